Source: an optimization exercise on an open RTL-to-GDS flow (aim: small area). Production flows keep margins and buffers that such runs may drop. In this exercise RTL edits were held to simulation tests only and were not proved equivalent to the original. The runs stand in the order in which they began. Some may have run side by side, so a run need not build on the results above it, and the first need not be the original design. The series may have gaps, and a smaller design here may also do less where the tests do not look. The clock cells of runs 7 to 15 come from the design's own scripts or RTL, not from TritonCTS. The clock input has no modelled driver; a real chip could not lean on it and would need a root buffer or a full tree. Power is estimated from default activity; no workload was simulated.

**design/flow/config.mk**
```make
export PLATFORM = sky130hd
export DESIGN_NAME = pass_through
export DESIGN_NICKNAME = pass_through
export VERILOG_FILES = /design/flow/design.v
export SDC_FILE = /design/flow/constraint.sdc
export NUM_CORES = 4
export LEC_CHECK = 0
export CAP_MARGIN = 20
export CORE_MARGIN = 2
export CORE_UTILIZATION = 40
export SLEW_MARGIN = 20
```
**design/flow/constraint.sdc**
```tcl
create_clock -name core_clock -period 10.0 [get_ports {mclk}]
set_input_delay 2.0000 -clock core_clock [delete_from_list [all_inputs] [get_ports {mclk}]]
set_output_delay 2.0000 -clock core_clock [all_outputs]
set_load 0.01 [all_outputs]
```
**design/flow/design.v**
```verilog
module Barrel_Shift_Gen#(
    parameter ADDRESS_BITS = 3,
              LEFT         = 0,
              RIGHT        = 0
    )(
    input  wire[ADDRESS_BITS-1:0] amt,
    input  wire[2**ADDRESS_BITS-1:0] num,
    output wire[2**ADDRESS_BITS-1:0] shifted
    );
    parameter WIDTH = 2**ADDRESS_BITS;
    wire[WIDTH-1:0] intermediate[ADDRESS_BITS:0];
    assign intermediate[0] = num;
    assign shifted         = intermediate[ADDRESS_BITS];
    genvar i;
    generate
       if (LEFT == 1)
         for(i=0;i<ADDRESS_BITS;i=i+1) begin: barrel_l_gen
            assign intermediate[i+1] = amt[i] ? {intermediate[i][WIDTH-2**i-1:0],intermediate[i][WIDTH-1:WIDTH-2**i]} : intermediate[i];
         end
       else if (RIGHT == 1)
         for(i=0;i<ADDRESS_BITS;i=i+1) begin: barrel_r_gen
            assign intermediate[i+1] = amt[i] ? {intermediate[i][2**i-1:0],intermediate[i][WIDTH-1:2**i]} : intermediate[i];
         end
    endgenerate
endmodule
`timescale 1ns / 1ps
module counter #(parameter BITS=20)
   (input                 clk,
    input                 reset,
    output reg [BITS-1:0] count
    );
   always @(posedge(clk), posedge(reset))
     if(reset)
       count <= 0;
     else
       count <= count+1;
endmodule
module debounce
   (
    input wire clk, reset,
    input wire sw,
    output reg db_level, db_tick
   );
   localparam  [1:0]
               zero  = 2'b00,
               wait0 = 2'b01,
               one   = 2'b10,
               wait1 = 2'b11;
   localparam N=14;
   reg [N-1:0] q_reg, q_next;
   reg [1:0] state_reg, state_next;
    always @(posedge clk, posedge reset)
       if (reset)
          begin
             state_reg <= zero;
             q_reg <= 0;
          end
       else
          begin
             state_reg <= state_next;
             q_reg <= q_next;
          end
   always @*
   begin
      state_next = state_reg;    
      q_next = q_reg;            
      db_tick = 1'b0;            
      db_level = 1'b0;           
      case (state_reg)
         zero:
            begin
               db_level = 1'b0;
               if (sw)
                  begin
                     state_next = wait1;
                     q_next = {N{1'b1}};  
                  end
            end
         wait1:
            begin
               db_level = 1'b0;
               if (sw)
                  begin
                     q_next = q_reg - 1;
                     if (q_next==0)
                        begin
                           state_next = one;
                           db_tick = 1'b1;
                        end
                  end
               else  
                  state_next = zero;
            end
         one:
            begin
               db_level = 1'b1;
               if (~sw)
                  begin
                     state_next = wait0;
                     q_next = {N{1'b1}};  
                  end
            end
         wait0:
            begin
               db_level = 1'b1;
               if (~sw)
                  begin
                     q_next = q_reg - 1;
                     if (q_next==0)
                        state_next = zero;
                  end
               else  
                  state_next = one;
            end
         default: state_next = zero;
      endcase
   end
endmodule
`timescale 1ns / 1ps
module sseg_driver(
    input [3:0] num,
    output reg [0:6] sseg,
    output dp
    );
    assign dp = 1;
    always@* begin
        case(num)
        0:       sseg <= 7'b0000001;
        1:       sseg <= 7'b1001111;
        2:       sseg <= 7'b0010010;
        3:       sseg <= 7'b0000110;
        4:       sseg <= 7'b1001100;
        5:       sseg <= 7'b0100100;
        6:       sseg <= 7'b0000010;
        7:       sseg <= 7'b0001111;
        8:       sseg <= 7'b0000000;
        9:       sseg <= 7'b0001100;
        10:      sseg <= 7'b0001000;
        11:      sseg <= 7'b1100000;
        12:      sseg <= 7'b0110001;
        13:      sseg <= 7'b1000010;
        14:      sseg <= 7'b0110000;
        default: sseg <= 7'b0111000;
        endcase
    end
endmodule
`timescale 1ns / 1ps
module pass_through
  (input [7:0]      sw,
   input            mclk,
   input            reset,
   input [2:0]      btn,
   output [7:0]     led,
   output [0:6]     seg,
   output           dp,
   output reg [3:0] an
   );
   reg [3:0]        value;
   reg [7:0]        shift_reg, shift_next,
                    result_reg, result_next;
   reg              start, start_next;
   wire [7:0]       right_shifted, left_shifted;
   wire [25:0]      count;
   wire             btn_0,
                    btn_1,
                    btn_2;
   assign led = shift_reg;
   debounce btn_0_db (.clk(mclk), .reset(reset), .sw(btn[0]), .db_level(), .db_tick(btn_0));
   debounce btn_1_db (.clk(mclk), .reset(reset), .sw(btn[1]), .db_level(), .db_tick(btn_1));
   debounce btn_2_db (.clk(mclk), .reset(reset), .sw(btn[2]), .db_level(), .db_tick(btn_2));
   sseg_driver my_sseg_conv(.num(value),
                            .sseg(seg),
                            .dp(dp)
                            );
   counter #(26) my_timer(.clk(mclk),
                          .reset(reset),
                          .count(count)
                          );
   Barrel_Shift_Gen #(.ADDRESS_BITS(3), .RIGHT(1))
   right_shifter (.num(result_reg),
                  .amt(sw[2:0]),
                  .shifted(right_shifted)
                  );
   Barrel_Shift_Gen #(.ADDRESS_BITS(3), .LEFT(1))
   left_shifter (.num(result_reg),
                 .amt(sw[2:0]),
                 .shifted(left_shifted)
                 );
   always @(posedge mclk, posedge reset)
     begin
        if (reset)
          begin
             start      <= 1'b0;
             result_reg <= 8'h00;
             shift_reg  <= 8'h00;
          end
        else
          begin
             start      <= start_next;
             result_reg <= result_next;
             shift_reg  <= shift_next;
          end
     end
   always @*
     begin
        value       <= 4'h0;
        an          <= 4'b1111;
        start_next  <= start;
        result_next <= result_reg;
        shift_next  <= shift_reg;
        case(count[19:18])
          2'b00: begin
             value <= sw[3:0];
             an    <= 4'b1110;
          end
          2'b01: begin
             value <= sw[7:4];
             an    <= 4'b1101;
          end
          2'b10: begin
             value <= result_reg[3:0];
             an    <= 4'b1011;
          end
          2'b11: begin
             value <= result_reg[7:4];
             an    <= 4'b0111;
          end
        endcase  
        case({btn_2, btn_1, btn_0})
          3'b000: begin
             if (start)
               result_next <= shift_reg;
          end
          3'b100: begin
             result_next <= sw;
             start_next  <= 1'b0;
          end
          3'b010: begin
             shift_next <= left_shifted;
             start_next <= 1'b1;
          end
          3'b001: begin
             shift_next <= right_shifted;
             start_next <= 1'b1;
          end
        endcase  
     end
endmodule
```
**design/flow/run.sh**
```bash
#!/bin/bash
# synth_recipe.tcl (not shown) runs the flow's synth.tcl, then flattens the netlist and writes it again
# the make line also repeats each setting of config.mk as NAME=value (left out here)
make -C /OpenROAD-flow-scripts/flow DESIGN_CONFIG=/design/flow/config.mk WORK_HOME=/design/flow/orfs CLKGATE_MAP_FILE= SYNTH_SCRIPT=/design/flow/synth_recipe.tcl finish
```
==> results of run 1 <==
## worst paths after layout
| path | start | end | cells past startpoint |
|---|---|---|---|
| max | sw[0] | seg[3] | 9 |
| min | my_timer.count[17] | my_timer.count[17] | 1 |
| max reg2reg | btn_2_db.q_reg[3] | result_reg[7] | 7 |
| min reg2reg | my_timer.count[17] | my_timer.count[17] | 1 |
| max in group asynchronous | reset | result_reg[3] | 3 |
| min in group asynchronous | reset | btn_1_db.q_reg[0] | 3 |
## metrics by stage
stage          power (mW)  setup slack (ns)
2_1_floorplan      0.5732             4.468
4_1_cts            0.9607             3.101
5_1_grt             1.012             2.916
6_report           0.9524             3.093
3_5_place_dp       0.6288             3.094
3_3_place_gp       0.6180             3.170
## kinds of logic after synthesis
family / count (synthesis) / share of synthesized area (%)
AO/OA/AOI/OAI: 186 / 20.23
XOR/XNOR: 32 / 4.943
adder cells (fa/ha/maj): 12 / 2.648
buffers and inverters: 60 / 4.523
flip-flops: 85 / 37.51
multiplexers: 47 / 9.576
other: 1 / 0.06613
AND/OR/NAND/NOR: 221 / 20.50
## critical path, cell delays in order
cell             delay (ns)
clkdlybuf4s50_1        1.09
mux4_2                 0.45
inv_1                  0.10
ha_1                   0.31
a21oi_1                0.07
a21oi_1                0.12
a21oi_1                0.05
a31oi_1                0.14
clkdlybuf4s50_1        0.55
## cells in the final DEF, fill, tap and decap left out, drive strengths merged, types with 4 or more instances in the layout
| master | instances |
|---|---|
| nor2 | 46 |
| and3 | 8 |
| nand3 | 19 |
| dfrtp | 85 |
| or4b | 4 |
| clkdlybuf4s50 | 31 |
| a2bb2oi | 8 |
| a41oi | 5 |
| a31oi | 18 |
| or2 | 6 |
| or4 | 6 |
| nor3 | 27 |
| clkbuf | 10 |
| o21a | 6 |
| mux4 | 4 |
| xnor2 | 25 |
| nand3b | 5 |
| nor4 | 8 |
| inv | 19 |
| o41ai | 6 |
| o21ai | 51 |
| o31ai | 4 |
| a21oi | 57 |
| mux2i | 25 |
| and2 | 4 |
| nand2b | 19 |
| nand2 | 49 |
| mux2 | 18 |
| ha | 12 |
| o22ai | 10 |
| xor2 | 7 |
## power by group through the flow
stage	clock, mW	combinational [mW]	sequential (mW)
floorplan	0	0.170	0.403
global placement	0	0.194	0.424
detailed placement	0	0.202	0.427
CTS	0.338	0.203	0.421
global route	0.354	0.229	0.429
finish	0.329	0.202	0.422
## layout make-up
class | instances | area [µm²] | area share [%]
Multi-Input combinational cell | 499 | 3294 | 51.95
Inverter | 17 | 65.06 | 1.026
Clock inverter | 6 | 53.80 | 0.8485
Clock buffer | 10 | 239.0 | 3.769
Tap cell | 180 | 225.2 | 3.552
Timing Repair Buffer | 34 | 336.6 | 5.308
Sequential cell | 85 | 2127 | 33.54
## routing by layer
| layer | vias up | GRT usage, % | part of all wire [%] |
|---|---|---|---|
| met3 | 13 | 3.183 | 3.9 |
| li1 | 2366 | - | - |
| met5 | - | 0 | 0 |
| met1 | 2371 | 25.64 | 49 |
| met2 | 91 | 27.97 | 46 |
| met4 | 0 | 5.043 | 1.1 |
==> results.txt, run 1 <==
outcome=finished clean; # setup viols final=0; clk buf depth=2; Initial Util=40.85%; CP required=8.00 ns; Root Driver=clkbuf_16; RSZ-0062 raised after global routing=no; FF+latch count, synth=85; post-layout util=45.68%; Rows=43; Unique masters post-synth=64; ys flop type=dfrtp_1; antenna cells=0; Routed Antenna Nets=0; clk sinks=85; fin. max-slew vios=0; CTS Hold Bufs=0; final WL=13,190 µm; die area=15,150 µm²; Post-synth top cells=85 x dfrtp_1, 56 x a21oi_1, 51 x o21ai_0, 49 x nand2_1, 46 x nor2_1; share of Yosys cell area claimed by the top area cell type=37.51%; Final nets=671; Syn Area/Cell=8.805 µm²; Crit path arrival time=4.91 ns; switch share=33.95%; Post-synth EDFFs=0; Total GRT Usage=17.95%; Setup Fix Bufs, Post-CTS=0; max-cap violations=0; P_sw=323.4 µW; First DRT Iteration DRCs=298; Fin Setup TNS=0 ns; Ports=33; count leader, synth=dfrtp_1; Port Buffers=31; hpwl dp=9445 µm; H-tree lvl count=3; Largest Register=my_timer.count; HP Class=reg -> reg; critical path peak fanout=18; Flop pwr share=44.3%; CTS tree=done; Worst Setup Start Kind=primary input; vias in the first global route=4,435; clk_skew=0.006624 ns; yosys warns=6; Fin Hold WS=0.4742 ns; maximum vdd drop=0.08678 mV; Synth Instances=644; cell taking the most area after synthesis=dfrtp_1; fin crit share=69.07%; Fmax=144.8 MHz; placed insts=815; drt drc=0; Placed Area=6045 µm²; initial antenna violation count=0; sequential area share after synthesis=37.51%; clock latency (worst-skew pair)=0.35 ns; Tmin final=6.907 ns; Synth Cell Area=5670 µm²; GPL Wtd Cong=0.8273; Worst Max-Slew Pin Slew=0.9662 ns; endpoints failing hold=0; Area Overhead vs Synth=11.83%; fillers=1,325; share of layout cells above drive strength 1=8.909%; post_cts resized=0; clock transition at the registers of the reported paths=0.07 ns; Lkg Pwr=2.441 nW; Avg WL per Cell=15.88 µm; Clock power frac=34.5%; R2R setup slack=6.22 ns; total core area=13,880 µm²; Non-Filler Instances=831; GR Overflow Total=0; power density over the cells=150.2 nW/µm²; post-synthesis net count=669; drt via density=5.826; Pre-antenna DRT Iters=5; largest net degree at the start of global routing=86; WS Path Type=in -> out; top cells by area, synth=dfrtp_1 38%, a21oi_1 4.9%, o21ai_0 4.5%, mux2i_1 4.4%, xnor2_1 3.9%; fin area=6341 µm²; chip height=123.1 µm; first-pass GRT wire length=21,760 µm; Rel. slew slack=35.40%; Comb power frac=21.2%; fraction of registers with async set/reset=100.0%; Die W=123.1 µm; Vias=4,841; Int Power=629.0 µW; Inserted Clock Buffers=9; Largest register FFs=20; endpoint class of the critical path=output port
==> run 2, diff against run 1 <==
==> design/flow/design.v (replaced) <==
module Barrel_Shift_Gen
   (input  wire [2:0] amt,
    input  wire [7:0] num,
    output wire [7:0] shifted
    );
   wire [7:0] s1 = amt[0] ? {num[0],   num[7:1]} : num;
   wire [7:0] s2 = amt[1] ? {s1[1:0],  s1[7:2]}  : s1;
   assign shifted = amt[2] ? {s2[3:0], s2[7:4]}  : s2;
endmodule
module counter
   (input            clk,
    input            reset,
    output reg [1:0] sel
    );
   reg [17:0] lo;
   wire       z  = ~|lo[16:0];
   wire       fb = lo[17] ^ lo[10] ^ z;
   wire       wrap = lo[17] & z;    
   always @(posedge clk, posedge reset)
     if (reset) begin
        lo  <= 18'b0;
        sel <= 2'b0;
     end else begin
        lo     <= {lo[16:0], fb};
        sel[0] <= sel[0] ^ wrap;
        sel[1] <= sel[1] ^ (sel[0] & wrap);
     end
endmodule
module debounce
   (
    input  wire clk, reset,
    input  wire sw,
    output wire db_tick
   );
   reg        L, W;
   reg [13:0] p;
   wire d    = sw ^ L;           
   wire term = &p;
   wire fire = W & d & term;
   always @(posedge clk, posedge reset)
     if (reset) begin
        L <= 1'b0;
        W <= 1'b0;
     end else begin
        L <= L ^ fire;
        W <= d & ~(W & term);
     end
   wire fb = p[0] ^ p[1] ^ p[11] ^ p[13];
   always @(posedge clk)
     p <= W ? {~p[12:0], fb} : 14'b0;
   assign db_tick = fire & ~L;
endmodule
module sseg_driver(
    input [3:0] num,
    output reg [0:6] sseg,
    output dp
    );
    assign dp = 1;
    always@* begin
        case(num)
        0:       sseg = 7'b0000001;
        1:       sseg = 7'b1001111;
        2:       sseg = 7'b0010010;
        3:       sseg = 7'b0000110;
        4:       sseg = 7'b1001100;
        5:       sseg = 7'b0100100;
        6:       sseg = 7'b0000010;
        7:       sseg = 7'b0001111;
        8:       sseg = 7'b0000000;
        9:       sseg = 7'b0001100;
        10:      sseg = 7'b0001000;
        11:      sseg = 7'b1100000;
        12:      sseg = 7'b0110001;
        13:      sseg = 7'b1000010;
        14:      sseg = 7'b0110000;
        default: sseg = 7'b0111000;
        endcase
    end
endmodule
module pass_through
  (input [7:0]      sw,
   input            mclk,
   input            reset,
   input [2:0]      btn,
   output [7:0]     led,
   output [0:6]     seg,
   output           dp,
   output [3:0]     an
   );
   reg  [7:0] shift_reg, result_reg;
   reg        start;
   wire       t0, t1, t2;
   wire [1:0] sel;
   wire [7:0] rotated;
   assign led = shift_reg;
   debounce btn_0_db (.clk(mclk), .reset(reset), .sw(btn[0]), .db_tick(t0));
   debounce btn_1_db (.clk(mclk), .reset(reset), .sw(btn[1]), .db_tick(t1));
   debounce btn_2_db (.clk(mclk), .reset(reset), .sw(btn[2]), .db_tick(t2));
   counter my_timer (.clk(mclk), .reset(reset), .sel(sel));
   wire [2:0] amt = t1 ? (3'd0 - sw[2:0]) : sw[2:0];
   Barrel_Shift_Gen rotator (.amt(amt), .num(result_reg), .shifted(rotated));
   wire none  = ~(t0 | t1 | t2);
   wire load  = t2 & ~t1 & ~t0;
   wire rot   = (t1 ^ t0) & ~t2;
   always @(posedge mclk, posedge reset)
     if (reset) begin
        start      <= 1'b0;
        result_reg <= 8'h00;
        shift_reg  <= 8'h00;
     end else begin
        if (load)
          result_reg <= sw;
        else if (none & start)
          result_reg <= shift_reg;
        if (rot)
          shift_reg <= rotated;
        if (load | rot)
          start <= rot;
     end
   wire [7:0] digits = sel[1] ? result_reg : sw;
   wire [3:0] value  = sel[0] ? digits[7:4] : digits[3:0];
   assign an = ~(4'b0001 << sel);
   sseg_driver my_sseg_conv (.num(value), .sseg(seg), .dp(dp));
endmodule
==> run 2 against run 1 <==
  * Worst hold slack worse by 0.091 ns
  * Maximum frequency up 5.2%
  * Critical path depth down 2
  * Setup slack better by 0.34 ns
  * Flip-flop and latch count unchanged
  * Via count down 52%
  * First-iteration DRC count down 67%
  * Sequential power down 11%
  * Global-route usage down 3.7 points
  * Still clean
  * Total power down 29%
  * Final cell count down 45%
==> results.txt, run 2 <==
drt drc=0; hpwl dp=4455 µm; total core area=8721 µm²; Placed Area=3971 µm²; max-cap violations=0; fraction of registers with async set/reset=50.59%; area of the multi-input gates=1545 µm²; antenna cells=0; commonest cells after routing, fill and taps aside=46 x nor2b_1, 43 x dfrtp_1, 42 x dfxtp_1; slowest cell delay on critical path=0.65 ns; post-synthesis net count=345; CTS tree=done; placed insts=443; GR Overflow Total=0; Lkg Pwr=1.765 nW; register area=1917 µm²; Top Layer Used=met4; clk_skew=0.008314 ns; Largest register FFs=18; CTS Hold Bufs=0; Tmin final=6.565 ns; power density over the cells=162.4 nW/µm²; fin area=4161 µm²; worst r2r src=btn_1_db.W; Total GRT Usage=14.29%; Ports=33; Pre-antenna DRT Iters=4; Worst Setup Start Kind=primary input; H-tree lvl count=3; Fmax=152.3 MHz; critical path peak fanout=10; fillers=816; share of Yosys cell area claimed by the top area cell type=29.91%; Rows=34; Worst Setup SP=sw[0]; vias in the first global route=2,320; met2 WL=2936 µm; final WL=6411 µm; Worst Max-Slew Pin Slew=0.9588 ns; clock transition at the registers of the reported paths=0.09 ns; # setup viols final=0; yosys warns=4; top cells by area, synth=dfrtp_1 30%, dfxtp_1 23%, nor2b_1 8.0%, ha_1 4.9%, mux4_1 4.4%; Place WS=3.431 ns; RSZ-0062 raised after global routing=no; Rel. slew slack=35.95%; Die W=98.83 µm; Area Overhead vs Synth=15.69%; Fin Setup TNS=0 ns; initial antenna violation count=0; Vias=2,315; drt via density=5.044; Port Buffers=31; clock latency (worst-skew pair)=0.35 ns; maximum vdd drop=0.09708 mV; Initial Util=41.25%; clk buf depth=2; Routed Antenna Nets=0; Avg WL per Cell=13.97 µm; FF+latch count, synth=85; count leader, synth=nor2b_1; endpoints failing hold=0; slowest cell on the critical path=clkdlybuf4s50_1; sequential area share after synthesis=53.29%; Synth Cell Area=3597 µm²; cell taking the most area after synthesis=dfrtp_1; worst path cell trace=clkdlybuf4s50_1 > mux4_2 > inv_1 > ha_1 > a32o_1 > a21oi_1 > clkdlybuf4s50_1; Inserted Clock Buffers=9; Crit path arrival time=4.57 ns; clk sinks=85; post-layout util=47.72%; Post-synth EDFFs=0; Unique masters post-synth=35; Largest Register=my_timer.lo; Setup WS post-layout=3.435 ns; Syn Area/Cell=11.31 µm²; R2R setup slack=6.89 ns; First DRT Iteration DRCs=98; Most common cell on crit path=clkdlybuf4s50_1; share of layout cells above drive strength 1=7.407%; Setup Fix Bufs, Post-CTS=0; endpoint class of the critical path=output port; post_cts resized=0; GPL Wtd Cong=0.7728; fin crit share=65.65%; chip height=98.83 µm; CP required=8.00 ns; largest net degree at the start of global routing=44; ys flop type=dfrtp_1; HP Class=reg -> reg; HP Start=my_timer.lo[5]; Root Driver=clkbuf_8; met3 routed wirelength=286 µm; Met1 Routed Length=3105 µm; outcome=finished clean; WP buf/inv=3; Non-Filler Instances=459; commonest non-fill, non-tap cell in the layout=nor2b_1; die area=9767 µm²; first-pass GRT wire length=11,130 µm; Synth Instances=318; WS Path Type=in -> out; Top delay family on crit path=buffers and inverters; fin. max-slew vios=0; Final nets=373; Post-synth top cells=46 x nor2b_1, 43 x dfrtp_1, 42 x dfxtp_1, 25 x nand2_1, 25 x nand3_1
==> run 2: worst paths after layout <==
| path | end | cells past startpoint |
|---|---|---|
| setup / recovery | seg[3] | 7 |
| hold / removal | my_timer.lo[6] | 0 |
| setup reg to reg | shift_reg[1] | 8 |
| hold reg to reg | my_timer.lo[6] | 0 |
| max in group asynchronous | btn_2_db.L | 3 |
| min in group asynchronous | my_timer.lo[5] | 3 |
==> run 2: area by class of cell <==
cell class,instances,area share (%)
sequential,85,46.06
multi-input combinational,203,37.13
tap,108,3.247
inverter,15,1.353
timing repair buffer,32,7.637
clock buffer,10,3.307
clock inverter,6,1.263
==> run 2: per-stage QoR <==
| stage | hold WS [ns] | power (mW) |
|---|---|---|
| after CTS | 0.3823 | 0.6885 |
| after global routing | 0.3986 | 0.7124 |
| after floorplan | 0.3540 | 0.4304 |
| final | 0.3836 | 0.6758 |
| after detailed placement | 0.3613 | 0.4503 |
| after global placement | 0.3591 | 0.4491 |
==> run 2: worst register-to-register path: cells and delay by family, from the launching register on <==
family / cells / cell delay [ns]
muxes: 2 / 1.34
and+or+nand+nor: 5 / 0.88
DFF: 1 / 0.55
adders and majority gates: 1 / 0.25
==> run 2: kinds of logic after synthesis <==
kind of cell / share of synthesized area (%)
multiplexers: 11.55
other: 0.1042
AND/OR/NAND/NOR: 19.76
AO/OA/AOI/OAI: 3.270
XOR/XNOR: 3.408
buffers and inverters: 3.757
adder cells (fa/ha/maj): 4.870
flip-flops: 53.29
==> run 2: per-layer routing <==
layer | vias up | global-route usage [%]
li1 | 1146 | -
met1 | 1110 | 19.23
met2 | 48 | 22.19
met3 | 11 | 4.184
met4 | 0 | 4.953
met5 | - | 0
==> run 2: power breakdown <==
| part | switching (mW) | internal, mW | leakage (nW) |
|---|---|---|---|
| sequential | 0.0134 | 0.363 | 0.905 |
| clock | 0.132 | 0.102 | 0.0971 |
| combinational | 0.0283 | 0.0377 | 0.763 |
| total | 0.173 | 0.502 | 1.76 |
==> run 3, diff against run 2 <==
--- a/design/flow/config.mk
+++ b/design/flow/config.mk
@@ -6,4 +6,5 @@
 export NUM_CORES = 4
 export LEC_CHECK = 0
+export ABC_AREA = 1
 export CAP_MARGIN = 20
 export CORE_MARGIN = 2
==> run 3 against run 2 <==
  * Count of clock-buffer cells in the layout shrank 1
  * Synthesized area rose by 4.2%
  * Flip-flop and latch count unchanged
  * Synthesized cell count rose by 48%
  * Setup slack improved by 0.46 ns
  * Largest cell class unchanged
  * Non-clock buffer count did not move
  * Still clean
  * Design area up 3.6%
  * Clock power decreased by 8%
  * Maximum frequency up 7.6%
==> results.txt, run 3 <==
Lkg Pwr=2.155 nW; Rel. slew slack=56.86%; WHS Path Cells=0; drt drc=0; Fin Setup TNS=0 ns; CTS Hold Bufs=0; Largest register FFs=18; count leader, synth=nand2_1; post_cts resized=0; clk_skew=0.008640 ns; Routed Antenna Nets=0; Largest Register=my_timer.lo; Place WS=3.899 ns; switch share=26.96%; clk sinks=85; HP Start=my_timer.lo[6]; placed insts=606; Total GRT Usage=15.50%; Synth Cell Area=3749 µm²; antenna cells=0; clock transition at the registers of the reported paths=0.09 ns; Crit path arrival time=4.10 ns; HP Class=reg -> reg; top cells by area, synth=dfrtp_1 29%, dfxtp_1 22%, nand2_1 17%, nor2_1 6.6%, ha_1 4.7%; die area=10,160 µm²; Reg2Reg Depth=11; yosys warns=4; Initial Util=40.96%; fraction of registers with async set/reset=50.59%; Synth Instances=472; Int Power=498.3 µW; Root Driver=clkbuf_8; H-tree lvl count=3; P_sw=183.9 µW; clock latency (worst-skew pair)=0.35 ns; Fmax=163.8 MHz; share of layout cells above drive strength 1=6.262%; Worst Hold End=my_timer.lo[7]; critical path peak fanout=11; RSZ-0062 raised after global routing=no; initial antenna violation count=0; Post-synth top cells=170 x nand2_1, 66 x nor2_1, 43 x dfrtp_1, 42 x dfxtp_1, 36 x inv_1; endpoint class of the critical path=output port; Die W=100.8 µm; Most common cell on crit path=nand2_1; drt via density=4.632; First DRT Iteration DRCs=146; commonest non-fill, non-tap cell in the layout=nand2_1; final WL=6983 µm; Final nets=533; endpoints failing hold=0; share of Yosys cell area claimed by the top area cell type=28.70%; Unique masters post-synth=34; worst path cell trace=clkdlybuf4s50_1 > nand2_1 > nand2_1 > nor2_1 > ha_1 > inv_1 > nand2_1 > nand2_1 > nand2_1 > nand2_1 > clkdlybuf4s50_1; Rows=35; R2R setup slack=7.68 ns; Worst Setup SP=sw[0]; Avg WL per Cell=11.23 µm; Vias=2,881; worst r2r src=btn_1_db.p[5]; Clock power frac=31.6%; cell taking the most area after synthesis=dfrtp_1; sequential area share after synthesis=51.13%; power density over the cells=158.2 nW/µm²; CTS tree=done; Post-synth EDFFs=0; Pre-antenna DRT Iters=4; slowest cell delay on critical path=0.59 ns; clk buf depth=2; hpwl dp=5160 µm; commonest cells after routing, fill and taps aside=170 x nand2_1, 66 x nor2_1, 43 x dfrtp_1; Setup Fix Bufs, Post-CTS=0; Comb power frac=10.7%; ys flop type=dfrtp_1; GPL Wtd Cong=0.8844; fin. max-slew vios=0; outcome=finished clean; post-layout util=47.11%; maximum vdd drop=0.09948 mV; Inserted Clock Buffers=9; GR Overflow Total=0; Area Overhead vs Synth=15.02%; total core area=9153 µm²; fin crit share=61.04%; Setup WS post-layout=3.896 ns; chip height=100.8 µm; CP required=8.00 ns; max-cap violations=0; Syn Area/Cell=7.942 µm²; Worst Setup Start Kind=primary input; post-synthesis net count=499; Ports=33; Flop pwr share=57.6%; first-pass GRT wire length=12,540 µm; vias in the first global route=2,712; slowest cell on the critical path=clkdlybuf4s50_1; WS Path Type=in -> out; # setup viols final=0; Tmin final=6.104 ns; Worst Max-Slew Pin Slew=0.6470 ns; largest net degree at the start of global routing=44; Non-Filler Instances=622; Port Buffers=31; FF+latch count, synth=85; RR Endpoint=shift_reg[5]
run 3: changes by cell type in the layout (fill, tap and decap cells not counted), sizes merged, moves of 10 or more:
cell / before / now
nand2: 25 / 176
mux2i: 10 / 0
nor2: 4 / 68
nor2b: 46 / 1
mux4: 12 / 0
inv: 18 / 42
run 3: routing by layer:
metal	global-route usage, %	share of wire [%]	up-vias
li1	-	-	1544
met1	21.13	50	1291
met2	23.74	45	38
met3	4.646	3.7	8
met4	4.847	1.2	0
met5	0	0	-
run 3: final cells by class:
type                    instances  area, µm²
inverters                      41      158.9
fillers                       900       4841
clock inverters                 7      47.55
repair buffers                 32      317.8
flip-flops and latches         85       1917
well taps                     111      138.9
multi-input cells             337       1608
clock buffers                   9      123.9
run 3: power by group through the flow:
| stage | Combinational [mW] | Clock [mW] | Sequential [mW] |
|---|---|---|---|
| detailed placement | 0.0746 | 0 | 0.400 |
| floorplan | 0.0546 | 0 | 0.396 |
| CTS | 0.0750 | 0.223 | 0.393 |
| global route | 0.0873 | 0.240 | 0.397 |
| finish | 0.0733 | 0.216 | 0.393 |
| global placement | 0.0727 | 0 | 0.399 |
run 3: cells by family (layout without fill, tap and decap cells):
family / count (synthesis) / count (layout) / synth area share (%)
adder cells (fa/ha/maj): 14 / 14 / 4.673
AO/OA/AOI/OAI: 23 / 23 / 3.772
buffers and inverters: 50 / 89 / 5.974
XOR/XNOR: 8 / 8 / 1.869
other: 1 / 1 / 0.1000
flip-flops: 85 / 85 / 51.13
AND/OR/NAND/NOR: 291 / 291 / 32.48
run 3: through the flow:
step / hold slack (ns) / area, µm² / power (mW)
floorplan: 0.3543 / 3749 / 0.4501
global placement: 0.3590 / 4140 / 0.4720
detailed placement: 0.3635 / 4140 / 0.4748
CTS: 0.3821 / 4312 / 0.6919
global route: 0.3877 / 4312 / 0.7244
finish: 0.3821 / 4312 / 0.6822
run 3: how the worst max path moves through the flow:
stage	to	slack [ns]
floorplan	seg[3]	5.00
global placement	seg[3]	3.94
detailed placement	seg[3]	3.90
CTS	seg[3]	3.90
global route	seg[3]	3.75
finish	seg[3]	3.90
run 3: worst max-delay path, delay by kind of cell:
| family | cells | cell delay (ns) |
|---|---|---|
| buffers and inverters | 3 | 1.18 |
| and+or+nand+nor | 7 | 0.63 |
| adders and majority gates | 1 | 0.29 |
==> run 4, diff against run 3 <==
==> design/flow/flow/run.sh (new file) <==
#!/bin/bash
# Standard layout, with two changes: synthesis maps with an area-oriented
# ABC script, and the port buffers are the smallest buffer (buf_1).
set -euo pipefail
W=$(pwd)
export FLOW_ABC_SCRIPT=$W/flow/area.abc
bash standard.sh \
  SYNTH_SCRIPT=$W/flow/synth_area.tcl \
  "BUFFER_PORTS_ARGS=-buffer_cell sky130_fd_sc_hd__buf_1" \
  finish > $W/flow.log 2>&1
==> design/flow/flow/area.abc (new file) <==
strash
balance
rewrite
refactor
balance
rewrite
rewrite -z
balance
refactor -z
rewrite -z
balance
dch -f
amap -m
topo
==> design/flow/flow/synth_area.tcl (new file) <==
# synth_recipe.tcl with one change: ABC maps for area with flow/area.abc.
proc synth {args} { yosys synth -nofsm -noshare {*}$args }
proc abc {args} {
  set i [lsearch -exact $args -script]
  if { $i >= 0 } { lset args [expr {$i + 1}] $::env(FLOW_ABC_SCRIPT) }
  yosys abc {*}$args
}
source $::env(SCRIPTS_DIR)/synth.tcl
# left out here: clear keep_hierarchy, flatten, clean up, hide names made inside functions, write 1_2_yosys.v
==> design/flow/standard.sh (new file) <==
#!/bin/bash
# synth_recipe.tcl (not shown) runs the flow's synth.tcl, then flattens the netlist and writes it again
# the make line also repeats each setting of config.mk as NAME=value (left out here)
make -C /OpenROAD-flow-scripts/flow DESIGN_CONFIG=/design/flow/config.mk WORK_HOME=/design/flow/orfs CLKGATE_MAP_FILE= SYNTH_SCRIPT=/design/flow/synth_recipe.tcl "${@:-finish}"
--- a/design/flow/config.mk
+++ b/design/flow/config.mk
@@ -6,5 +6,4 @@
 export NUM_CORES = 4
 export LEC_CHECK = 0
-export ABC_AREA = 1
 export CAP_MARGIN = 20
 export CORE_MARGIN = 2
removed: design/flow/run.sh
==> run 4 against run 3 <==
  * Setup slack better by 0.38 ns
  * Sequential share of layout area up 7.2 points
  * Clock power up 14%
  * Critical path depth down 3
  * First-iteration DRC count down 24%
  * Worst hold slack worse by 0.0019 ns
  * Non-clock buffer count unchanged
  * Synthesized cell count down 30%
  * Critical path type unchanged
  * Critical endpoint is now seg[0]
  * Largest cell class unchanged
  * Largest power group unchanged
==> results.txt, run 4 <==
critical path peak fanout=10; cell taking the most area after synthesis=dfrtp_1; Synth Instances=332; antenna cells=0; post-synthesis net count=359; First DRT Iteration DRCs=111; Setup Fix Bufs, Post-CTS=0; # setup viols final=0; CTS Hold Bufs=0; Setup WS post-layout=4.273 ns; Non-Filler Instances=481; R2R setup slack=6.66 ns; Syn Area/Cell=9.810 µm²; yosys warns=4; RSZ-0062 raised after global routing=no; Place WS=4.287 ns; Total GRT Usage=15.08%; maximum vdd drop=0.1005 mV; Largest register FFs=18; post_cts resized=0; Crit path arrival time=3.73 ns; commonest cells after routing, fill and taps aside=69 x nor2_1, 43 x dfrtp_1, 42 x dfxtp_1; fin. max-slew vios=0; Pre-antenna DRT Iters=4; FF+latch count, synth=85; clock latency (worst-skew pair)=0.34 ns; fin crit share=57.27%; Reg2Reg Depth=10; Worst Setup Start Kind=primary input; Final nets=401; sequential area share after synthesis=58.86%; largest net degree at the start of global routing=44; clk_skew=0.009562 ns; Rows=32; Avg WL per Cell=12.88 µm; CP required=8.00 ns; GR Overflow Total=0; Tmin final=5.727 ns; clock transition at the registers of the reported paths=0.09 ns; post-layout util=47.48%; Synth Cell Area=3257 µm²; Worst Max-Slew Pin Slew=0.9811 ns; endpoint class of the critical path=output port; Post-synth EDFFs=0; Largest Register=my_timer.lo; Port Buffers=31; H-tree lvl count=3; Area Overhead vs Synth=13.83%; outcome=finished clean; Unique masters post-synth=30; drt drc=0; die area=8880 µm²; Rel. slew slack=34.09%; share of layout cells above drive strength 1=4.749%; worst r2r src=btn_1_db.p[0]; WS Path Type=in -> out; chip height=94.24 µm; clk sinks=85; vias in the first global route=2,314; Fmax=174.6 MHz; Lkg Pwr=1.532 nW; initial antenna violation count=0; Root Driver=clkbuf_8; clk buf depth=2; total core area=7807 µm²; top cells by area, synth=dfrtp_1 33%, dfxtp_1 26%, nor2_1 8.0%, ha_1 5.4%, o22ai_1 4.6%; CTS tree=done; count leader, synth=nor2_1; power density over the cells=180.2 nW/µm²; endpoints failing hold=0; RR Endpoint=shift_reg[6]; Fin Setup TNS=0 ns; hpwl dp=4481 µm; Fin Hold WS=0.3802 ns; GPL Wtd Cong=0.9079; Ports=33; placed insts=465; Post-synth top cells=69 x nor2_1, 43 x dfrtp_1, 42 x dfxtp_1, 32 x clkinv_1, 24 x o22ai_1; first-pass GRT wire length=10,360 µm; Routed Antenna Nets=0; commonest non-fill, non-tap cell in the layout=nor2_1; Inserted Clock Buffers=9; Initial Util=41.71%; HP Start=my_timer.lo[14]; ys flop type=dfrtp_1; fraction of registers with async set/reset=50.59%; share of Yosys cell area claimed by the top area cell type=33.04%; final WL=6193 µm; Worst Hold End=my_timer.lo[15]; max-cap violations=0; WHS Path Cells=0; drt via density=5.146; HP Class=reg -> reg; Die W=94.24 µm; Vias=2,475
## run 4: cell count changes after synthesis, sizes merged, moves of 4 or more
cell | previous run | this run
nand4 | 5 | 9
inv | 40 | 0
buf | 6 | 1
nand2 | 176 | 23
clkinv | 1 | 32
o22a | 0 | 8
nand3 | 34 | 1
or2 | 0 | 4
xnor2 | 6 | 0
nor4 | 0 | 5
o22ai | 5 | 24
a21oi | 4 | 16
## run 4: cells by family (layout without fill, tap and decap cells)
| kind of cell | Yosys count | in the layout | synth area share [%] |
|---|---|---|---|
| AO/OA/AOI/OAI | 79 | 79 | 15.83 |
| adder cells (fa/ha/maj) | 14 | 14 | 5.378 |
| other | 1 | 1 | 0.1151 |
| AND/OR/NAND/NOR | 120 | 120 | 15.90 |
| flip-flops | 85 | 85 | 58.86 |
| buffers and inverters | 33 | 80 | 3.919 |
## run 4: worst max-delay path by stage
stage	startpoint	endpoint	slack, ns
after floorplan	sw[4]	seg[0]	4.73
after global placement	sw[0]	seg[0]	4.33
after detailed placement	sw[0]	seg[0]	4.29
after CTS	sw[0]	seg[0]	4.28
after global routing	sw[0]	seg[0]	4.16
final	sw[0]	seg[0]	4.27
## run 4: layer usage
metal  track usage [%]  share of wire (%)  up-vias
li1                  -                  -     1254
met1             19.21                 47     1149
met2             23.69                 45       62
met3             4.976                5.4       10
met4             5.918                2.0        0
met5                 0                  0        -
## run 4: stage by stage
stage               area (µm²)  power, mW
detailed placement        3501     0.4293
global route              3707     0.7017
CTS                       3705     0.6776
finish                    3707     0.6682
floorplan                 3257     0.4140
global placement          3501     0.4273
## run 4: worst max-delay path, stage by stage
cell      delay (ns)
buf_1           0.19
o22a_1          0.26
o221ai_1        0.16
clkinv_1        0.22
ha_1            0.27
or2_0           0.25
a32o_1          0.25
buf_1           0.12
## run 4: layout make-up
cell class | instances | area [µm²]
Clock buffer | 9 | 123.9
Multi-Input combinational cell | 214 | 1215
Inverter | 32 | 120.1
Timing Repair Buffer | 32 | 123.9
Tap cell | 102 | 127.6
Clock inverter | 7 | 80.08
Fill cell | 750 | 4100
Sequential cell | 85 | 1917
## run 4: report_power, final
| part | switching, mW | internal [mW] | leakage [nW] | total (mW) |
|---|---|---|---|---|
| sequential | 0.0108 | 0.360 | 0.897 | 0.371 |
| combinational | 0.0322 | 0.0197 | 0.532 | 0.0519 |
| clock | 0.126 | 0.119 | 0.103 | 0.246 |
| total | 0.169 | 0.499 | 1.53 | 0.668 |
==> run 5, diff against run 4 <==
==> design/flow/flow/run.sh (replaced) <==
#!/bin/bash
set -euo pipefail
W=$(pwd)
export FLOW_ABC_SCRIPT=$W/flow/area.abc
bash standard.sh \
  SYNTH_SCRIPT=$W/flow/synth_area.tcl ADDER_MAP_FILE= \
  "BUFFER_PORTS_ARGS=-buffer_cell sky130_fd_sc_hd__buf_1" \
  "CTS_ARGS=-sink_clustering_enable -repair_clock_nets -dont_use_dummy_load -sink_clustering_size 90 -sink_clustering_max_diameter 200 -buf_list sky130_fd_sc_hd__clkbuf_16" \
  finish > $W/flow.log 2>&1
==> design/flow/flow/area.abc (replaced) <==
strash
balance
rewrite
refactor
balance
rewrite
rewrite -z
balance
refactor -z
rewrite -z
balance
dch
amap
topo
==> run 5 against run 4 <==
  * First-iteration DRC count down 2.7%
  * Clock power rose by 8.9%
  * Setup slack better by 0.042 ns
  * Still clean on timing, DRC and antenna
  * Via count down 1.3%
  * Die area fell by 4.0%
  * Routed wire length fell by 0.61%
  * Count of clock-buffer cells in the layout unchanged
  * Worst hold slack worse by 0.011 ns
==> results.txt, run 5 <==
top cells by area, synth=dfrtp_1 34%, dfxtp_1 27%, nor2_1 10%, o22ai_1 3.6%, nand2_1 3.1%; Synth Instances=326; clk buf depth=2; post-synthesis net count=339; H-tree lvl count=3; largest net degree at the start of global routing=44; antenna cells=0; sequential area share after synthesis=61.40%; first-pass GRT wire length=10,350 µm; slowest cell on the critical path=buf_1; Rows=32; clock transition at the registers of the reported paths=0.05 ns; commonest non-fill, non-tap cell in the layout=nor2_1; total core area=7647 µm²; Synth Cell Area=3122 µm²; Inserted Clock Buffers=9; hpwl dp=4367 µm; commonest cells after routing, fill and taps aside=87 x nor2_1, 43 x dfrtp_1, 42 x dfxtp_1; WS Path Type=in -> out; ys flop type=dfrtp_1; CP Depth=8; Lkg Pwr=1.451 nW; clk sinks=85; placed insts=459; RSZ-0062 raised after global routing=no; maximum vdd drop=0.1159 mV; Worst Max-Slew Pin Slew=1.093 ns; post_cts resized=0; drt via density=5.220; Reg2Reg Depth=9; HP Class=reg -> reg; final WL=6155 µm; share of layout cells above drive strength 1=2.732%; fraction of registers with async set/reset=50.59%; Pre-antenna DRT Iters=4; Unique masters post-synth=28; Root Driver=clkbuf_16; drt drc=0; Routed Antenna Nets=0; Setup Fix Bufs, Post-CTS=0; Port Buffers=31; Vias=2,443; Largest register FFs=18; clock latency (worst-skew pair)=0.32 ns; Fin Setup TNS=0 ns; Tmin final=5.684 ns; GPL Wtd Cong=0.9236; Syn Area/Cell=9.576 µm²; fin area=3591 µm²; count leader, synth=nor2_1; Final nets=381; Initial Util=40.82%; initial antenna violation count=0; outcome=finished clean; chip height=92.34 µm; overall power=716.3 µW; First DRT Iteration DRCs=108; Non-Filler Instances=468; Rel. slew slack=26.56%; vias in the first global route=2,201; Crit path arrival time=3.68 ns; Worst Setup Start Kind=primary input; WP buf/inv=3; Placed Area=3366 µm²; Top delay family on crit path=buffers and inverters; fin crit share=56.84%; Post-synth top cells=87 x nor2_1, 43 x dfrtp_1, 42 x dfxtp_1, 26 x nand2_1, 25 x clkinv_1; CTS tree=done; endpoints failing hold=0; # setup viols final=0; Area Overhead vs Synth=15.03%; critical path peak fanout=13; Largest Register=my_timer.lo; Total GRT Usage=15.45%; post-layout util=46.96%; fin. max-slew vios=0; GR Overflow Total=0; share of Yosys cell area claimed by the top area cell type=34.47%; CP required=8.00 ns; slowest cell delay on critical path=0.39 ns; Die W=92.34 µm; Avg WL per Cell=13.15 µm; Fmax=175.9 MHz; yosys warns=4; cell taking the most area after synthesis=dfrtp_1; endpoint class of the critical path=output port; max-cap violations=0; clk_skew=0.01715 ns; WHS Path Cells=0; power density over the cells=199.5 nW/µm²; FF+latch count, synth=85; Ports=33; CTS Hold Bufs=0; worst path cell trace=buf_1 > o22ai_1 > nor2_1 > clkinv_1 > nor2_1 > a21oi_1 > o21ai_0 > buf_1; die area=8527 µm²; Post-synth EDFFs=0
[run 5: worst paths after layout]
| kind | start | end | slack, ns |
|---|---|---|---|
| worst max-delay path | sw[0] | seg[3] | 4.32 |
| worst min-delay path | my_timer.lo[15] | my_timer.lo[16] | 0.37 |
| worst max register to register | btn_0_db.p[11] | result_reg[0] | 6.37 |
| worst min register to register | my_timer.lo[15] | my_timer.lo[16] | 0.37 |
| max in group asynchronous | reset | shift_reg[3] | 7.85 |
| min in group asynchronous | reset | my_timer.lo[13] | 1.77 |
[run 5: cell type report]
class	instances	area [µm²]
fillers	746	4056
flip-flops and latches	85	1917
repair buffers	32	123.9
clock buffers	9	225.2
multi-input cells	215	1104
inverters	25	93.84
well taps	102	127.6
[run 5: worst register-to-register path, cell delays in order, from the launching register on]
cell and delay (ns):
dfxtp_1 0.38, nand4_1 0.11, nor4_1 0.53, clkinv_1 0.19, nor3_1 0.35, nor3_1 0.27
a31oi_1 0.65, clkinv_1 0.46, and3_1 0.31, a221o_1 0.25
[run 5: cells by family after synthesis]
group | count (synthesis) | share of synthesized area [%]
flip-flops | 85 | 61.40
other | 1 | 0.1201
AND/OR/NAND/NOR | 137 | 18.20
AO/OA/AOI/OAI | 77 | 17.03
buffers and inverters | 26 | 3.247
[run 5: where the power goes]
group | internal (mW) | switching, mW | total [mW]
registers | 0.368 | 0.0186 | 0.386
logic | 0.0238 | 0.0383 | 0.0621
clock network | 0.158 | 0.110 | 0.268
total | 0.549 | 0.167 | 0.716
[run 5: routing by layer]
metal,vias up,GRT usage (%),routed length [µm]
li1,1234,-,-
met1,1145,22.07,3124
met5,-,0,0
met2,58,22.57,2678
met4,0,5.970,72
met3,6,3.987,279
[run 5: through the flow]
step,setup WS [ns],hold WS [ns]
6_report,4.316,0.3696
3_3_place_gp,4.489,0.3562
2_1_floorplan,4.994,0.3461
4_1_cts,4.348,0.3718
3_5_place_dp,4.358,0.3579
5_1_grt,4.082,0.3802
==> run 6, diff against run 5 <==
==> design/flow/flow/run.sh (replaced) <==
#!/bin/bash
set -euo pipefail
W=$(pwd)
export FLOW_ABC_SCRIPT=$W/flow/area.abc
bash standard.sh \
  SYNTH_SCRIPT=$W/flow/synth_area.tcl ADDER_MAP_FILE= \
  "BUFFER_PORTS_ARGS=-buffer_cell sky130_fd_sc_hd__buf_1" \
  "CTS_ARGS=-sink_clustering_enable -repair_clock_nets -dont_use_dummy_load -sink_clustering_size 50 -sink_clustering_max_diameter 200 -buf_list sky130_fd_sc_hd__clkbuf_8" \
  finish > $W/flow.log 2>&1
==> run 6 against run 5 <==
  * Still clean on timing, DRC and antenna
  * Non-clock buffer count unchanged
  * Final cell count unchanged
  * Flip-flop and latch count unchanged
  * Register-to-register slack improved by 0.05 ns
  * Setup slack got worse by 0.0085 ns
  * Total power decreased by 12%
  * Via count decreased by 0.57%
  * Critical path depth unchanged
  * Critical endpoint unchanged
==> results.txt, run 6 <==
maximum vdd drop=0.09314 mV; count leader, synth=nor2_1; Worst Max-Slew Pin Slew=1.076 ns; final WL=6130 µm; Final nets=381; post-synthesis net count=339; Met1 Routed Length=3122 µm; vias in the first global route=2,200; Worst Setup Start Kind=primary input; GR Overflow Total=0; power density over the cells=180.2 nW/µm²; Die W=92.34 µm; R2R setup slack=6.42 ns; die area=8527 µm²; Port Buffers=31; met2 WL=2663 µm; largest net degree at the start of global routing=44; Unique masters post-synth=28; Top Layer Used=met4; Worst Setup EP=seg[3]; post_cts resized=0; switch share=25.03%; Avg WL per Cell=13.10 µm; endpoints failing hold=0; sequential area share after synthesis=61.40%; cell taking the most area after synthesis=dfrtp_1; Lkg Pwr=1.405 nW; top cells by area, synth=dfrtp_1 34%, dfxtp_1 27%, nor2_1 10%, o22ai_1 3.6%, nand2_1 3.1%; Tmin final=5.693 ns; Non-Filler Instances=468; Ports=33; Int Power=471.4 µW; first-pass GRT wire length=10,220 µm; Clock power frac=28.8%; GPL Wtd Cong=0.9236; Initial Util=40.82%; outcome=finished clean; Post-synth EDFFs=0; Fmax=175.7 MHz; antenna cells=0; clk buf depth=2; register area=1917 µm²; Crit path arrival time=3.69 ns; yosys warns=4; Syn Area/Cell=9.576 µm²; clock latency (worst-skew pair)=0.34 ns; Worst Setup SP=sw[0]; Rel. slew slack=27.69%; initial antenna violation count=0; Synth Instances=326; Area Overhead vs Synth=11.78%; FF+latch count, synth=85; Total GRT Usage=15.28%; worst r2r src=btn_0_db.p[11]; fin crit share=56.93%; Root Driver=clkbuf_8; # setup viols final=0; endpoint class of the critical path=output port; drt via density=5.190; commonest cells after routing, fill and taps aside=87 x nor2_1, 43 x dfrtp_1, 42 x dfxtp_1; ys flop type=dfrtp_1; Inserted Clock Buffers=9; Vias=2,429; clock transition at the registers of the reported paths=0.07 ns; Synth Cell Area=3122 µm²; max-cap violations=0; Flop pwr share=61.3%; WS Path Type=in -> out; HP Class=reg -> reg; Rows=32; RR Endpoint=result_reg[0]; Pre-antenna DRT Iters=4; Fin Setup TNS=0 ns; P_sw=157.3 µW; critical path peak fanout=13; placed insts=459; Comb power frac=9.9%; Setup WS post-layout=4.307 ns; RSZ-0062 raised after global routing=no; fillers=755; commonest non-fill, non-tap cell in the layout=nor2_1; hpwl dp=4367 µm; Largest register FFs=18; Place WS=4.358 ns; total core area=7647 µm²; clk_skew=0.02460 ns; Largest Register=my_timer.lo; Fin Hold WS=0.3681 ns; drt drc=0; clk sinks=85; share of layout cells above drive strength 1=2.732%; area of the multi-input gates=1104 µm²; fin. max-slew vios=0; CTS tree=done; Reg2Reg Depth=9; First DRT Iteration DRCs=86; chip height=92.34 µm; share of Yosys cell area claimed by the top area cell type=34.47%; CP required=8.00 ns; CTS Hold Bufs=0; fraction of registers with async set/reset=50.59%; Routed Antenna Nets=0; met3 routed wirelength=263 µm; Post-synth top cells=87 x nor2_1, 43 x dfrtp_1, 42 x dfxtp_1, 26 x nand2_1, 25 x clkinv_1; H-tree lvl count=3; Setup Fix Bufs, Post-CTS=0
[run 6: cell counts after synthesis]
Identical to the previous run, type by type.
[run 6: critical path: stages]
cell and delay (ns):
buf_1 0.40, o22ai_1 0.16, nor2_1 0.36, clkinv_1 0.18, nor2_1 0.17, a21oi_1 0.05, o21ai_0 0.19, buf_1 0.17
[run 6: logic make-up (layout without fill, tap and decap cells)]
kind of cell	Yosys count	after routing	synth area share [%]
other	1	1	0.1201
AO/OA/AOI/OAI	77	77	17.03
buffers and inverters	26	66	3.247
flip-flops	85	85	61.40
AND/OR/NAND/NOR	137	137	18.20
[run 6: area by class of cell]
class / count / share of cell area [%]
sequential: 85 / 54.93
multi-input combinational: 215 / 31.62
tap: 102 / 3.657
clock buffer: 9 / 3.550
timing repair buffer: 32 / 3.550
inverter: 25 / 2.689
[run 6: how the worst min path moves through the flow]
| stage | start | endpoint | slack [ns] | cells after the start |
|---|---|---|---|---|
| after floorplan | my_timer.lo[14] | my_timer.lo[15] | 0.35 | 0 |
| after global placement | my_timer.lo[7] | my_timer.lo[8] | 0.36 | 0 |
| after detailed placement | my_timer.lo[15] | my_timer.lo[16] | 0.36 | 0 |
| after CTS | my_timer.lo[3] | my_timer.lo[4] | 0.37 | 0 |
| after global routing | my_timer.lo[7] | my_timer.lo[8] | 0.38 | 0 |
| final | my_timer.lo[7] | my_timer.lo[8] | 0.37 | 0 |
[run 6: metrics by stage]
stage                     util, %  power, mW  instance area [µm²]
after floorplan                 -     0.4337                 3122
after global placement      44.01     0.4527                 3366
after detailed placement    44.01     0.4545                 3366
after CTS                   45.63     0.6377                 3490
after global routing        45.63     0.6653                 3490
final                       45.63     0.6287                 3490
[run 6: power groups by stage]
stage | sequential (mW) | clock (mW) | combinational, mW
2_1_floorplan | 0.389 | 0 | 0.0452
3_3_place_gp | 0.392 | 0 | 0.0604
3_5_place_dp | 0.393 | 0 | 0.0620
4_1_cts | 0.385 | 0.190 | 0.0622
5_1_grt | 0.389 | 0.205 | 0.0711
6_report | 0.386 | 0.181 | 0.0621
[run 6: per-layer routing]
metal,up-vias,track usage (%)
met5,-,0
met4,0,5.970
met3,8,3.987
met2,58,22.63
met1,1131,21.52
li1,1232,-
==> run 7, diff against run 6 <==
==> design/flow/flow/run.sh (replaced) <==
#!/bin/bash
# Standard layout with three changes: synthesis maps with an area-oriented
# ABC script (without the half-adder extraction), the port buffers are
# buf_1, and the clock tree is one buffer driving all registers.
set -euo pipefail
W=$(pwd)
export FLOW_ABC_SCRIPT=$W/flow/area.abc
export FLOW_CLKBUF=${FLOW_CLKBUF:-sky130_fd_sc_hd__clkbuf_16}
export FLOW_CLK_K=${FLOW_CLK_K:-4}
bash standard.sh \
  SYNTH_SCRIPT=$W/flow/synth_area.tcl ADDER_MAP_FILE= \
  "BUFFER_PORTS_ARGS=-buffer_cell sky130_fd_sc_hd__buf_1" \
  PRE_CTS_TCL=$W/flow/cts_single.tcl \
  finish > $W/flow.log 2>&1
==> design/flow/flow/cts_single.tcl (new file) <==
rename clock_tree_synthesis orig_clock_tree_synthesis
proc clock_tree_synthesis {args} {
  set db [ord::get_db]
  set block [ord::get_db_block]
  set clk_net [$block findNet mclk]
  set master [$db findMaster $::env(FLOW_CLKBUF)]
  set k $::env(FLOW_CLK_K)
  set sinks {}
  foreach it [$clk_net getITerms] {
    set bb [[$it getInst] getBBox]
    lappend sinks [list $it [expr {([$bb xMin] + [$bb xMax]) / 2.0}] \
                       [expr {([$bb yMin] + [$bb yMax]) / 2.0}]]
  }
  set n [llength $sinks]
  # initial centres: sinks spread along x
  set sorted [lsort -real -index 1 $sinks]
  set cx {}; set cy {}
  for {set j 0} {$j < $k} {incr j} {
    set s [lindex $sorted [expr {int(($j + 0.5) * $n / $k)}]]
    lappend cx [lindex $s 1]; lappend cy [lindex $s 2]
  }
  for {set iter 0} {$iter < 50} {incr iter} {
    set assign {}
    foreach s $sinks {
      set best 0; set bd 1e30
      for {set j 0} {$j < $k} {incr j} {
        set d [expr {abs([lindex $s 1] - [lindex $cx $j]) + abs([lindex $s 2] - [lindex $cy $j])}]
        if {$d < $bd} { set bd $d; set best $j }
      }
      lappend assign $best
    }
    set nx {}; set ny {}
    for {set j 0} {$j < $k} {incr j} {
      set sx 0; set sy 0; set c 0
      foreach s $sinks a $assign {
        if {$a == $j} { set sx [expr {$sx + [lindex $s 1]}]; set sy [expr {$sy + [lindex $s 2]}]; incr c }
      }
      if {$c > 0} { lappend nx [expr {$sx / $c}]; lappend ny [expr {$sy / $c}] } else { lappend nx [lindex $cx $j]; lappend ny [lindex $cy $j] }
    }
    set cx $nx; set cy $ny
  }
  for {set j 0} {$j < $k} {incr j} {
    set inst [odb::dbInst_create $block $master clkbuf_leaf_$j]
    set leaf [odb::dbNet_create $block clknet_leaf_$j]
    $leaf setSigType CLOCK
    set c 0
    foreach s $sinks a $assign {
      if {$a == $j} {
        set it [lindex $s 0]
        $it disconnect
        $it connect $leaf
        incr c
      }
    }
    [$inst findITerm A] connect $clk_net
    [$inst findITerm X] connect $leaf
    $inst setLocation [expr {int([lindex $cx $j])}] [expr {int([lindex $cy $j])}]
    $inst setPlacementStatus PLACED
    puts "cts: clkbuf_leaf_$j ($::env(FLOW_CLKBUF)) drives $c registers"
  }
}
==> run 7 against run 6 <==
  * Sequential power is essentially flat
  * Clock skew barely moved
  * Design area down 0.68%
  * First-iteration DRC count shrank 15%
  * Highest routed layer unchanged
  * Routed wire length decreased by 1.8%
  * Maximum frequency grew 0.12%
  * Core utilization shrank 0.31 points
  * Still clean
  * Flip-flop and latch count did not move
  * Worst hold slack improved by 0.012 ns
==> results.txt, run 7 <==
outcome=finished clean; register area=1917 µm²; endpoints failing hold=0; Routed Antenna Nets=0; share of Yosys cell area claimed by the top area cell type=34.47%; clock transition at the registers of the reported paths=0.09 ns; Setup Fix Bufs, Post-CTS=0; Syn Area/Cell=9.576 µm²; GPL Wtd Cong=0.9236; # setup viols final=0; Fmax=175.9 MHz; WP buf/inv=3; critical path peak fanout=13; CTS Hold Bufs=0; total core area=7647 µm²; Worst Setup SP=sw[0]; Worst Setup EP=seg[3]; initial antenna violation count=0; Area Overhead vs Synth=11.02%; power density over the cells=173.7 nW/µm²; RSZ-0062 raised after global routing=no; area of the multi-input gates=1104 µm²; drt via density=5.259; Final nets=376; clock latency (worst-skew pair)=0.15 ns; final WL=6020 µm; Vias=2,435; sequential area share after synthesis=61.40%; yosys warns=4; Unique masters post-synth=28; antenna cells=0; commonest non-fill, non-tap cell in the layout=nor2_1; drt drc=0; largest net degree at the start of global routing=44; CP required=8.00 ns; top cells by area, synth=dfrtp_1 34%, dfxtp_1 27%, nor2_1 10%, o22ai_1 3.6%, nand2_1 3.1%; Worst Max-Slew Pin Slew=1.070 ns; R2R setup slack=6.36 ns; Lkg Pwr=1.389 nW; hpwl dp=4367 µm; Reg2Reg Depth=9; Worst Setup Start Kind=primary input; slowest cell delay on critical path=0.38 ns; Avg WL per Cell=13.00 µm; vias in the first global route=2,165; ys flop type=dfrtp_1; Initial Util=40.82%; cell taking the most area after synthesis=dfrtp_1; First DRT Iteration DRCs=73; Largest Register=my_timer.lo; worst r2r src=btn_0_db.p[11]; Post-synth top cells=87 x nor2_1, 43 x dfrtp_1, 42 x dfxtp_1, 26 x nand2_1, 25 x clkinv_1; Synth Instances=326; post-synthesis net count=339; maximum vdd drop=0.1194 mV; share of layout cells above drive strength 1=1.385%; chip height=92.34 µm; Synth Cell Area=3122 µm²; endpoint class of the critical path=output port; WS Path Type=in -> out; HP Class=reg -> reg; Port Buffers=31; Place WS=4.358 ns; commonest cells after routing, fill and taps aside=87 x nor2_1, 43 x dfrtp_1, 42 x dfxtp_1; Crit path arrival time=3.69 ns; Setup WS post-layout=4.314 ns; max-cap violations=0; Tmin final=5.686 ns; fin. max-slew vios=0; RR Endpoint=result_reg[0]; count leader, synth=nor2_1; fin crit share=56.86%; worst path cell trace=buf_1 > o22ai_1 > nor2_1 > clkinv_1 > nor2_1 > a21oi_1 > o21ai_0 > buf_1; GR Overflow Total=0; FF+latch count, synth=85; Pre-antenna DRT Iters=4; Ports=33; Die W=92.34 µm; Rows=32; die area=8527 µm²; fraction of registers with async set/reset=50.59%; Top delay family on crit path=buffers and inverters; CP Depth=8; Rel. slew slack=28.13%; Total GRT Usage=13.91%; Post-synth EDFFs=0; Largest register FFs=18; clk_skew=0.02434 ns; Fin Setup TNS=0 ns; fillers=751; post_cts resized=0; first-pass GRT wire length=10,050 µm; slowest cell on the critical path=buf_1
[run 7: cell type report]
cell class | count | share of cell area, %
flip-flops and latches | 85 | 55.31
inverters | 25 | 2.708
multi-input cells | 215 | 31.84
repair buffers | 32 | 3.574
plain buffers | 4 | 2.888
well taps | 102 | 3.682
[run 7: layer usage]
layer / up-vias / global-route usage [%] / share of wire (%)
li1: 1227 / - / -
met1: 1141 / 20.70 / 50
met2: 57 / 22.69 / 43
met3: 10 / 1.139 / 4.6
met4: 0 / 2.363 / 1.6
met5: - / 0 / 0
[run 7: report_power, final]
| part | internal [mW] | switching [mW] | total, mW |
|---|---|---|---|
| sequential | 0.367 | 0.0185 | 0.385 |
| combinational | 0.0238 | 0.0381 | 0.0619 |
| clock | 0.0728 | 0.0818 | 0.155 |
[run 7: logic make-up (layout without fill, tap and decap cells)]
kind of cell           Yosys count  in the layout  share of synthesized area [%]
and+or+nand+nor                137            137                          18.20
DFF                             85             85                          61.40
AOI/OAI and AO/OA               77             77                          17.03
buffers and inverters           26             61                          3.247
other                            1              1                         0.1201
[run 7: worst register-to-register path: cells and delay by family (launching register included)]
family                 cells  cell delay, ns
AO/OA/AOI/OAI              2            0.89
buffers and inverters      2            0.65
flip-flops                 1            0.38
AND/OR/NAND/NOR            5            1.58
[run 7: through the flow]
step | util (%) | power, mW | std cells | cell area (µm²) | hold WS [ns]
after CTS | 45.32 | 0.5780 | 463 | 3466 | 0.3617
after floorplan | - | 0.4337 | 326 | 3122 | 0.3461
after global placement | 44.01 | 0.4527 | 459 | 3366 | 0.3562
after detailed placement | 44.01 | 0.4545 | 459 | 3366 | 0.3579
final | 45.32 | 0.6019 | 463 | 3466 | 0.3798
after global routing | 45.32 | 0.6320 | 463 | 3466 | 0.3958
[run 7: how the worst min path moves through the flow]
| stage | from | endpoint | slack (ns) | cells past startpoint |
|---|---|---|---|---|
| 6_report | my_timer.lo[14] | my_timer.lo[15] | 0.38 | 0 |
| 5_1_grt | my_timer.lo[16] | my_timer.lo[17] | 0.40 | 0 |
| 4_1_cts | my_timer.lo[15] | my_timer.lo[16] | 0.36 | 0 |
| 3_5_place_dp | my_timer.lo[15] | my_timer.lo[16] | 0.36 | 0 |
| 3_3_place_gp | my_timer.lo[7] | my_timer.lo[8] | 0.36 | 0 |
| 2_1_floorplan | my_timer.lo[14] | my_timer.lo[15] | 0.35 | 0 |
==> run 8, diff against run 7 <==
--- a/design/flow/flow/run.sh
+++ b/design/flow/flow/run.sh
@@ -7,5 +7,5 @@
 export FLOW_ABC_SCRIPT=$W/flow/area.abc
 export FLOW_CLKBUF=${FLOW_CLKBUF:-sky130_fd_sc_hd__clkbuf_16}
-export FLOW_CLK_K=${FLOW_CLK_K:-4}
+export FLOW_CLK_K=${FLOW_CLK_K:-3}
 bash standard.sh \
   SYNTH_SCRIPT=$W/flow/synth_area.tcl ADDER_MAP_FILE= \
==> run 8 against run 7 <==
  * Clock skew down 0.012 ns
  * Largest cell class unchanged
  * Synthesized cell count stayed put
  * Still clean
  * Setup slack better by 0.0016 ns
  * Die area unchanged
  * Total power shrank 2.9%
  * Via count shrank 0.74%
  * Combinational power hardly changed
  * Critical path depth is the same
==> results.txt, run 8 <==
yosys warns=4; Avg WL per Cell=12.91 µm; share of Yosys cell area claimed by the top area cell type=34.47%; Initial Util=40.82%; Post-synth EDFFs=0; Area Overhead vs Synth=10.22%; largest net degree at the start of global routing=44; Syn Area/Cell=9.576 µm²; maximum vdd drop=0.1474 mV; top cells by area, synth=dfrtp_1 34%, dfxtp_1 27%, nor2_1 10%, o22ai_1 3.6%, nand2_1 3.1%; Largest register FFs=18; share of layout cells above drive strength 1=1.111%; Synth Instances=326; first-pass GRT wire length=10,030 µm; drt via density=5.232; outcome=finished clean; Vias=2,417; Final nets=375; fin. max-slew vios=0; initial antenna violation count=0; ys flop type=dfrtp_1; die area=8527 µm²; Routed Antenna Nets=0; post_cts resized=0; Setup Fix Bufs, Post-CTS=0; slowest cell delay on critical path=0.39 ns; HP Class=reg -> reg; GR Overflow Total=0; antenna cells=0; Fin Hold WS=0.3787 ns; Fmax=175.9 MHz; Synth Cell Area=3122 µm²; CTS Hold Bufs=0; Ports=33; final WL=5966 µm; CP required=8.00 ns; RSZ-0062 raised after global routing=no; Post-synth top cells=87 x nor2_1, 43 x dfrtp_1, 42 x dfxtp_1, 26 x nand2_1, 25 x clkinv_1; GPL Wtd Cong=0.9236; WS Path Type=in -> out; Worst Max-Slew Pin Slew=1.075 ns; fin crit share=56.85%; commonest cells after routing, fill and taps aside=87 x nor2_1, 43 x dfrtp_1, 42 x dfxtp_1; drt drc=0; sequential area share after synthesis=61.40%; Port Buffers=31; Die W=92.34 µm; Worst Setup Start Kind=primary input; WHS Path Cells=0; max-cap violations=0; Crit path arrival time=3.68 ns; commonest non-fill, non-tap cell in the layout=nor2_1; chip height=92.34 µm; Lkg Pwr=1.377 nW; hpwl dp=4367 µm; placed insts=459; # setup viols final=0; endpoint class of the critical path=output port; clk_skew=0.01221 ns; Fin Setup TNS=0 ns; Total GRT Usage=13.85%; Largest Register=my_timer.lo; slowest cell on the critical path=buf_1; First DRT Iteration DRCs=92; Unique masters post-synth=28; Pre-antenna DRT Iters=4; Non-Filler Instances=462; count leader, synth=nor2_1; vias in the first global route=2,149; Reg2Reg Depth=9; FF+latch count, synth=85; power density over the cells=169.8 nW/µm²; cell taking the most area after synthesis=dfrtp_1; critical path peak fanout=13; Rel. slew slack=27.80%; post-synthesis net count=339; worst path cell trace=buf_1 > o22ai_1 > nor2_1 > clkinv_1 > nor2_1 > a21oi_1 > o21ai_0 > buf_1; Tmin final=5.685 ns; fraction of registers with async set/reset=50.59%; clock transition at the registers of the reported paths=0.11 ns; clock latency (worst-skew pair)=0.17 ns; Rows=32; total core area=7647 µm²; endpoints failing hold=0
## run 8: changes by cell type in the layout (fill, tap and decap cells not counted), sizes merged
cell and delta:
clkbuf -1
## run 8: path summary, 6_finish.rpt
path	start	to	slack [ns]
max in group asynchronous	reset	shift_reg[1]	7.71
min	my_timer.lo[16]	my_timer.lo[17]	0.38
max reg2reg	btn_0_db.p[11]	result_reg[0]	6.40
min in group asynchronous	reset	my_timer.lo[12]	1.91
max	sw[0]	seg[3]	4.32
min reg2reg	my_timer.lo[16]	my_timer.lo[17]	0.38
## run 8: cells by family (layout without fill, tap and decap cells)
| group | Yosys count | count (layout) | synth area share [%] |
|---|---|---|---|
| buf+inv | 26 | 60 | 3.247 |
| other cells | 1 | 1 | 0.1201 |
| compound gates | 77 | 77 | 17.03 |
| flops | 85 | 85 | 61.40 |
| simple gates | 137 | 137 | 18.20 |
## run 8: layout make-up
type	count	area, µm²
buffer	3	75.07
fill	755	4207
inverter	25	93.84
multi-input combinational	215	1104
sequential	85	1917
tap	102	127.6
timing repair buffer	32	123.9
## run 8: routing by layer
metal | global-route usage [%] | vias to the layer above | routed length (µm)
met4 | 1.244 | 0 | 53
met5 | 0 | - | 0
met2 | 22.63 | 52 | 2634
met3 | 1.139 | 6 | 250
li1 | - | 1226 | -
met1 | 21.05 | 1133 | 3027
## run 8: stage by stage
| stage | setup WS [ns] | utilization (%) | cell area [µm²] | power (mW) |
|---|---|---|---|---|
| CTS | 4.348 | 44.99 | 3441 | 0.5608 |
| detailed placement | 4.358 | 44.01 | 3366 | 0.4545 |
| floorplan | 4.994 | - | 3122 | 0.4337 |
| finish | 4.315 | 44.99 | 3441 | 0.5844 |
| global route | 4.082 | 44.99 | 3441 | 0.6145 |
| global placement | 4.489 | 44.01 | 3366 | 0.4527 |
## run 8: report_power, final
| group | switching, mW | internal [mW] | leakage, nW |
|---|---|---|---|
| logic | 0.0382 | 0.0238 | 0.450 |
| registers | 0.0185 | 0.367 | 0.890 |
| clock network | 0.0815 | 0.0555 | 0.0370 |
## run 8: worst max-delay path, delay by kind of cell
family | cells | cell delay [ns]
compound gates | 3 | 0.40
buf+inv | 3 | 0.74
simple gates | 2 | 0.53
==> run 9, diff against run 8 <==
--- a/design/flow/config.mk
+++ b/design/flow/config.mk
@@ -8,4 +8,5 @@
 export CAP_MARGIN = 20
 export CORE_MARGIN = 2
-export CORE_UTILIZATION = 40
+export CORE_UTILIZATION = 70
+export PLACE_DENSITY = 0.8
 export SLEW_MARGIN = 20
==> run 9 against run 8 <==
  * Critical endpoint is now seg[0]
  * Synthesized area stayed put
  * Sequential power hardly changed
  * Maximum frequency is 0.49% higher
  * Still clean on timing, DRC and antenna
  * Sequential share of layout area is 0.95 points higher
  * Combinational power is 2% higher
  * Setup slack better by 0.028 ns
  * Via count is 2.2% higher
  * Design area is 1.7% lower
  * Final cell count is 11% lower
==> results.txt, run 9 <==
Largest register FFs=18; Pre-antenna DRT Iters=5; GR Overflow Total=0; Top delay family on crit path=simple AND/OR/NAND/NOR gates; first-pass GRT wire length=10,630 µm; Tmin final=5.657 ns; # setup viols final=0; RSZ-0062 raised after global routing=no; Synth Cell Area=3122 µm²; total core area=4324 µm²; fraction of registers with async set/reset=50.59%; worst path cell trace=buf_1 > o22ai_1 > nor2_1 > o21ai_0 > nor2_1 > nand2_1 > o41ai_1 > buf_1; drt drc=0; top cells by area, synth=dfrtp_1 34%, dfxtp_1 27%, nor2_1 10%, o22ai_1 3.6%, nand2_1 3.1%; vias in the first global route=2,330; final WL=6311 µm; commonest non-fill, non-tap cell in the layout=nor2_1; largest net degree at the start of global routing=44; WS Path Type=in -> out; sequential area share after synthesis=61.40%; First DRT Iteration DRCs=177; maximum vdd drop=0.1536 mV; Rel. slew slack=38.21%; hpwl dp=4737 µm; Total GRT Usage=25.75%; slowest cell delay on critical path=0.38 ns; max-cap violations=0; Fmax=176.8 MHz; Lkg Pwr=1.382 nW; Vias=2,471; clock transition at the registers of the reported paths=0.11 ns; Crit path arrival time=3.66 ns; initial antenna violation count=0; post-layout util=78.24%; Routed Antenna Nets=0; clock latency (worst-skew pair)=0.17 ns; Non-Filler Instances=412; count leader, synth=nor2_1; share of layout cells above drive strength 1=1.389%; drt via density=5.998; Avg WL per Cell=15.32 µm; Final nets=375; slowest cell on the critical path=nor2_1; Post-synth EDFFs=0; FF+latch count, synth=85; CTS Hold Bufs=0; Synth Instances=326; Initial Util=72.19%; Largest Register=my_timer.lo; outcome=finished clean; WP buf/inv=2; power density over the cells=172.6 nW/µm²; endpoints failing hold=0; post_cts resized=0; commonest cells after routing, fill and taps aside=87 x nor2_1, 43 x dfrtp_1, 42 x dfxtp_1; Area Overhead vs Synth=8.377%; yosys warns=4; CP required=8.00 ns; fin. max-slew vios=0; Post-synth top cells=87 x nor2_1, 43 x dfrtp_1, 42 x dfxtp_1, 26 x nand2_1, 25 x clkinv_1; Fin Hold WS=0.3909 ns; antenna cells=0; Rows=24; HP Class=reg -> reg; endpoint class of the critical path=output port; post-synthesis net count=339; Ports=33; clk_skew=0.02874 ns; Worst Max-Slew Pin Slew=0.9171 ns; Die W=70.78 µm; fin crit share=56.57%; chip height=70.78 µm; share of Yosys cell area claimed by the top area cell type=34.47%; critical path peak fanout=13; Unique masters post-synth=28; Port Buffers=31; die area=5010 µm²; placed insts=409; ys flop type=dfrtp_1; Worst Setup Start Kind=primary input; Setup Fix Bufs, Post-CTS=0; Fin Setup TNS=0 ns; Syn Area/Cell=9.576 µm²; GPL Wtd Cong=0.9271; cell taking the most area after synthesis=dfrtp_1
run 9: cell families after synthesis:
| kind of cell | share of synthesized area, % |
|---|---|
| simple gates | 18.20 |
| flops | 61.40 |
| compound gates | 17.03 |
| buf+inv | 3.247 |
| other cells | 0.1201 |
run 9: layout make-up:
type | count | area [µm²]
fill | 301 | 940.9
timing repair buffer | 32 | 123.9
sequential | 85 | 1917
tap | 52 | 65.06
inverter | 25 | 93.84
multi-input combinational | 215 | 1109
buffer | 3 | 75.07
run 9: worst paths after layout:
check	from	end	slack (ns)	cells after the start
hold / removal	my_timer.lo[15]	my_timer.lo[16]	0.39	0
setup reg to reg	btn_0_db.p[11]	result_reg[0]	6.48	9
hold reg to reg	my_timer.lo[15]	my_timer.lo[16]	0.39	0
max in group asynchronous	reset	my_timer.sel[0]	7.67	3
min in group asynchronous	reset	btn_2_db.L	1.93	3
setup / recovery	sw[0]	seg[0]	4.34	8
run 9: stage by stage:
stage          worst slack [ns]  power, mW  area [µm²]
3_5_place_dp              4.405     0.4559        3303
3_3_place_gp              4.484     0.4509        3303
5_1_grt                   4.098     0.6093        3383
4_1_cts                   4.392     0.5626        3378
2_1_floorplan             4.994     0.4337        3122
6_report                  4.343     0.5840        3383
run 9: power breakdown:
group / switching [mW] / internal (mW)
Clock: 0.0791 / 0.0554
Combinational: 0.0392 / 0.0238
Sequential: 0.0197 / 0.367
Total: 0.138 / 0.446
run 9: metal layers:
metal  routed length [µm]  global-route usage [%]  part of all wire (%)
met3                  310                   2.137                   4.9
met1                 2811                   36.49                    45
met2                 3105                   44.96                    49
met5                    0                       0                     0
met4                   82                   3.983                   1.3
==> run 10, diff against run 9 <==
--- a/design/flow/flow/run.sh
+++ b/design/flow/flow/run.sh
@@ -6,6 +6,7 @@
 W=$(pwd)
 export FLOW_ABC_SCRIPT=$W/flow/area.abc
-export FLOW_CLKBUF=${FLOW_CLKBUF:-sky130_fd_sc_hd__clkbuf_16}
-export FLOW_CLK_K=${FLOW_CLK_K:-3}
+export FLOW_CLKBUF=${FLOW_CLKBUF:-sky130_fd_sc_hd__inv_16}
+export FLOW_CLK_K=3
+export FLOW_CLK_ROOT=sky130_fd_sc_hd__inv_4
 bash standard.sh \
   SYNTH_SCRIPT=$W/flow/synth_area.tcl ADDER_MAP_FILE= \
--- a/design/flow/flow/cts_single.tcl
+++ b/design/flow/flow/cts_single.tcl
@@ -40,4 +40,19 @@
     set cx $nx; set cy $ny
   }
+  # optional root cell between the clock port and the leaves (the leaves are
+  # then inverters when the root is one, so every register still sees mclk's
+  # rising edge after an even number of inversions)
+  set drv_net $clk_net
+  if {[info exists ::env(FLOW_CLK_ROOT)] && $::env(FLOW_CLK_ROOT) ne ""} {
+    set rinst [odb::dbInst_create $block [$db findMaster $::env(FLOW_CLK_ROOT)] clkbuf_root]
+    set drv_net [odb::dbNet_create $block clknet_root]
+    $drv_net setSigType CLOCK
+    [$rinst findITerm A] connect $clk_net
+    [$rinst findITerm Y] connect $drv_net
+    set sx 0; set sy 0
+    foreach x $cx y $cy { set sx [expr {$sx + $x}]; set sy [expr {$sy + $y}] }
+    $rinst setLocation [expr {int($sx / $k)}] [expr {int($sy / $k)}]
+    $rinst setPlacementStatus PLACED
+  }
   for {set j 0} {$j < $k} {incr j} {
     set inst [odb::dbInst_create $block $master clkbuf_leaf_$j]
@@ -53,6 +68,8 @@
       }
     }
-    [$inst findITerm A] connect $clk_net
-    [$inst findITerm X] connect $leaf
+    [$inst findITerm A] connect $drv_net
+    set out [$inst findITerm X]
+    if {$out eq "NULL" || $out eq ""} { set out [$inst findITerm Y] }
+    $out connect $leaf
     $inst setLocation [expr {int([lindex $cx $j])}] [expr {int([lindex $cy $j])}]
     $inst setPlacementStatus PLACED
--- a/design/flow/config.mk
+++ b/design/flow/config.mk
@@ -8,5 +8,4 @@
 export CAP_MARGIN = 20
 export CORE_MARGIN = 2
-export CORE_UTILIZATION = 70
-export PLACE_DENSITY = 0.8
+export CORE_UTILIZATION = 40
 export SLEW_MARGIN = 20
==> run 10 against run 9 <==
  * Still clean on timing, DRC and antenna
  * Total power rose by 0.47%
  * Clock skew fell by 0.020 ns
  * Via count fell by 1.6%
  * Combinational power fell by 2%
  * Register-to-register slack got worse by 0.08 ns
  * Die area rose by 70%
  * Critical path type unchanged
  * Largest cell class unchanged
==> results.txt, run 10 <==
Worst Setup Start Kind=primary input; fin. max-slew vios=0; fraction of registers with async set/reset=50.59%; Placed Area=3366 µm²; endpoints failing hold=0; commonest cells after routing, fill and taps aside=87 x nor2_1, 43 x dfrtp_1, 42 x dfxtp_1; post_cts resized=0; CTS Hold Bufs=0; power density over the cells=171.0 nW/µm²; max-cap violations=0; clock latency (worst-skew pair)=0.24 ns; critical path peak fanout=13; commonest non-fill, non-tap cell in the layout=nor2_1; maximum vdd drop=0.1189 mV; Largest register FFs=18; clk_skew=0.008535 ns; fillers=755; placed insts=459; Tmin final=5.677 ns; Total GRT Usage=13.95%; Largest Register=my_timer.lo; yosys warns=4; drt via density=5.251; CP required=8.00 ns; Post-synth top cells=87 x nor2_1, 43 x dfrtp_1, 42 x dfxtp_1, 26 x nand2_1, 25 x clkinv_1; ys flop type=dfrtp_1; FF+latch count, synth=85; Die W=92.34 µm; initial antenna violation count=0; fin crit share=56.77%; cell taking the most area after synthesis=dfrtp_1; Fin Hold WS=0.3793 ns; Unique masters post-synth=28; Fin Setup TNS=0 ns; outcome=finished clean; Crit path arrival time=3.68 ns; Final nets=376; hpwl dp=4367 µm; share of layout cells above drive strength 1=1.385%; drt drc=0; post-synthesis net count=339; Port Buffers=31; Pre-antenna DRT Iters=4; Vias=2,431; vias in the first global route=2,144; fin area=3432 µm²; GR Overflow Total=0; Syn Area/Cell=9.576 µm²; die area=8527 µm²; endpoint class of the critical path=output port; Routed Antenna Nets=0; largest net degree at the start of global routing=44; Worst Max-Slew Pin Slew=1.068 ns; Ports=33; Post-synth EDFFs=0; Synth Instances=326; chip height=92.34 µm; Non-Filler Instances=463; Area Overhead vs Synth=9.940%; Rows=32; HP Class=reg -> reg; Fmax=176.1 MHz; count leader, synth=nor2_1; final WL=5989 µm; antenna cells=0; RSZ-0062 raised after global routing=no; top cells by area, synth=dfrtp_1 34%, dfxtp_1 27%, nor2_1 10%, o22ai_1 3.6%, nand2_1 3.1%; clock transition at the registers of the reported paths=0.09 ns; Avg WL per Cell=12.94 µm; total core area=7647 µm²; GPL Wtd Cong=0.9236; Setup Fix Bufs, Post-CTS=0; share of Yosys cell area claimed by the top area cell type=34.47%; # setup viols final=0; Lkg Pwr=1.374 nW; Initial Util=40.82%; Rel. slew slack=28.25%; sequential area share after synthesis=61.40%; Synth Cell Area=3122 µm²; WS Path Type=in -> out; First DRT Iteration DRCs=98; first-pass GRT wire length=10,040 µm
run 10: report_power, final:
part | switching (mW) | internal [mW]
clock | 0.118 | 0.0212
combinational | 0.0382 | 0.0238
sequential | 0.0185 | 0.367
total | 0.175 | 0.412
run 10: layer usage:
layer / track usage, % / part of all wire (%)
met5: 0 / 0
met2: 22.69 / 44
met1: 20.93 / 50
met4: 1.617 / 1.2
met3: 1.465 / 4.5
run 10: final timing paths:
path / startpoint / to / slack (ns) / cells after the start
setup / recovery: sw[0] / seg[3] / 4.32 / 8
hold / removal: my_timer.lo[14] / my_timer.lo[15] / 0.38 / 0
setup reg to reg: btn_0_db.p[11] / result_reg[0] / 6.40 / 9
hold reg to reg: my_timer.lo[14] / my_timer.lo[15] / 0.38 / 0
max in group asynchronous: reset / btn_2_db.W / 7.78 / 3
min in group asynchronous: reset / my_timer.lo[12] / 1.85 / 3
run 10: final cells by class:
type,count,area [µm²],share of cell area [%]
flip-flops and latches,85,1917,55.85
multi-input cells,215,1104,32.15
inverters,29,160.2,4.666
well taps,102,127.6,3.719
repair buffers,32,123.9,3.609
run 10: worst max-delay path, stage by stage:
cell	delay (ns)
buf_1	0.39
o22ai_1	0.16
nor2_1	0.36
clkinv_1	0.18
nor2_1	0.17
a21oi_1	0.05
o21ai_0	0.19
buf_1	0.17
run 10: through the flow:
| stage | setup slack [ns] | util [%] | power (mW) |
|---|---|---|---|
| floorplan | 4.994 | - | 0.4337 |
| global placement | 4.489 | 44.01 | 0.4527 |
| detailed placement | 4.358 | 44.01 | 0.4545 |
| CTS | 4.348 | 44.88 | 0.5680 |
| global route | 4.082 | 44.88 | 0.6204 |
| finish | 4.323 | 44.88 | 0.5868 |
run 10: kinds of logic (layout without fill, tap and decap cells):
group,after synthesis,count (layout),share of synthesized area (%)
DFF,85,85,61.40
AOI/OAI and AO/OA,77,77,17.03
buffers and inverters,26,61,3.247
other,1,1,0.1201
and+or+nand+nor,137,137,18.20
==> run 11, diff against run 10 <==
--- a/design/flow/flow/run.sh
+++ b/design/flow/flow/run.sh
@@ -6,5 +6,5 @@
 W=$(pwd)
 export FLOW_ABC_SCRIPT=$W/flow/area.abc
-export FLOW_CLKBUF=${FLOW_CLKBUF:-sky130_fd_sc_hd__inv_16}
+export FLOW_CLKBUF=${FLOW_CLKBUF:-sky130_fd_sc_hd__inv_12}
 export FLOW_CLK_K=3
 export FLOW_CLK_ROOT=sky130_fd_sc_hd__inv_4
==> run 11 against run 10 <==
  * Synthesized cell count unchanged
  * Total power is 2.0% lower
  * Setup slack worse by 0.0069 ns
  * Combinational power barely moved
  * Largest cell class unchanged
==> results.txt, run 11 <==
Total GRT Usage=13.95%; Worst Setup Start Kind=primary input; GPL Wtd Cong=0.9236; Lkg Pwr=1.366 nW; antenna cells=0; die area=8527 µm²; RSZ-0062 raised after global routing=no; CTS Hold Bufs=0; Fin Hold WS=0.3787 ns; Tmin final=5.684 ns; Port Buffers=31; drt drc=0; Routed Antenna Nets=0; HP Start=my_timer.lo[16]; Rows=32; cell taking the most area after synthesis=dfrtp_1; WHS Path Cells=0; Synth Cell Area=3122 µm²; fillers=756; FF+latch count, synth=85; total core area=7647 µm²; worst r2r src=btn_0_db.p[11]; post_cts resized=0; Final nets=376; vias in the first global route=2,165; Post-synth top cells=87 x nor2_1, 43 x dfrtp_1, 42 x dfxtp_1, 26 x nand2_1, 25 x clkinv_1; ys flop type=dfrtp_1; hpwl dp=4367 µm; Largest register FFs=18; power density over the cells=168.1 nW/µm²; fin crit share=56.84%; CP required=8.00 ns; Largest Register=my_timer.lo; outcome=finished clean; R2R setup slack=6.39 ns; Placed Area=3366 µm²; endpoint class of the critical path=output port; Worst Setup SP=sw[0]; largest net degree at the start of global routing=44; post-layout util=44.73%; Ports=33; first-pass GRT wire length=10,060 µm; critical path peak fanout=13; Post-synth EDFFs=0; Worst Hold End=my_timer.lo[17]; sequential area share after synthesis=61.40%; Fmax=175.9 MHz; fin. max-slew vios=0; top cells by area, synth=dfrtp_1 34%, dfxtp_1 27%, nor2_1 10%, o22ai_1 3.6%, nand2_1 3.1%; clock latency (worst-skew pair)=0.22 ns; Fin Setup TNS=0 ns; yosys warns=4; fraction of registers with async set/reset=50.59%; share of Yosys cell area claimed by the top area cell type=34.47%; placed insts=459; area of the multi-input gates=1104 µm²; endpoints failing hold=0; Vias=2,425; RR Endpoint=result_reg[0]; clk_skew=0.009518 ns; GR Overflow Total=0; drt via density=5.238; post-synthesis net count=339; initial antenna violation count=0; HP Class=reg -> reg; Synth Instances=326; commonest cells after routing, fill and taps aside=87 x nor2_1, 43 x dfrtp_1, 42 x dfxtp_1; Rel. slew slack=26.48%; Die W=92.34 µm; Crit path arrival time=3.68 ns; commonest non-fill, non-tap cell in the layout=nor2_1; Syn Area/Cell=9.576 µm²; count leader, synth=nor2_1; Setup Fix Bufs, Post-CTS=0; max-cap violations=0; chip height=92.34 µm; clock transition at the registers of the reported paths=0.10 ns; Worst Max-Slew Pin Slew=1.094 ns; final WL=5998 µm; Pre-antenna DRT Iters=4; Unique masters post-synth=28; Avg WL per Cell=12.95 µm; Non-Filler Instances=463; First DRT Iteration DRCs=90; Reg2Reg Depth=9; register area=1917 µm²; # setup viols final=0; WS Path Type=in -> out; maximum vdd drop=0.1075 mV; fin area=3421 µm²; Area Overhead vs Synth=9.579%; share of layout cells above drive strength 1=1.385%; Initial Util=40.82%
==> run 11: per-layer routing <==
layer / GRT usage (%) / vias up / routed length, µm
met3: 1.465 / 6 / 234
met1: 20.77 / 1147 / 3039
li1: - / 1224 / -
met5: 0 / - / 0
met4: 1.617 / 0 / 61
met2: 22.87 / 48 / 2662
==> run 11: per-stage QoR <==
step           worst slack, ns  total power, mW
2_1_floorplan            4.994           0.4337
3_3_place_gp             4.489           0.4527
3_5_place_dp             4.358           0.4545
4_1_cts                  4.348           0.5557
5_1_grt                  4.082           0.6084
6_report                 4.316           0.5752
==> run 11: cell families (layout without fill, tap and decap cells) <==
group / count (synthesis) / in the layout / synth area share (%)
AND/OR/NAND/NOR: 137 / 137 / 18.20
other: 1 / 1 / 0.1201
buffers and inverters: 26 / 61 / 3.247
flip-flops: 85 / 85 / 61.40
AO/OA/AOI/OAI: 77 / 77 / 17.03
==> run 11: power by group <==
group / total [mW] / internal, mW / switching, mW
Combinational: 0.0622 / 0.0238 / 0.0384
Sequential: 0.385 / 0.367 / 0.0185
Clock: 0.128 / 0.0174 / 0.110
Total: 0.575 / 0.408 / 0.167
==> run 11: worst max-delay path by stage <==
stage	to	depth (start not counted)
2_1_floorplan	seg[6]	6
5_1_grt	seg[3]	8
6_report	seg[3]	8
4_1_cts	seg[3]	8
3_5_place_dp	seg[3]	8
3_3_place_gp	seg[3]	8
==> run 11: critical path: stages <==
cell and delay, ns:
buf_1 0.38, o22ai_1 0.16, nor2_1 0.37, clkinv_1 0.18, nor2_1 0.18, a21oi_1 0.05, o21ai_0 0.19, buf_1 0.17
==> run 11: cell type report <==
cell class	instances	area share (%)
tap	102	3.731
timing repair buffer	32	3.621
sequential	85	56.04
multi-input combinational	215	32.26
inverter	29	4.353
==> run 12, diff against run 11 <==
--- a/design/flow/design.v
+++ b/design/flow/design.v
@@ -35,7 +35,5 @@
    reg        L, W;
    reg [13:0] p;
-   wire d    = sw ^ L;           
-   wire term = &p;
-   wire fire = W & d & term;
+   wire last = W & (&p);         
    always @(posedge clk, posedge reset)
      if (reset) begin
@@ -43,11 +41,11 @@
         W <= 1'b0;
      end else begin
-        L <= L ^ fire;
-        W <= d & ~(W & term);
+        if (last) L <= sw;
+        W <= ~last & (sw ^ L);
      end
    wire fb = p[0] ^ p[1] ^ p[11] ^ p[13];
    always @(posedge clk)
      p <= W ? {~p[12:0], fb} : 14'b0;
-   assign db_tick = fire & ~L;
+   assign db_tick = last & sw & ~L;
 endmodule
 module sseg_driver(
==> design/flow/flow/run.sh (replaced) <==
#!/bin/bash
# The standard layout (standard.sh) with four changes:
#  - synthesis (flow/synth_area.tcl) is synth_recipe.tcl with ABC mapping for
#    area (flow/area.abc) and without the half-adder extraction; registers
#    and their names are the standard synthesis's;
#  - the port buffers are buf_1;
#  - the clock tree (flow/cts_single.tcl, run as ORFS's PRE_CTS_TCL hook) is
#    one root inverter driving three inverters, each driving a third of the
#    registers, so every register is two inverters from mclk.
# Each step's full log is in orfs/logs/; make's output is in flow.log.
set -euo pipefail
W=$(pwd)
export FLOW_ABC_SCRIPT=$W/flow/area.abc
export FLOW_CLKBUF=sky130_fd_sc_hd__inv_12
export FLOW_CLK_K=3
export FLOW_CLK_ROOT=sky130_fd_sc_hd__inv_4
bash standard.sh \
  SYNTH_SCRIPT=$W/flow/synth_area.tcl ADDER_MAP_FILE= \
  "BUFFER_PORTS_ARGS=-buffer_cell sky130_fd_sc_hd__buf_1" \
  PRE_CTS_TCL=$W/flow/cts_single.tcl \
  finish > $W/flow.log 2>&1
==> run 12 against run 11 <==
  * Final cell count decreased by 0.86%
  * Synthesized cell count decreased by 1.2%
  * Highest routed layer unchanged
  * Flip-flop and latch count unchanged
  * Worst hold slack improved by 0.0050 ns
  * Setup slack got worse by 0.15 ns
  * Core utilization decreased by 0.16 points
  * Die area decreased by 0.38%
  * Design area decreased by 0.37%
  * Still clean
  * Critical path depth increased by 1
  * Clock skew increased by 0.025 ns
==> results.txt, run 12 <==
outcome=finished clean; Routed Antenna Nets=0; max-cap violations=0; Post-Synth Adder-Cell Area=0%; Lkg Pwr=1.397 nW; HP Class=reg -> reg; Clock power frac=23.5%; Synth Area in Simple Gates=18.23%; Avg WL per Cell=13.07 µm; Largest Register=my_timer.lo; Rel. slew slack=34.65%; Non-Filler Instances=459; Top delay family on crit path=buffers and inverters; switch share=27.58%; First DRT Iteration DRCs=83; cell taking the most area after synthesis=dfrtp_1; Setup WS post-layout=4.167 ns; Worst Max-Slew Pin Slew=0.9700 ns; Tmin final=5.833 ns; first-pass GRT wire length=10,240 µm; Worst Setup Start Kind=primary input; Synth Area in Compound Gates=17.34%; Syn Area/Cell=9.656 µm²; slowest cell on the critical path=buf_1; FF+latch count, synth=85; Port Buffers=31; initial antenna violation count=0; yosys warns=4; clock transition at the registers of the reported paths=0.11 ns; total core area=7647 µm²; Fmax=171.4 MHz; Ports=33; placed insts=455; Flop pwr share=68.5%; CTS Hold Bufs=0; clock latency (worst-skew pair)=0.22 ns; Synth Instances=322; Place WS=4.253 ns; commonest cells after routing, fill and taps aside=87 x nor2_1, 43 x dfrtp_1, 42 x dfxtp_1; Comb power frac=8.1%; Setup Fix Bufs, Post-CTS=0; commonest non-fill, non-tap cell in the layout=nor2_1; Total GRT Usage=14.15%; top cells by area, synth=dfrtp_1 35%, dfxtp_1 27%, nor2_1 11%, o22ai_1 3.6%, nand2_1 3.3%; Die W=92.17 µm; Vias=2,367; sequential area share after synthesis=61.65%; hpwl dp=4373 µm; Final nets=372; power density over the cells=158.9 nW/µm²; maximum vdd drop=0.1179 mV; count leader, synth=nor2_1; Post-synth top cells=87 x nor2_1, 43 x dfrtp_1, 42 x dfxtp_1, 27 x nand2_1, 20 x clkinv_1; post-layout util=44.57%; antenna cells=0; fin. max-slew vios=0; Rows=32; XOR/XNOR Fraction of Synth Area=0%; # setup viols final=0; Largest register FFs=18; share of Yosys cell area claimed by the top area cell type=34.61%; critical path peak fanout=13; WP buf/inv=3; Crit path arrival time=3.83 ns; Initial Util=40.66%; vias in the first global route=2,200; fin crit share=58.33%; slowest cell delay on critical path=0.39 ns; fraction of registers with async set/reset=50.59%; overall power=541.7 µW; drt via density=5.157; ys flop type=dfrtp_1; post-synthesis net count=335; Synth Cell Area=3109 µm²; Area Overhead vs Synth=9.618%; P_sw=149.4 µW; post_cts resized=0; chip height=92.17 µm; Post-synth EDFFs=0; largest net degree at the start of global routing=44; worst path cell trace=buf_1 > o22ai_1 > nor2_1 > clkinv_1 > nor2_1 > a21oi_1 > o21ai_0 > o21ai_0 > buf_1; Pre-antenna DRT Iters=6; WS Path Type=in -> out; Fin Setup TNS=0 ns; GR Overflow Total=0; GPL Wtd Cong=0.8256; drt drc=0; Int Power=392.3 µW; die area=8494 µm²; share of layout cells above drive strength 1=1.401%; fin area=3408 µm²; CP required=8.00 ns; fraction of synthesized area in multiplexers=0%; endpoints failing hold=0; Placed Area=3353 µm²; endpoint class of the critical path=output port; final WL=5997 µm; Unique masters post-synth=28; clk_skew=0.03460 ns; Fin Hold WS=0.3838 ns; RSZ-0062 raised after global routing=no; main combinational cell family by area after synthesis=simple AND/OR/NAND/NOR gates
run 12: power groups by stage:
stage | Sequential, mW | Clock [mW] | Combinational (mW)
global placement | 0.378 | 0 | 0.0427
global route | 0.373 | 0.146 | 0.0509
floorplan | 0.375 | 0 | 0.0327
CTS | 0.378 | 0.101 | 0.0442
finish | 0.371 | 0.127 | 0.0437
detailed placement | 0.378 | 0 | 0.0440
run 12: logic make-up (layout without fill, tap and decap cells):
| group | Yosys count | count (layout) |
|---|---|---|
| buffers and inverters | 21 | 56 |
| AO/OA/AOI/OAI | 78 | 78 |
| AND/OR/NAND/NOR | 137 | 137 |
| other | 1 | 1 |
| flip-flops | 85 | 85 |
run 12: final cells by class:
cell class	count	area [µm²]
Fill cell	733	4239
Inverter	24	130.1
Multi-Input combinational cell	216	1110
Sequential cell	85	1917
Tap cell	102	127.6
Timing Repair Buffer	32	123.9
run 12: per-layer routing:
layer,global-route usage (%),vias up,wire length [µm]
met2,23.71,42,2780
met1,20.61,1101,2933
met4,1.493,0,45
li1,-,1220,-
met5,0,-,0
met3,1.479,4,237
run 12: worst paths after layout:
path / slack, ns / depth (start not counted) / to / start
worst max-delay path: 4.17 / 9 / seg[3] / sw[0]
worst min-delay path: 0.38 / 0 / my_timer.lo[16] / my_timer.lo[15]
worst max register to register: 6.28 / 10 / result_reg[0] / btn_1_db.p[3]
worst min register to register: 0.38 / 0 / my_timer.lo[16] / my_timer.lo[15]
max in group asynchronous: 7.75 / 3 / shift_reg[4] / reset
min in group asynchronous: 1.85 / 3 / btn_1_db.W / reset
==> run 13, diff against run 12 <==
--- a/design/flow/config.mk
+++ b/design/flow/config.mk
@@ -6,6 +6,6 @@
 export NUM_CORES = 4
 export LEC_CHECK = 0
-export CAP_MARGIN = 20
+export CAP_MARGIN = 0
 export CORE_MARGIN = 2
 export CORE_UTILIZATION = 40
-export SLEW_MARGIN = 20
+export SLEW_MARGIN = 0
==> run 13 against run 12 <==
  * Die area unchanged
  * Clock skew unchanged
  * Global-route usage unchanged
  * Combinational power about the same
  * Total power unchanged
  * Worst hold slack unchanged
  * Register-to-register slack about the same
  * Setup slack unchanged
  * Sequential power about the same
  * Largest power group unchanged
  * Critical path depth unchanged
  * Clock power about the same
  * Maximum frequency unchanged
  * Critical endpoint unchanged
  * Still clean on timing, DRC and antenna
==> results.txt, run 13 <==
outcome=finished clean; area of the multi-input gates=1110 µm²; GR Overflow Total=0; critical path peak fanout=13; total core area=7647 µm²; post-layout util=44.57%; Die W=92.17 µm; Fin Setup TNS=0 ns; cell taking the most area after synthesis=dfrtp_1; clock transition at the registers of the reported paths=0.11 ns; endpoints failing hold=0; post-synthesis net count=335; first-pass GRT wire length=10,240 µm; Initial Util=40.66%; drt via density=5.157; Rows=32; Post-synth EDFFs=0; Synth Cell Area=3109 µm²; ys flop type=dfrtp_1; count leader, synth=nor2_1; share of Yosys cell area claimed by the top area cell type=34.61%; Area Overhead vs Synth=9.618%; chip height=92.17 µm; endpoint class of the critical path=output port; largest net degree at the start of global routing=44; initial antenna violation count=0; Routed Antenna Nets=0; share of layout cells above drive strength 1=1.401%; sequential area share after synthesis=61.65%; Port Buffers=31; clk_skew=0.03460 ns; register area=1917 µm²; Post-synth top cells=87 x nor2_1, 43 x dfrtp_1, 42 x dfxtp_1, 27 x nand2_1, 20 x clkinv_1; worst r2r src=btn_1_db.p[3]; WS Path Type=in -> out; Total GRT Usage=14.15%; CTS Hold Bufs=0; Placed Area=3353 µm²; Crit path arrival time=3.83 ns; hpwl dp=4373 µm; drt drc=0; Setup WS post-layout=4.167 ns; RSZ-0062 raised after global routing=no; clock latency (worst-skew pair)=0.22 ns; fraction of registers with async set/reset=50.59%; final WL=5997 µm; # setup viols final=0; Largest Register=my_timer.lo; maximum vdd drop=0.1179 mV; Final nets=372; fin area=3408 µm²; top cells by area, synth=dfrtp_1 35%, dfxtp_1 27%, nor2_1 11%, o22ai_1 3.6%, nand2_1 3.3%; commonest non-fill, non-tap cell in the layout=nor2_1; Syn Area/Cell=9.656 µm²; Worst Max-Slew Pin Slew=0.9700 ns; Ports=33; Worst Setup Start Kind=primary input; yosys warns=4; fin. max-slew vios=0; max-cap violations=0; Largest register FFs=18; overall power=541.7 µW; HP Class=reg -> reg; die area=8494 µm²; post_cts resized=0; Synth Instances=322; Worst Setup SP=sw[0]; Avg WL per Cell=13.07 µm; GPL Wtd Cong=0.8256; CP required=8.00 ns; Rel. slew slack=34.65%; power density over the cells=158.9 nW/µm²; HP Start=my_timer.lo[15]; antenna cells=0; commonest cells after routing, fill and taps aside=87 x nor2_1, 43 x dfrtp_1, 42 x dfxtp_1; Tmin final=5.833 ns; First DRT Iteration DRCs=83; fillers=733; Place WS=4.253 ns; vias in the first global route=2,200; FF+latch count, synth=85; Pre-antenna DRT Iters=6; Fmax=171.4 MHz; Lkg Pwr=1.397 nW; fin crit share=58.33%; Unique masters post-synth=28; Vias=2,367; Setup Fix Bufs, Post-CTS=0
-- run 13: cell counts after synthesis --
Identical to the previous run, type by type.
-- run 13: final cells by class --
type | instances | share of cell area (%)
inverter | 24 | 3.818
multi-input combinational | 216 | 32.56
sequential | 85 | 56.24
tap | 102 | 3.744
timing repair buffer | 32 | 3.634
-- run 13: path summary, 6_finish.rpt --
kind,endpoint,slack [ns],cells past startpoint
worst max-delay path,seg[3],4.17,9
worst min-delay path,my_timer.lo[16],0.38,0
worst max register to register,result_reg[0],6.28,10
worst min register to register,my_timer.lo[16],0.38,0
max in group asynchronous,shift_reg[4],7.75,3
min in group asynchronous,btn_1_db.W,1.85,3
-- run 13: where the power goes --
| group | switching (mW) | internal (mW) |
|---|---|---|
| combinational | 0.0283 | 0.0155 |
| sequential | 0.0114 | 0.359 |
| clock | 0.110 | 0.0174 |
-- run 13: worst max-delay path: stages --
cell,delay [ns]
buf_1,0.39
o22ai_1,0.16
nor2_1,0.35
clkinv_1,0.22
nor2_1,0.22
a21oi_1,0.10
o21ai_0,0.11
o21ai_0,0.13
buf_1,0.15
-- run 13: routing by layer --
layer,track usage [%],routed length [µm]
met1,20.61,2933
met4,1.493,45
met2,23.71,2780
met3,1.479,237
met5,0,0
-- run 13: cell families after synthesis --
group / count (synthesis) / synth area share [%]
AO/OA/AOI/OAI: 78 / 17.34
buffers and inverters: 21 / 2.656
flip-flops: 85 / 61.65
other: 1 / 0.1206
AND/OR/NAND/NOR: 137 / 18.23
-- run 13: metrics by stage --
stage | hold slack, ns | instances
finish | 0.3838 | 459
global route | 0.4044 | 459
CTS | 0.3583 | 459
detailed placement | 0.3583 | 455
global placement | 0.3547 | 455
floorplan | 0.3461 | 322
==> run 14, diff against run 13 <==
--- a/design/flow/flow/run.sh
+++ b/design/flow/flow/run.sh
@@ -12,6 +12,6 @@
 W=$(pwd)
 export FLOW_ABC_SCRIPT=$W/flow/area.abc
-export FLOW_CLKBUF=sky130_fd_sc_hd__inv_12
-export FLOW_CLK_K=3
+export FLOW_CLKBUF=sky130_fd_sc_hd__inv_8
+export FLOW_CLK_K=4
 export FLOW_CLK_ROOT=sky130_fd_sc_hd__inv_4
 bash standard.sh \
--- a/design/flow/flow/cts_single.tcl
+++ b/design/flow/flow/cts_single.tcl
@@ -21,12 +21,22 @@
   }
   for {set iter 0} {$iter < 50} {incr iter} {
-    set assign {}
+    # balanced assignment: nearest free centre first, at most ceil(n/k)
+    # registers per group
+    set cap [expr {($n + $k - 1) / $k}]
+    set pairs {}
+    set i 0
     foreach s $sinks {
-      set best 0; set bd 1e30
       for {set j 0} {$j < $k} {incr j} {
-        set d [expr {abs([lindex $s 1] - [lindex $cx $j]) + abs([lindex $s 2] - [lindex $cy $j])}]
-        if {$d < $bd} { set bd $d; set best $j }
+        lappend pairs [list [expr {abs([lindex $s 1] - [lindex $cx $j]) + abs([lindex $s 2] - [lindex $cy $j])}] $i $j]
       }
-      lappend assign $best
+      incr i
+    }
+    set assign [lrepeat $n -1]
+    set used [lrepeat $k 0]
+    foreach pr [lsort -real -index 0 $pairs] {
+      lassign $pr d i j
+      if {[lindex $assign $i] >= 0 || [lindex $used $j] >= $cap} { continue }
+      lset assign $i $j
+      lset used $j [expr {[lindex $used $j] + 1}]
     }
     set nx {}; set ny {}
==> run 14 against run 13 <==
  * Still clean
  * Maximum frequency about the same
  * Flip-flop and latch count is the same
  * Sequential power hardly changed
  * Combinational power barely moved
  * Register-to-register slack gained 0.07 ns
  * Global-route usage grew 0.28 points
  * Setup slack is essentially flat
  * Via count rose by 0.97%
  * Worst hold slack lost 0.0019 ns
  * Die area did not move
  * Synthesized area unchanged
  * Total power increased by 0.72%
  * Highest routed layer unchanged
==> results.txt, run 14 <==
Area Overhead vs Synth=9.497%; hpwl dp=4373 µm; count leader, synth=nor2_1; commonest non-fill, non-tap cell in the layout=nor2_1; Port Buffers=31; Crit path arrival time=3.83 ns; # setup viols final=0; chip height=92.17 µm; first-pass GRT wire length=10,420 µm; Synth Cell Area=3109 µm²; placed insts=455; Vias=2,390; drt drc=0; GPL Wtd Cong=0.8256; HP Class=reg -> reg; initial antenna violation count=0; FF+latch count, synth=85; Ports=33; Largest register FFs=18; Worst Max-Slew Pin Slew=0.9543 ns; Avg WL per Cell=13.30 µm; Rel. slew slack=35.71%; Setup WS post-layout=4.167 ns; total core area=7647 µm²; Setup Fix Bufs, Post-CTS=0; Fin Setup TNS=0 ns; Final nets=373; ys flop type=dfrtp_1; Initial Util=40.66%; Total GRT Usage=14.43%; post-layout util=44.52%; die area=8494 µm²; Place WS=4.253 ns; largest net degree at the start of global routing=44; Placed Area=3353 µm²; fraction of registers with async set/reset=50.59%; share of layout cells above drive strength 1=1.676%; Rows=32; yosys warns=4; max-cap violations=0; power density over the cells=160.3 nW/µm²; WS Path Type=in -> out; vias in the first global route=2,211; overall power=545.6 µW; fin crit share=58.33%; fin. max-slew vios=0; Unique masters post-synth=28; endpoints failing hold=0; Largest Register=my_timer.lo; Lkg Pwr=1.399 nW; post_cts resized=0; Post-synth top cells=87 x nor2_1, 43 x dfrtp_1, 42 x dfxtp_1, 27 x nand2_1, 20 x clkinv_1; drt via density=5.196; top cells by area, synth=dfrtp_1 35%, dfxtp_1 27%, nor2_1 11%, o22ai_1 3.6%, nand2_1 3.3%; post-synthesis net count=335; outcome=finished clean; GR Overflow Total=0; clock latency (worst-skew pair)=0.22 ns; Post-synth EDFFs=0; Synth Instances=322; CTS Hold Bufs=0; endpoint class of the critical path=output port; commonest cells after routing, fill and taps aside=87 x nor2_1, 43 x dfrtp_1, 42 x dfxtp_1; final WL=6119 µm; critical path peak fanout=13; cell taking the most area after synthesis=dfrtp_1; Syn Area/Cell=9.656 µm²; Non-Filler Instances=460; fin area=3405 µm²; sequential area share after synthesis=61.65%; antenna cells=0; Fin Hold WS=0.3819 ns; RSZ-0062 raised after global routing=no; CP required=8.00 ns; Die W=92.17 µm; First DRT Iteration DRCs=96; clk_skew=0.01393 ns; Pre-antenna DRT Iters=6; Routed Antenna Nets=0; share of Yosys cell area claimed by the top area cell type=34.61%; clock transition at the registers of the reported paths=0.10 ns; Worst Setup Start Kind=primary input; Tmin final=5.833 ns; Fmax=171.4 MHz; maximum vdd drop=0.08743 mV
-- run 14: cells by family (layout without fill, tap and decap cells) --
logic type             Yosys count  count (layout)  share of synthesized area [%]
AO/OA/AOI/OAI                   78              78                          17.34
other                            1               1                         0.1206
AND/OR/NAND/NOR                137             137                          18.23
buffers and inverters           21              57                          2.656
flip-flops                      85              85                          61.65
-- run 14: critical path, stage by stage --
cell and delay, ns:
buf_1 0.39, o22ai_1 0.16, nor2_1 0.35, clkinv_1 0.22, nor2_1 0.22, a21oi_1 0.10
o21ai_0 0.11, o21ai_0 0.13, buf_1 0.15
-- run 14: area by class of cell --
| cell class | instances | area (µm²) |
|---|---|---|
| fillers | 738 | 4243 |
| inverters | 25 | 126.4 |
| multi-input cells | 216 | 1110 |
| flip-flops and latches | 85 | 1917 |
| well taps | 102 | 127.6 |
| repair buffers | 32 | 123.9 |
-- run 14: worst paths after layout --
check	startpoint	endpoint	slack (ns)	cells after the start
max in group asynchronous	reset	my_timer.lo[8]	7.78	3
worst max register to register	btn_1_db.p[4]	result_reg[0]	6.35	10
worst min register to register	my_timer.lo[16]	my_timer.lo[17]	0.38	0
worst min-delay path	my_timer.lo[16]	my_timer.lo[17]	0.38	0
worst max-delay path	sw[0]	seg[3]	4.17	9
min in group asynchronous	reset	result_reg[1]	1.86	3
-- run 14: report_power, final --
group          switching, mW  leakage (nW)  total, mW  internal, mW
clock                  0.115        0.0287      0.131        0.0162
combinational         0.0283         0.459     0.0438        0.0155
sequential            0.0115         0.912      0.371         0.359
-- run 14: per-layer routing --
layer | vias to the layer above | track usage, % | wire length (µm)
met3 | 7 | 1.315 | 194
li1 | 1223 | - | -
met4 | 0 | 1.990 | 64
met5 | - | 0 | 0
met1 | 1121 | 21.20 | 3032
met2 | 39 | 23.90 | 2827
==> run 15, diff against run 14 <==
--- a/design/flow/flow/run.sh
+++ b/design/flow/flow/run.sh
@@ -12,6 +12,6 @@
 W=$(pwd)
 export FLOW_ABC_SCRIPT=$W/flow/area.abc
-export FLOW_CLKBUF=sky130_fd_sc_hd__inv_8
-export FLOW_CLK_K=4
+export FLOW_CLKBUF=sky130_fd_sc_hd__inv_12
+export FLOW_CLK_K=3
 export FLOW_CLK_ROOT=sky130_fd_sc_hd__inv_4
 bash standard.sh \
==> design/flow/flow/area.abc (replaced) <==
strash
balance
rewrite
refactor
balance
rewrite
rewrite -z
balance
refactor -z
rewrite -z
balance
if -K 4
mfs2
strash
strash
balance
rewrite
refactor
balance
rewrite
rewrite -z
balance
refactor -z
rewrite -z
balance
dch
amap
topo
--- a/design/flow/config.mk
+++ b/design/flow/config.mk
@@ -6,6 +6,6 @@
 export NUM_CORES = 4
 export LEC_CHECK = 0
-export CAP_MARGIN = 0
+export CAP_MARGIN = 20
 export CORE_MARGIN = 2
 export CORE_UTILIZATION = 40
-export SLEW_MARGIN = 0
+export SLEW_MARGIN = 20
==> run 15 against run 14 <==
  * Still clean
  * Die area fell by 0.39%
  * Critical path depth fell by 1
  * Design area rose by 0.18%
  * Core utilization rose by 0.32 points
  * Via count fell by 1.4%
  * Maximum frequency fell by 2.9%
  * First-iteration DRC count fell by 8.3%
  * Sequential share of layout area fell by 0.10 points
  * Flip-flop and latch count did not move
  * Clock power barely moved
==> results.txt, run 15 <==
worst path cell trace=buf_1 > clkinv_1 > o221ai_1 > clkinv_1 > nor2_1 > nor2_1 > nor2_1 > buf_1; Worst Setup Start Kind=primary input; Int Power=415.3 µW; slowest cell delay on critical path=0.51 ns; Clock power frac=22.1%; Die W=91.99 µm; Final nets=371; hpwl dp=4449 µm; Vias=2,357; First DRT Iteration DRCs=88; post-synthesis net count=332; share of Yosys cell area claimed by the top area cell type=34.75%; endpoint class of the critical path=output port; FF+latch count, synth=85; share of layout cells above drive strength 1=1.966%; Tmin final=6.005 ns; Syn Area/Cell=9.708 µm²; Largest register FFs=18; power density over the cells=173.2 nW/µm²; Flop pwr share=66.5%; Setup Fix Bufs, Post-CTS=0; Unique masters post-synth=23; Place WS=4.061 ns; first-pass GRT wire length=10,470 µm; RR Endpoint=shift_reg[2]; clock latency (worst-skew pair)=0.22 ns; chip height=91.99 µm; Fin Hold WS=0.3757 ns; Lkg Pwr=1.328 nW; vias in the first global route=2,207; ys flop type=dfrtp_1; max-cap violations=0; outcome=finished clean; Worst Max-Slew Pin Slew=0.8910 ns; slowest cell on the critical path=o221ai_1; commonest cells after routing, fill and taps aside=63 x nor2_1, 43 x dfrtp_1, 42 x dfxtp_1; Reg2Reg Depth=8; Synth Cell Area=3097 µm²; count leader, synth=nor2_1; Routed Antenna Nets=0; R2R setup slack=6.76 ns; Post-synth EDFFs=0; Initial Util=40.71%; WHS Path Cells=0; Avg WL per Cell=13.19 µm; antenna cells=0; Rows=32; # setup viols final=0; RSZ-0062 raised after global routing=no; largest net degree at the start of global routing=44; drt drc=0; CP required=8.00 ns; top cells by area, synth=dfrtp_1 35%, dfxtp_1 27%, nor2_1 7.6%, o22ai_1 4.4%, o21ai_0 3.6%; fraction of registers with async set/reset=50.59%; total core area=7607 µm²; drt via density=5.146; GPL Wtd Cong=0.9021; initial antenna violation count=0; Area Overhead vs Synth=10.14%; Largest Register=my_timer.lo; HP Class=reg -> reg; commonest non-fill, non-tap cell in the layout=nor2_1; yosys warns=4; Fmax=166.5 MHz; Pre-antenna DRT Iters=4; Post-synth top cells=63 x nor2_1, 43 x dfrtp_1, 42 x dfxtp_1, 26 x clkinv_1, 23 x nand2_1; GR Overflow Total=0; clk_skew=0.008427 ns; HP Start=my_timer.lo[2]; fin. max-slew vios=0; Worst Hold End=my_timer.lo[3]; Comb power frac=11.4%; critical path peak fanout=12; sequential area share after synthesis=61.90%; maximum vdd drop=0.07675 mV; Setup WS post-layout=3.995 ns; worst r2r src=btn_1_db.p[11]; Total GRT Usage=14.55%; fin crit share=60.05%; clock transition at the registers of the reported paths=0.10 ns; die area=8461 µm²; WS Path Type=in -> out; endpoints failing hold=0; Synth Instances=319; Fin Setup TNS=0 ns; post_cts resized=0; Rel. slew slack=39.97%; switch share=29.72%; final WL=6042 µm; cell taking the most area after synthesis=dfrtp_1; Port Buffers=31; Ports=33; CTS Hold Bufs=0; Crit path arrival time=4.00 ns; P_sw=175.6 µW; Most common cell on crit path=nor2_1
==> run 15: changes by cell type in the layout (fill, tap and decap cells not counted), moves of 6 or more <==
| cell | delta |
|---|---|
| nor2_1 | -24 |
| o32a_1 | -8 |
| a32oi_1 | -6 |
| clkinv_1 | +6 |
| a221oi_1 | +6 |
| o21ai_0 | +13 |
==> run 15: critical path, delay by kind of cell <==
kind | cells | cell delay, ns
AO/OA/AOI/OAI | 1 | 0.51
buffers and inverters | 4 | 1.09
AND/OR/NAND/NOR | 3 | 0.40
==> run 15: how the worst max path moves through the flow <==
stage / from / to / slack (ns) / cells past startpoint
finish: sw[0] / seg[4] / 4.00 / 8
global placement: sw[0] / seg[4] / 4.20 / 8
detailed placement: sw[0] / seg[4] / 4.06 / 8
global route: sw[0] / seg[6] / 3.69 / 8
CTS: sw[0] / seg[4] / 4.05 / 8
floorplan: sw[6] / seg[6] / 4.82 / 10
==> run 15: power groups by stage <==
stage	combinational [mW]	sequential (mW)	clock, mW
6_report	0.0672	0.393	0.131
2_1_floorplan	0.0507	0.395	0
4_1_cts	0.0678	0.400	0.101
3_3_place_gp	0.0655	0.400	0
3_5_place_dp	0.0678	0.400	0
5_1_grt	0.0778	0.397	0.151
==> run 15: kinds of logic (layout without fill, tap and decap cells) <==
kind of cell	Yosys count	after routing	synth area share, %
and+or+nand+nor	113	113	15.60
AOI/OAI and AO/OA	93	93	18.99
DFF	85	85	61.90
buffers and inverters	27	64	3.394
other	1	1	0.1211
==> run 15: per-stage QoR <==
stage	instance area (µm²)	power (mW)	utilization [%]	std cells
finish	3411	0.5909	44.84	458
global route	3411	0.6266	44.84	458
CTS	3411	0.5690	44.84	458
detailed placement	3356	0.4676	44.11	454
global placement	3356	0.4651	44.11	454
floorplan	3097	0.4456	-	319
==> run 15: cell type report <==
type	count	area, µm²
Tap cell	102	127.6
Timing Repair Buffer	34	138.9
Sequential cell	85	1917
Fill cell	768	4197
Multi-Input combinational cell	207	1075
Inverter	30	152.6
==> run 15: per-layer routing <==
layer | global-route usage, % | share of wire (%) | vias to the layer above
met3 | 1.315 | 4.1 | 8
met1 | 20.88 | 50 | 1084
met5 | 0 | 0 | -
met4 | 2.363 | 1.7 | 0
met2 | 24.57 | 44 | 51
li1 | - | - | 1214

## port drivers added, routing unchanged
How much do the figures lean on ideal ports? The routed layouts below were timed once more, with nothing changed but the port constraints.
Step 1 assumes that a clkbuf_16 drives the clock port and a buf_2 every other input.
Step 2 adds t to the input delays and takes it off the output delays; t is the mean of the earliest and latest rising clock arrival at the registers after step 1. Input paths then give back, and output paths get back, about the clock's delay inside the block.
a / b / c = no drivers / after step 1 / after step 2; a / b = the first two.
run | t (ns) | slack for setup (ns) | worst setup path after step 2
run 1 | 0.383 | 3.093 / 3.059 / 3.059 | input to output
run 2 | 0.377 | 3.435 / 3.402 / 3.402 | input to output
run 3 | 0.377 | 3.896 / 3.869 / 3.869 | input to output
run 4 | 0.369 | 4.273 / 4.244 / 4.244 | input to output
run 5 | 0.352 | 4.316 / 4.293 / 4.293 | input to output
run 6 | 0.361 | 4.307 / 4.284 / 4.284 | input to output
run 7 | 0.215 | 4.314 / 4.291 / 4.291 | input to output
run 8 | 0.220 | 4.315 / 4.292 / 4.292 | input to output
run 9 | 0.218 | 4.343 / 4.311 / 4.311 | input to output
run 10 | 0.265 | 4.323 / 4.300 / 4.300 | input to output
run 11 | 0.244 | 4.316 / 4.293 / 4.293 | input to output
run 12 | 0.239 | 4.167 / 4.141 / 4.141 | input to output
run 13 | 0.239 | 4.167 / 4.141 / 4.141 | input to output
run 14 | 0.245 | 4.167 / 4.140 / 4.140 | input to output
run 15 | 0.247 | 3.995 / 3.970 / 3.970 | input to output
After both steps every run listed still meets setup and hold. For run 1, which loses most, drivers alone change the setup slack by -0.034 ns; drivers and shift together by -0.034 ns.
